This is an optimization exercise on Yosys and OpenROAD, whose aim is small area, not a production implementation. RTL that was checked went through simulation tests only; none was proved equivalent to the original. The runs stand in the order in which they began. Some may have run side by side, so a run need not build on the results above it, and the first need not be the original design. The series may have gaps, and a smaller design here may also do less where the tests do not look. Function not checked in runs 4 to 7: the RTL went through the layout flow alone. No activity file was given, so power comes from the tool's default toggle rates.

==> constraint.sdc <==
create_clock -name core_clock -period 10.0 [get_ports {sys_clk}]
set_input_delay 2.0000 -clock core_clock [delete_from_list [all_inputs] [get_ports {sys_clk}]]
set_output_delay 2.0000 -clock core_clock [all_outputs]
set_load 0.01 [all_outputs]
==> config.mk <==
export PLATFORM = sky130hd
export DESIGN_NAME = NewdephaseV1
export DESIGN_NICKNAME = NewdephaseV1
export VERILOG_FILES = /design/flow/design.v
export SDC_FILE = /design/flow/constraint.sdc
export NUM_CORES = 4
export LEC_CHECK = 0
export CAP_MARGIN = 20
export CORE_MARGIN = 2
export CORE_UTILIZATION = 40
export SLEW_MARGIN = 20
==> run.sh <==
#!/bin/bash
# synth_recipe.tcl (not shown) runs the flow's synth.tcl, then flattens the netlist and writes it again
# the make line also repeats each setting of config.mk as NAME=value (left out here)
make -C /OpenROAD-flow-scripts/flow DESIGN_CONFIG=/design/flow/config.mk WORK_HOME=/design/flow/orfs CLKGATE_MAP_FILE= SYNTH_SCRIPT=/design/flow/synth_recipe.tcl finish
==> design.v <==
`timescale 1ns / 1ps
module NewdephaseV1(
    input                               sys_clk                    ,
    input                               sys_rstn                   ,
    input                               GRI_DATA_Valid             ,
    input              [  15:0]         Cor_Peak_Index             ,
    input                               Cor_Peak_Valid             ,
    input                               GRI_MXY                    , 
    output             [   1:0]         phase_out                  ,
    output                              phase_valid                 
 );
    localparam                              static_num = 10             ; 
    reg                                     GRI_DATA_Valid_d1          ;
    reg                                     GRI_DATA_Valid_d2          ;
    wire                                    GRI_START                  ;
    always @(posedge sys_clk) begin
        if(!sys_rstn) begin
            GRI_DATA_Valid_d1 <= 'd0 ;
            GRI_DATA_Valid_d2 <= 'd0 ;
        end
        else begin
            GRI_DATA_Valid_d1 <= GRI_DATA_Valid    ;
            GRI_DATA_Valid_d2 <= GRI_DATA_Valid_d1 ;
        end
    end
    assign  GRI_START = GRI_DATA_Valid_d1 & (~GRI_DATA_Valid_d2);
    (*mark_debug="true"*)reg                    [   7:0]         state                      ;
    (*mark_debug="true"*)reg      signed        [  15:0]         peak_std                   ;  
    (*mark_debug="true"*)reg      signed        [  15:0]         peak_sum                   ;
    (*mark_debug="true"*)reg                                     peak_sum_valid             ;
    always @(posedge sys_clk) begin
        if(!sys_rstn) begin
            state          <= 'd0 ;
            peak_std       <= 'd0 ;
            peak_sum       <= 'd0 ;
            peak_sum_valid <= 'd0 ;
        end
        else begin
            case (state)
                'd0 : begin
                    peak_sum_valid <= 'd0 ;
                    if(GRI_START) begin
                        state <= 'd1      ;
                    end
                    else begin
                        state <= state    ;
                    end
                end
                'd1 : begin
                    if(Cor_Peak_Valid) begin
                        state    <= 'd2            ;
                        peak_std <= Cor_Peak_Index ;                    
                    end
                    else begin
                        state    <= state    ;
                        peak_std <= peak_std ;
                    end
                end
                'd2 : begin
                    if(Cor_Peak_Valid) begin
                        state    <= 'd3                                           ; 
                        peak_sum <= Cor_Peak_Index  - 1000 - peak_std             ;
                    end
                    else begin
                        state    <= state    ;
                        peak_sum <= peak_sum ;
                    end
                end
                'd3 : begin
                    if(Cor_Peak_Valid) begin
                        state    <= 'd4                                           ; 
                        peak_sum <= peak_sum + Cor_Peak_Index  - 2000 - peak_std  ;
                    end
                    else begin
                        state    <= state    ;
                        peak_sum <= peak_sum ;
                    end                
                end
                'd4 : begin
                    if(Cor_Peak_Valid) begin
                        state    <= 'd5                                           ; 
                        peak_sum <= peak_sum + Cor_Peak_Index  - 3000 - peak_std  ;
                    end
                    else begin
                        state    <= state    ;
                        peak_sum <= peak_sum ;
                    end                
                end      
                'd5 : begin
                    if(Cor_Peak_Valid) begin
                        state    <= 'd6                                           ; 
                        peak_sum <= peak_sum + Cor_Peak_Index  - 4000 - peak_std  ;
                    end
                    else begin
                        state    <= state    ;
                        peak_sum <= peak_sum ;
                    end                
                end      
                'd6 : begin
                    if(Cor_Peak_Valid) begin
                        state    <= 'd7                                           ; 
                        peak_sum <= peak_sum + Cor_Peak_Index  - 5000 - peak_std  ;
                    end
                    else begin
                        state    <= state    ;
                        peak_sum <= peak_sum ;
                    end                
                end  
                'd7 : begin
                    if(Cor_Peak_Valid) begin
                        state    <= 'd8                                           ; 
                        peak_sum <= peak_sum + Cor_Peak_Index  - 6000 - peak_std  ;
                    end
                    else begin
                        state    <= state    ;
                        peak_sum <= peak_sum ;
                    end                
                end      
                'd8 : begin
                    if(Cor_Peak_Valid) begin
                        state    <= (GRI_MXY)?'d10:'d9                            ; 
                        peak_sum <= peak_sum + Cor_Peak_Index  - 7000 - peak_std  ;
                    end
                    else begin
                        state    <= state    ;
                        peak_sum <= peak_sum ;
                    end                
                end 
                'd9 : begin
                    if(Cor_Peak_Valid) begin
                        state    <= 'd10                                          ; 
                        peak_sum <= peak_sum + Cor_Peak_Index  - 9000 - peak_std  ;
                    end
                    else begin
                        state    <= state    ;
                        peak_sum <= peak_sum ;
                    end                
                end    
                'd10 : begin
                    peak_sum_valid <= 1'd1 ;
                    state          <=  'd0 ;
                end                                               
            endcase
        end
    end
    (*mark_debug="true"*)reg                    [   1:0]         phase_out_r                ;
    (*mark_debug="true"*)reg                                     phase_valid_r              ;
    (*mark_debug="true"*)reg                    [   7:0]         pos_result_cnt             ;
    (*mark_debug="true"*)reg                    [   7:0]         neg_result_cnt             ;
    (*mark_debug="true"*)reg                    [   7:0]         phase_sta                  ;
    (*mark_debug="true"*)reg                    [   7:0]         gri_cnt                    ;
    always @(posedge sys_clk) begin
        if(!sys_rstn) begin
            gri_cnt        <= 'd0  ;
            phase_sta      <= 'd0  ;
            phase_out_r    <= 'b10 ;
            phase_valid_r  <= 'd0  ;
            pos_result_cnt <= 'd0  ;
            neg_result_cnt <= 'd0  ;
        end
        else begin
            case (phase_sta) 
                'd0 : begin
                    phase_valid_r    <= 1'd0                        ;
                    if(peak_sum_valid) begin
                        if(peak_sum <= 16'd23 && peak_sum >= 16'd12 ) begin
                            pos_result_cnt <= pos_result_cnt + 1'd1 ;
                        end
                        else if(peak_sum <= -16'd12 && peak_sum >= -16'd23 ) begin
                            neg_result_cnt <= neg_result_cnt + 1'd1 ;
                        end
                        else begin
                            pos_result_cnt <= pos_result_cnt ;
                            neg_result_cnt <= neg_result_cnt ;
                        end
                        gri_cnt      <= gri_cnt + 1'd1          ;
                    end
                    else begin
                        phase_valid_r <= (gri_cnt == static_num -1)?'d1 : 'd0       ;
                        gri_cnt       <= (gri_cnt == static_num -1)?'d0 : gri_cnt   ;
                        phase_sta     <= (gri_cnt == static_num -1)?'d1 : phase_sta ;
                    end
                end
                'd1 : begin
                    neg_result_cnt  <= 'd0   ;
                    pos_result_cnt  <= 'd0   ;
                    phase_valid_r   <= 1'd0  ;
                    phase_sta       <= 'd0   ;
                    if( neg_result_cnt >= pos_result_cnt ) begin
                        phase_out_r <= 2'b01 ;
                    end
                    else begin
                        phase_out_r <= 2'b10 ;
                    end
                end
            endcase
        end
    end
assign  phase_out   = phase_out_r   ;
assign  phase_valid = phase_valid_r ;
endmodule
==> results of run 1 <==
==> flip-flops by register name, summed over array words and instances (netlist names), 2 cells and up <==
register	cells
phase_out_r	2
gri_cnt	8
peak_sum	16
neg_result_cnt	8
pos_result_cnt	8
peak_std	16
state	4
==> power groups by stage <==
stage / Sequential (mW) / Clock (mW) / Combinational (mW)
3_5_place_dp: 0.285 / 0 / 0.603
3_3_place_gp: 0.285 / 0 / 0.604
6_report: 0.279 / 0.344 / 0.618
5_1_grt: 0.280 / 0.361 / 0.676
2_1_floorplan: 0.280 / 0 / 0.454
4_1_cts: 0.279 / 0.352 / 0.607
==> critical path: cells and delay by family <==
family / cells / cell delay, ns
buffers and inverters: 2 / 0.56
AND/OR/NAND/NOR: 4 / 0.57
adder cells (fa/ha/maj): 4 / 1.26
XOR/XNOR: 1 / 0.15
AO/OA/AOI/OAI: 13 / 2.79
==> layer usage <==
layer  vias to the layer above  GRT usage  share of wire
li1                       4190          -              -
met1                      3867      0.322           0.47
met2                       242      0.385           0.44
met3                        69     0.0339          0.052
met4                         0     0.0967          0.040
met5                         -          0              0
==> final timing paths <==
kind,from,endpoint,slack [ns],cells past startpoint
setup / recovery,Cor_Peak_Index[0],peak_sum[14]$_SDFFE_PN0P_,2.88,24
hold / removal,peak_std[2]$_SDFFE_PN0P_,peak_std[2]$_SDFFE_PN0P_,0.46,2
setup reg to reg,peak_sum[0]$_SDFFE_PN0P_,peak_sum[14]$_SDFFE_PN0P_,4.63,23
hold reg to reg,peak_std[2]$_SDFFE_PN0P_,peak_std[2]$_SDFFE_PN0P_,0.46,2
==> area by class of cell <==
type | count | area, um^2 | area share
multi-input cells | 962 | 6680 | 0.718
well taps | 275 | 344 | 0.0370
flip-flops and latches | 67 | 1340 | 0.144
inverters | 95 | 357 | 0.0383
clock buffers | 10 | 229 | 0.0246
repair buffers | 27 | 260 | 0.0280
clock inverters | 6 | 88.8 | 0.00955
==> cells in the final DEF (no fill, tap or decap), drive strengths merged, types with 15 or more instances in the layout <==
cell and instances:
nand2 116, a31oi 23, a21boi 21, nor3 17
clkdlybuf4s50 23, o21ai 70, ha 120, dfxtp 67
nor2b 15, a21o 23, nor2 90, nand3 32
a211oi 15, xnor2 57, xor2 36, inv 96
a21oi 110, nand2b 22
==> through the flow <==
step | instances | setup slack [ns] | util | total power [mW]
finish | 1442 | 2.88 | 0.442 | 1.24
global route | 1442 | 2.50 | 0.442 | 1.32
CTS | 1442 | 2.96 | 0.442 | 1.24
detailed placement | 1426 | 2.63 | 0.427 | 0.888
global placement | 1426 | 2.74 | 0.427 | 0.888
floorplan | 1173 | 3.96 | - | 0.734
==> logic make-up after synthesis <==
group / count (synthesis) / share of synthesized area
mux: 5 / 0.00585
xor+xnor: 93 / 0.0982
flops: 67 / 0.157
compound gates: 388 / 0.301
fa+ha+maj: 123 / 0.182
buf+inv: 144 / 0.0634
simple gates: 353 / 0.193
==> run summary, run 1 <==
outcome timing/DRC/antenna clean; Crit Path Class in -> reg; post-synthesis cell type count 69; CP Capture Type flop; peak supply drop 75.3 uV; sequential fraction of the synthesis area 0.157; synth top area cells ha_1 (18%), dfxtp_1 (16%), a21oi_1 (6.4%); clk_skew 0.00869 ns; vias in the first global route 7857; max-cap violations 0; top-count cell post-synth ha_1; fmax 140 MHz; top cell type's share of synthesized area 0.175; Worst EP arrival 7.34 ns; internal power 723 uW; final hold viol count 0; Power Density 133 nW/um^2; DRC errors left 0; CP max-delay cell clkdlybuf4s50_1; cell area after layout 9300 um^2; chip width 150 um; Netlist Area Pre-Place 8560 um^2; Root Buffer clkbuf_16; Leak Pwr 3.78 nW; global-route wire length before repair 42400 um; number of port buffers 23; Async SR Flop Fraction 0; Max FO, Critical Path 18; gr usage total 0.240; Syn Nets 1317; initial drt markers 653; Layout fillers 2170; pin count of the biggest net entering global routing 51; Max Slew Vio Count 0; part of the power in the clock network 0.277; synth cell count leaders ha_1 (120), nand2_1 (116), a21oi_1 (110); Std-Cell Rows 53; #FFs+latches synth 67; vias per cell 5.80; Sum Neg Setup Slack 0 ns; post-CTS setup buffer count 0; DR WL/cell 18.7 um; detailed placement HPWL 21200 um; core area 21000 um^2; area leader, netlist ha_1; remaining antenna violation count 0; cts hold-fix bufs 0; gpl congestion 0.957; initial antenna violation count 0; CP most frequent cell a21oi_1; Least-Margin Pin Slew 1.15 ns; Initial Utilization 0.407; H-tree Lvls 3; Logic pwr share 0.498; dominant synthesized flop cell dfxtp_1; first-pass iteration count of the detailed router 5; later-pin clock latency in the skew report 0.33 ns; Sw Ratio 0.417; Worst Path Required 10.22 ns; placed cell area 8980 um^2; layout cells sized above 1 0.0360; # diodes 0; Hold Crit Class reg -> reg; RSZ-0062 raised after global routing false; crit-path cells clkdlybuf4s50_1, ha_1, inv_1, fa_1, nor2b_1, o21ai_0, a21boi_0, o21ai_0, nand2b_1, a21o_1, a21oi_1, xnor2_1, ha_1, ha_1, a21oi_1, o31ai_1, a31oi_1, or4_1, a21oi_1, a211o_1, o32ai_1, nand3_1, a211oi_2, a21oi_1; die area 22600 um^2; number of synthesized flops with an enable pin 0; Min Hold Slack 0.464 ns; Post-layout nets 1306; Clock Pin Slew Worst Setup and Hold Paths 0.06 ns; Worst Setup Start Kind input port; clk buf depth 2; routed wire length 27000 um; Sequential Power Share 0.225; fin crit share 0.712; switching pwr 518 uW; cts bufs inserted 9; slew margin rel. 0.228; Vias 8368; Ys Warns 1; CTS tree built; post_cts resized 0; aggregate global routing overflow 0; Chip Height 150 um; I/O pin cnt 24; # setup viols final 0; CP peak stage delay 0.50 ns; Layout area overhead 8.65%; Avg Cell Area, Syn 7.30 um^2; minimum clock period 7.12 ns; Syn Inst Count 1173; number of clock sinks 67
==> run 2: changes to the inputs <==
==> design.v (replaced) <==
module NewdephaseV1(
    input               sys_clk,
    input               sys_rstn,
    input               GRI_DATA_Valid,
    input      [15:0]   Cor_Peak_Index,
    input               Cor_Peak_Valid,
    input               GRI_MXY,
    output     [1:0]    phase_out,
    output              phase_valid
);
    localparam [15:0] OFS = 16'd27992;             
    localparam [15:0] KM  = 16'd28000 - 16'd37000;  
    localparam [3:0] S_IDLE = 4'd0,  S_CAP = 4'd1,
                     S_P1 = 4'd2, S_P7 = 4'd8, S_P8 = 4'd9,
                     S_FXS = 4'd10, S_FXM = 4'd11;
    reg        g1, g2;
    reg [3:0]  state;
    reg        sv;           
    reg [15:0] std;
    reg [15:0] acc;
    reg [3:0]  cnt;          
    reg [4:0]  dif;          
    reg        po;           
    wire gstart = g1 & ~g2;
    wire v      = Cor_Peak_Valid;
    wire is_cap  = (state == S_CAP);
    wire is_peak = (state >= S_P1) && (state <= S_P8);
    wire is_fxs  = (state == S_FXS);
    wire is_fxm  = (state == S_FXM);
    wire [15:0] b = ({16{is_peak & v}} & Cor_Peak_Index)
                  | ({16{is_fxs}} & std)
                  | ({16{is_fxm}} & KM);
    wire [16:0] c;
    wire [15:0] sum;
    assign c[0] = 1'b0;
    genvar i;
    generate for (i = 0; i < 16; i = i + 1) begin : g_add
        assign sum[i]   = acc[i] ^ b[i] ^ c[i];
        assign c[i+1]   = (acc[i] & b[i]) | (acc[i] & c[i]) | (b[i] & c[i]);
    end endgenerate
    always @(posedge sys_clk) begin
        if (is_cap & v) begin
            std <= Cor_Peak_Index;
            acc <= {~Cor_Peak_Index[12:0], 3'b000};
        end else begin
            acc <= sum;
        end
    end
    always @(posedge sys_clk) begin
        if (!sys_rstn) begin
            g1    <= 1'b0;
            g2    <= 1'b0;
            state <= S_IDLE;
            sv    <= 1'b0;
        end else begin
            g1 <= GRI_DATA_Valid;
            g2 <= g1;
            sv <= is_fxs | is_fxm;
            case (state)
                S_IDLE: if (gstart) state <= S_CAP;
                S_FXS, S_FXM: state <= S_IDLE;
                S_P7: if (v) state <= GRI_MXY ? S_FXS : S_P8;
                S_P8: if (v) state <= S_FXM;
                default: if (v) state <= state + 4'd1;
            endcase
        end
    end
    wire hi  = (acc[15:6] == 10'b0110110101) & ~acc[4];
    wire pos = hi &  acc[5] & (acc[3] | acc[2]);
    wire neg = hi & ~acc[5] & (acc[3:0] != 4'd0) & (acc[3:0] <= 4'd12);
    always @(posedge sys_clk) begin
        if (!sys_rstn) begin
            cnt <= 4'd0;
            dif <= 5'h1F;
            po  <= 1'b1;
        end else begin
            if (cnt == 4'd10) begin
                cnt <= 4'd0;
                dif <= 5'h1F;
                po  <= ~dif[4];
            end else if (cnt == 4'd9) begin
                cnt <= 4'd10;
            end else if (sv) begin
                cnt <= cnt + 4'd1;
                if (pos) dif <= dif + 5'd1;
                else if (neg) dif <= dif - 5'd1;
            end
        end
    end
    assign phase_valid = (cnt == 4'd10);
    assign phase_out   = {po, ~po};
endmodule
==> run 2 against run 1 <==
Worst hold slack improved by 0.025 ns. Maximum frequency decreased by 19%. Global-route usage fell by 9.5 points. Power decreased by 47%. Combinational power fell by about 60%. Non-clock buffer count did not move. Worst setup slack worse by 1.7 ns. Register-to-register slack lost 2.0 ns. Final cell count shrank 77%. Synthesized cell count down 81%. Critical path type unchanged. Largest power group is now sequential cells.
==> run summary, run 2 <==
number of clock sinks 49 (-27%); Crit Path Class in -> reg; chip width 84.0 um (-44%); Avg Cell Area, Syn 11.2 um^2 (+54%); met2 GRT Util 0.209 (-0.176); top-count cell post-synth dfxtp_1; CP peak stage delay 0.54 ns (+0.04 ns); global-route wire length before repair 8110 um (-81%); Netlist Area Pre-Place 2560 um^2 (-70%); # setup viols final 0 (unchanged); crit-path cells clkdlybuf4s50_1, o41ai_1, a21oi_1, a22o_1, ha_1, fa_1, inv_1, fa_1, fa_1, fa_1, fa_1, fa_1, fa_1, fa_1, fa_1, fa_1, fa_1, fa_1, fa_1, fa_1, xor2_1, xnor2_1, mux2i_1; Final Util 0.472 (+0.0294); die area 7060 um^2 (-69%); Logic pwr share 0.380 (-0.118); Clock Pin Slew Worst Setup and Hold Paths 0.09 ns (+0.03 ns); Syn Inst Count 228 (-81%); placed cells 323 (-77%); Vias 1743 (-79%); synth top area cells dfxtp_1 (26%), edfxtp_1 (19%), fa_1 (12%); fin crit share 0.883 (+0.171); CP most frequent cell fa_1; max-cap violations 0 (unchanged); H-tree Lvls 2 (-1); Worst R2R Setup Slack 2.63 ns (-2.00 ns); I/O pin cnt 24 (unchanged); number of synthesized flops with an enable pin 16 (+16); number of port buffers 23 (unchanged); cts hold-fix bufs 0 (unchanged); pin count of the biggest net entering global routing 33 (-35%); Initial Utilization 0.408 (+0.00103); Buffers & Inverters on Critical Path 2 (unchanged); Worst EP arrival 9.01 ns (+1.67 ns); cts bufs inserted 5 (-4); GR peak layer met1; remaining antenna violation count 0 (unchanged); routed wire length 4730 um (-82%); Sequential Power Share 0.446 (+0.221); Worst Path Required 10.18 ns (-0.04 ns); Worst Setup Start Kind input port; Syn Nets 276 (-79%); layout cells sized above 1 0.0472 (+0.0113); CP max-delay cell clkdlybuf4s50_1; Max FO, Critical Path 5 (-13); gpl congestion 0.776 (-19%); CP Capture Type flop; reg2reg path depth 24 (+4.3%); worst slack at placement 0.865 ns (-1.76 ns); Layout area overhead 15.6%; clk_skew 0.00747 ns (-0.00122 ns); synth cell count leaders dfxtp_1 (33), inv_1 (23), edfxtp_1 (16), mux2i_1 (16), fa_1 (15); Sum Neg Setup Slack 0 ns (unchanged); Root Buffer clkbuf_8; sequential fraction of the synthesis area 0.445 (+0.289); Hold Crit Class reg -> reg; Leak Pwr 1.07 nW (-72%); worst r2r dst acc[15]$_DFF_P_; initial antenna violation count 0 (unchanged); met1 Use GR 0.212 (-0.110); slew margin rel. 0.671 (+0.444); core area 6280 um^2 (-70%); Least-Margin Pin Slew 0.491 ns (-0.663 ns); most frequent cells in the layout dfxtp_1 (33), inv_1 (23), clkdlybuf4s50_1 (23); DR WL/cell 14.3 um (-24%); # diodes 0 (unchanged); cell area after layout 2960 um^2 (-68%); Sw Ratio 0.353 (-0.0646); Total Power 654 uW (-47%); vias per cell 5.27 (-9.3%); part of the power in the clock network 0.175 (-0.102); final hold viol count 0 (unchanged); Std-Cell Rows 29 (-45%); later-pin clock latency in the skew report 0.31 ns (-0.02 ns); Post-layout nets 301 (-77%); #FFs+latches synth 49 (-27%); internal power 424 uW (-41%); Power Density 221 nW/um^2 (+66%); RSZ-0062 raised after global routing false; peak supply drop 118 uV (+57%); area leader, netlist dfxtp_1; Async SR Flop Fraction 0 (unchanged); PnR worst setup slack 1.17 ns (-1.71 ns); switching pwr 231 uW (-55%); Min Hold Slack 0.489 ns (+0.0249 ns); initial drt markers 110 (-83%); Top delay family on crit path adder cells; detailed placement HPWL 3360 um (-84%); post_cts resized 0 (unchanged); aggregate global routing overflow 0 (unchanged); Layout Cells excl Fill 331 (-77%); Largest regs acc x16, std x16, dif x5; clk buf depth 2 (unchanged); hold-critical path endpoint dif[2]$_SDFFE_PP1P_; placed cell area 2880 um^2 (-68%); first-pass iteration count of the detailed router 4 (-1); gr usage total 0.144 (-0.0953); CTS tree built; post-CTS setup buffer count 0 (unchanged); DRC errors left 0 (unchanged); post-synthesis cell type count 47 (-32%); dominant synthesized flop cell dfxtp_1; M3 GR Usage 0.0336 (-0.000309); Hold Path Depth 2 (unchanged); vias in the first global route 1634 (-79%); Layout fillers 579 (-73%); Ys Warns 1 (unchanged); outcome timing/DRC/antenna clean; top cell type's share of synthesized area 0.258 (+0.0824); most common cell after layout, fill and taps aside dfxtp_1; Max Slew Vio Count 0 (unchanged); r2r startpoint state[1]$_SDFFE_PN0P_; fmax 113 MHz (-19%); minimum clock period 8.83 ns (+1.71 ns); Chip Height 84.0 um (-44%); Hold Crit Start dif[2]$_SDFFE_PP1P_
[run 2: cell types whose count changed in the layout (fill, tap and decap cells not counted), moves of 20 or more]
cell / delta
a21boi_0: -21
a21o_1: -21
a21oi_1: -100
a31oi_1: -23
dfxtp_1: -34
ha_1: -108
inv_1: -72
nand2_1: -103
nand2b_1: -20
nand3_1: -30
nor2_1: -80
o21ai_0: -64
xnor2_1: -50
xor2_1: -32
[run 2: worst reg2reg max path, cell delays in order (launching register included)]
cell,delay (ns)
dfxtp_1,0.38
inv_1,0.12
ha_1,0.25
o21bai_1,0.11
a21oi_1,0.38
a22o_1,0.21
ha_1,0.15
fa_1,0.16
inv_1,0.05
fa_1,0.37
fa_1,0.39
fa_1,0.39
fa_1,0.38
fa_1,0.39
fa_1,0.39
fa_1,0.38
fa_1,0.38
fa_1,0.39
fa_1,0.39
fa_1,0.38
fa_1,0.40
fa_1,0.39
xor2_1,0.16
xnor2_1,0.16
mux2i_1,0.08
[run 2: logic make-up (layout without fill, tap and decap cells)]
| family | after synthesis | after routing | synth area share |
|---|---|---|---|
| simple gates | 49 | 49 | 0.109 |
| xor+xnor | 9 | 9 | 0.0308 |
| fa+ha+maj | 27 | 27 | 0.176 |
| mux | 16 | 16 | 0.0625 |
| compound gates | 46 | 46 | 0.128 |
| flops | 49 | 49 | 0.445 |
| buf+inv | 32 | 58 | 0.0483 |
[run 2: cell type report]
cell class / instances / area (um^2) / area share
clock buffers: 8 / 80.1 / 0.0270
inverters: 23 / 86.3 / 0.0292
multi-input cells: 147 / 1300 / 0.438
flip-flops and latches: 49 / 1140 / 0.385
well taps: 77 / 96.3 / 0.0325
repair buffers: 27 / 260 / 0.0879
[run 2: power by group through the flow]
stage / Combinational, mW / Clock, mW / Sequential, mW
detailed placement: 0.248 / 0 / 0.294
global route: 0.287 / 0.128 / 0.297
global placement: 0.247 / 0 / 0.295
floorplan: 0.194 / 0 / 0.284
CTS: 0.250 / 0.118 / 0.291
finish: 0.248 / 0.114 / 0.292
[run 2: worst max path at each step]
stage,startpoint,end,cells past startpoint
floorplan,Cor_Peak_Valid,acc[15]$_DFF_P_,23
global placement,Cor_Peak_Valid,acc[15]$_DFF_P_,23
detailed placement,Cor_Peak_Valid,acc[15]$_DFF_P_,23
CTS,Cor_Peak_Valid,acc[15]$_DFF_P_,23
global route,Cor_Peak_Valid,acc[15]$_DFF_P_,23
finish,Cor_Peak_Valid,acc[15]$_DFF_P_,23
[run 2: routing by layer]
metal | routed length (um) | share of wire
met5 | 0 | 0
met1 | 2370 | 0.50
met3 | 180 | 0.038
met4 | 72 | 0.015
met2 | 2100 | 0.44
==> run 3: changes to the inputs <==
==> flow/run.sh (new file) <==
#!/bin/bash
# Standard layout, with the full log kept here.
bash standard.sh > standard.log 2>&1
==> standard.sh (new file) <==
#!/bin/bash
# synth_recipe.tcl (not shown) runs the flow's synth.tcl, then flattens the netlist and writes it again
# the make line also repeats each setting of config.mk as NAME=value (left out here)
make -C /OpenROAD-flow-scripts/flow DESIGN_CONFIG=/design/flow/config.mk WORK_HOME=/design/flow/orfs CLKGATE_MAP_FILE= SYNTH_SCRIPT=/design/flow/synth_recipe.tcl "${@:-finish}"
removed: run.sh
==> run 3 against run 2 <==
Design area unchanged. Wire length is the same. Worst hold slack stayed put. Register-to-register slack is essentially flat. Count of clock-buffer cells in the layout unchanged. Global-route usage did not move. Synthesized cell count unchanged. Maximum frequency stayed put. Clock skew stayed put. Combinational power barely moved. Die area did not move. Critical path type unchanged. Largest cell class unchanged. Highest routed layer unchanged.
==> run summary, run 3 <==
routed wire length 4730 um (unchanged); number of port buffers 23 (unchanged); CP most frequent cell fa_1; clk buf depth 2 (unchanged); cts bufs inserted 5 (unchanged); RSZ-0062 raised after global routing false; CP Capture Type flop; synth cell count leaders dfxtp_1 (33), inv_1 (23), edfxtp_1 (16), mux2i_1 (16), fa_1 (15); CP peak stage delay 0.54 ns (about the same); Syn Nets 276 (unchanged); placed cells 323 (unchanged); Sequential Power Share 0.446 (about the same); Initial Utilization 0.408 (unchanged); Hold Crit Class reg -> reg; Largest regs acc x16, std x16, dif x5; switching pwr 231 uW (unchanged); Worst EP arrival 9.01 ns (about the same); I/O pin cnt 24 (unchanged); core area 6280 um^2 (unchanged); Layout Cells excl Fill 331 (unchanged); outcome timing/DRC/antenna clean; Crit Path Class in -> reg; final hold viol count 0 (unchanged); Ys Warns 1 (unchanged); #FFs+latches synth 49 (unchanged); part of the power in the clock network 0.175 (about the same); # diodes 0 (unchanged); dominant synthesized flop cell dfxtp_1; initial drt markers 110 (unchanged); cts hold-fix bufs 0 (unchanged); peak supply drop 118 uV (unchanged); area leader, netlist dfxtp_1; vias per cell 5.27 (unchanged); Netlist Area Pre-Place 2560 um^2 (unchanged); Worst Path Required 10.18 ns (about the same); DR WL/cell 14.3 um (unchanged); Least-Margin Pin Slew 0.491 ns (unchanged); gr usage total 0.144 (unchanged); Clock Pin Slew Worst Setup and Hold Paths 0.09 ns (about the same); max-cap violations 0 (unchanged); post-CTS setup buffer count 0 (unchanged); layout cells sized above 1 0.0472 (unchanged); initial antenna violation count 0 (unchanged); top-count cell post-synth dfxtp_1; post_cts resized 0 (unchanged); Max Slew Vio Count 0 (unchanged); top cell type's share of synthesized area 0.258 (unchanged); aggregate global routing overflow 0 (unchanged); minimum clock period 8.83 ns (unchanged); CP max-delay cell clkdlybuf4s50_1; most common cell after layout, fill and taps aside dfxtp_1; slew margin rel. 0.671 (unchanged); Sum Neg Setup Slack 0 ns (unchanged); H-tree Lvls 2 (unchanged); Worst Setup Start Kind input port; remaining antenna violation count 0 (unchanged); Std-Cell Rows 29 (unchanged); number of synthesized flops with an enable pin 16 (unchanged); Vias 1743 (unchanged); fmax 113 MHz (unchanged); # setup viols final 0 (unchanged); Power Density 221 nW/um^2 (unchanged); Leak Pwr 1.07 nW (unchanged); Min Hold Slack 0.489 ns (unchanged); Sw Ratio 0.353 (unchanged); Async SR Flop Fraction 0 (unchanged); Logic pwr share 0.380 (about the same); global-route wire length before repair 8110 um (unchanged); pin count of the biggest net entering global routing 33 (unchanged); crit-path cells clkdlybuf4s50_1, o41ai_1, a21oi_1, a22o_1, ha_1, fa_1, inv_1, fa_1, fa_1, fa_1, fa_1, fa_1, fa_1, fa_1, fa_1, fa_1, fa_1, fa_1, fa_1, fa_1, xor2_1, xnor2_1, mux2i_1; Chip Height 84.0 um (unchanged); internal power 424 uW (unchanged); clk_skew 0.00747 ns (unchanged); die area 7060 um^2 (unchanged); detailed placement HPWL 3360 um (unchanged); synth top area cells dfxtp_1 (26%), edfxtp_1 (19%), fa_1 (12%); gpl congestion 0.776 (unchanged); chip width 84.0 um (unchanged); Max FO, Critical Path 5 (unchanged); Syn Inst Count 228 (unchanged); Post-layout nets 301 (unchanged); Layout area overhead 15.6% (unchanged); Avg Cell Area, Syn 11.2 um^2 (unchanged); vias in the first global route 1634 (unchanged); first-pass iteration count of the detailed router 4 (unchanged); post-synthesis cell type count 47 (unchanged); later-pin clock latency in the skew report 0.31 ns (about the same); DRC errors left 0 (unchanged); number of clock sinks 49 (unchanged); Root Buffer clkbuf_8; sequential fraction of the synthesis area 0.445 (unchanged); most frequent cells in the layout dfxtp_1 (33), inv_1 (23), clkdlybuf4s50_1 (23); fin crit share 0.883 (unchanged); CTS tree built
==> run 3: metal layers <==
layer	routed length, um	track usage
met5	0	0
met4	72	0.0484
met3	180	0.0336
met2	2100	0.209
met1	2370	0.212
==> run 3: logic make-up (layout without fill, tap and decap cells) <==
| family | Yosys count | in the layout | synth area share |
|---|---|---|---|
| buffers and inverters | 32 | 58 | 0.0483 |
| AND/OR/NAND/NOR | 49 | 49 | 0.109 |
| flip-flops | 49 | 49 | 0.445 |
| adder cells (fa/ha/maj) | 27 | 27 | 0.176 |
| AO/OA/AOI/OAI | 46 | 46 | 0.128 |
| multiplexers | 16 | 16 | 0.0625 |
| XOR/XNOR | 9 | 9 | 0.0308 |
==> run 3: final cells by class <==
type / instances / area [um^2]
flip-flops and latches: 49 / 1140
clock buffers: 8 / 80.1
well taps: 77 / 96.3
fillers: 579 / 3320
multi-input cells: 147 / 1300
repair buffers: 27 / 260
inverters: 23 / 86.3
==> run 3: per-stage QoR <==
stage | power [mW] | setup slack [ns] | instance area [um^2] | util
3_5_place_dp | 0.543 | 0.865 | 2880 | 0.459
3_3_place_gp | 0.543 | 1.02 | 2880 | 0.459
5_1_grt | 0.712 | 0.876 | 2960 | 0.472
2_1_floorplan | 0.478 | 1.39 | 2560 | -
4_1_cts | 0.659 | 1.19 | 2960 | 0.472
6_report | 0.654 | 1.17 | 2960 | 0.472
==> run 3: worst paths after layout <==
path	startpoint	endpoint	slack [ns]	cells past startpoint
min reg2reg	dif[2]$_SDFFE_PP1P_	dif[2]$_SDFFE_PP1P_	0.49	2
max reg2reg	state[1]$_SDFFE_PN0P_	acc[15]$_DFF_P_	2.63	24
max	Cor_Peak_Valid	acc[15]$_DFF_P_	1.17	23
min	dif[2]$_SDFFE_PP1P_	dif[2]$_SDFFE_PP1P_	0.49	2
==> run 3: critical path: cells and delay by family <==
kind            cells  cell delay (ns)
compound gates      3             0.67
xor+xnor            2             0.32
fa+ha+maj          15             5.33
buf+inv             2             0.59
mux                 1             0.08
==> run 3: power groups by stage <==
stage	Sequential (mW)	Combinational, mW	Clock (mW)
floorplan	0.284	0.194	0
global placement	0.295	0.247	0
detailed placement	0.294	0.248	0
CTS	0.291	0.250	0.118
global route	0.297	0.287	0.128
finish	0.292	0.248	0.114
==> run 4: changes to the inputs <==
==> design.v (replaced) <==
module NewdephaseV1(
    input               sys_clk,
    input               sys_rstn,
    input               GRI_DATA_Valid,
    input      [15:0]   Cor_Peak_Index,
    input               Cor_Peak_Valid,
    input               GRI_MXY,
    output     [1:0]    phase_out,
    output              phase_valid
);
    localparam [15:0] KM = 16'd9000;    
    wire v = Cor_Peak_Valid;
    reg        g1, g2;
    reg [3:0]  s;
    reg        sv;           
    wire gstart = g1 & ~g2;
    wire idle   = ~(s[0] | s[1] | s[2] | s[3]);
    wire fx     = s[3] & s[1];
    wire fclr   = ~sys_rstn | fx;
    wire t      = idle ? gstart : v;
    wire c1     = t & s[0];
    wire c2     = c1 & s[1];
    wire c3     = c2 & s[2];
    wire jump   = s[3] & ~s[1] & ~s[0] & v & GRI_MXY;    
    wire cap    = ~s[3] & ~s[2] & ~s[1] & s[0] & v;
    wire pkv    = v & (s[3] ? ~s[1] : (s[2] | s[1]));
    wire is_fxs = fx & s[0];
    wire is_fxm = fx & ~s[0];
    always @(posedge sys_clk) begin
        g1   <= sys_rstn & GRI_DATA_Valid;
        g2   <= g1;
        sv   <= sys_rstn & fx;
        s[0] <= ~fclr & (s[0] ^ t);
        s[1] <= ~fclr & ((s[1] ^ c1) | jump);
        s[2] <= ~fclr & (s[2] ^ c2);
        s[3] <= ~fclr & (s[3] ^ c3);
    end
    reg [15:0] std;
    reg [15:0] acc;
    wire [15:0] b = ({16{pkv}} & ~Cor_Peak_Index)
                  | ({16{is_fxs}} & ~std)
                  | ({16{is_fxm}} & KM);
    wire [16:1] c;
    wire [15:0] sum;
    dph_ha u_ha (.a(acc[0]), .b(b[0]), .s(sum[0]), .co(c[1]));
    genvar i;
    generate for (i = 1; i < 16; i = i + 1) begin : g_add
        dph_fa u_fa (.a(acc[i]), .b(b[i]), .ci(c[i]), .s(sum[i]), .co(c[i+1]));
    end endgenerate
    always @(posedge sys_clk) begin
        if (cap) begin
            std <= Cor_Peak_Index;
            acc <= {Cor_Peak_Index[12:0], 3'b000};
        end else begin
            acc <= sum;
        end
    end
    wire hi  = (acc[15:6] == 10'b1001001010) & ~acc[4];
    wire pos = hi & ~acc[5] & (acc[3:0] != 4'd0) & (acc[3:0] <= 4'd12);
    wire neg = hi &  acc[5] & (acc[3] | acc[2]);
    reg [3:0] cnt;
    reg [4:0] dif;           
    reg       po;            
    wire dec  = cnt[3] & cnt[1];
    wire c9   = cnt[3] & cnt[0];
    wire inc  = sv | c9;
    wire vclr = ~sys_rstn | dec;
    wire up   = sv & pos;
    wire dn   = sv & neg;
    wire [4:0] tg;
    assign tg[0] = up | dn;
    assign tg[1] = tg[0] & (dif[0] ^ dn);
    assign tg[2] = tg[1] & (dif[1] ^ dn);
    assign tg[3] = tg[2] & (dif[2] ^ dn);
    assign tg[4] = tg[3] & (dif[3] ^ dn);
    always @(posedge sys_clk) begin
        cnt[0] <= ~vclr & (cnt[0] ^ inc);
        cnt[1] <= ~vclr & (cnt[1] ^ (inc & cnt[0]));
        cnt[2] <= ~vclr & (cnt[2] ^ (inc & cnt[0] & cnt[1]));
        cnt[3] <= ~vclr & (cnt[3] ^ (inc & cnt[0] & cnt[1] & cnt[2]));
        dif    <= {5{vclr}} | (dif ^ tg);
        po     <= ~sys_rstn | (dec ? ~dif[4] : po);
    end
    assign phase_valid = dec;
    assign phase_out   = {po, ~po};
endmodule
module dph_fa(input a, input b, input ci, output s, output co);
    assign s  = a ^ b ^ ci;
    assign co = (a & b) | (a & ci) | (b & ci);
endmodule
module dph_ha(input a, input b, output s, output co);
    assign s  = a ^ b;
    assign co = a & b;
endmodule
==> run.sh (new file) <==
#!/bin/bash
# synth_recipe.tcl (not shown) runs the flow's synth.tcl, then flattens the netlist and writes it again
# the make line also repeats each setting of config.mk as NAME=value (left out here)
make -C /OpenROAD-flow-scripts/flow DESIGN_CONFIG=/design/flow/config.mk WORK_HOME=/design/flow/orfs CLKGATE_MAP_FILE= SYNTH_SCRIPT=/design/flow/synth_recipe.tcl finish
--- a/config.mk
+++ b/config.mk
@@ -9,3 +9,5 @@
 export CORE_MARGIN = 2
 export CORE_UTILIZATION = 40
 export SLEW_MARGIN = 20
+export SYNTH_HIERARCHICAL = 1
+export SYNTH_MINIMUM_KEEP_SIZE = 0
removed: flow/run.sh
removed: standard.sh
==> run 4 against run 3 <==
Final cell count fell by 15%. Global-route usage is 1.0 points higher. Via count is 15% lower. Flip-flop and latch count did not move. Worst setup slack got worse by 0.17 ns. Clock power increased by 6%. Sequential share of layout area up 3.2 points. Still clean. Power is 18% lower. Count of clock-buffer cells in the layout fell by 2. Largest power group unchanged.
==> run summary, run 4 <==
outcome timing/DRC/antenna clean; DR WL/cell 15.5 um (+8.2%); Leak Pwr 1.10 nW (+2.8%); Crit Path Class in -> reg; Clock Pin Slew Worst Setup and Hold Paths 0.09 ns (about the same); # diodes 0 (unchanged); fmax 111 MHz (-1.9%); clk buf depth 2 (unchanged); Max Slew Vio Count 0 (unchanged); final hold viol count 0 (unchanged); minimum clock period 9.00 ns (+0.173 ns); RSZ-0062 raised after global routing false; detailed placement HPWL 3270 um (-2.7%); synth cell count leaders dfxtp_1 (33), edfxtp_1 (16), fa_1 (15); H-tree Lvls 2 (unchanged); CP Capture Type flop; Hold Crit Class reg -> reg; core area 5570 um^2 (-11%); WL met2 2270 um (+7.9%); placed cell area 2640 um^2 (-8.3%); met1 wire length 1920 um (-19%); Syn Nets 227 (-18%); gpl congestion 0.770 (-0.75%); register area 1140 um^2 (unchanged); Worst Setup Start Kind input port; synth top area cells dfxtp_1 (28%), edfxtp_1 (21%), fa_1 (13%); Layout area overhead 17.1%; CTS tree built; number of port buffers 23 (unchanged); slew margin rel. 0.676 (+0.00441); Layout fillers 502 (-13%); r2r startpoint s[1]$_DFF_P_; Crit. Startpoint Cor_Peak_Valid; vias in the first global route 1528 (-6.5%); initial drt markers 68 (-38%); top-count cell post-synth dfxtp_1; Total Power 537 uW (-18%); Vias 1475 (-15%); initial antenna violation count 0 (unchanged); Worst R2R Setup Slack 2.31 ns (-0.32 ns); Async SR Flop Fraction 0 (unchanged); cts hold-fix bufs 0 (unchanged); later-pin clock latency in the skew report 0.30 ns (about the same); multi-input logic area 1150 um^2 (-11%); fin crit share 0.900 (+0.0173); Max FO, Critical Path 4 (-1); Std-Cell Rows 27 (-6.9%); Worst EP arrival 9.20 ns (+0.19 ns); top cell type's share of synthesized area 0.283 (+0.0251); Worst Path Required 10.20 ns (+0.02 ns); Top Metal Used met4; dominant synthesized flop cell dfxtp_1; DRC errors left 0 (unchanged); hold-critical path endpoint g2$_DFF_P_; peak supply drop 120 uV (+1.6%); Avg Cell Area, Syn 12.7 um^2 (+13%); cts bufs inserted 5 (unchanged); max-cap violations 0 (unchanged); pin count of the biggest net entering global routing 33 (unchanged); Netlist Area Pre-Place 2330 um^2 (-8.9%); post-CTS setup buffer count 0 (unchanged); Chip Height 80.4 um (-4.3%); # setup viols final 0 (unchanged); cell area after layout 2730 um^2 (-7.7%); aggregate global routing overflow 0 (unchanged); Ys Warns 7 (+6); gr usage total 0.155 (+0.0104); Largest regs acc x16, std x16, dif x5; Post-layout nets 253 (-16%); remaining antenna violation count 0 (unchanged); reg2reg path depth 20 (-17%); layout cells sized above 1 0.137 (+0.0902); #FFs+latches synth 49 (unchanged); first-pass iteration count of the detailed router 4 (unchanged); Least-Margin Pin Slew 0.485 ns (-0.00589 ns); Syn Inst Count 184 (-19%); number of synthesized flops with an enable pin 16 (unchanged); met3 WL 136 um (-24%); worst slack at placement 0.713 ns (-0.152 ns); sequential fraction of the synthesis area 0.489 (+0.0434); post_cts resized 0 (unchanged); PnR worst setup slack 0.998 ns (-0.173 ns); global-route wire length before repair 7470 um (-7.9%); Hold Crit Start g1$_DFF_P_; Power Density 196 nW/um^2 (-11%); die area 6460 um^2 (-8.5%); routed wire length 4380 um (-7.5%); Sum Neg Setup Slack 0 ns (unchanged); number of clock sinks 49 (unchanged); Initial Utilization 0.419 (+0.0106); most common cell after layout, fill and taps aside dfxtp_1; Min Hold Slack 0.355 ns (-0.134 ns); I/O pin cnt 24 (unchanged); most frequent cells in the layout dfxtp_1 (33), clkdlybuf4s50_1 (23), edfxtp_1 (16); post-synthesis cell type count 42 (-11%); clk_skew 0.00335 ns (-0.00412 ns); worst r2r dst acc[15]$_DFF_P_; chip width 80.4 um (-4.3%); Hold Path Depth 0 (-2); vias per cell 5.21 (-1.0%); Root Buffer clkbuf_8; area leader, netlist dfxtp_1
run 4: worst max-delay path by stage:
stage,cells after the start,to
after global placement,20,acc[15]$_DFF_P_
after global routing,20,acc[15]$_DFF_P_
after floorplan,20,acc[15]$_DFF_P_
after CTS,20,acc[15]$_DFF_P_
after detailed placement,20,acc[15]$_DFF_P_
final,20,acc[15]$_DFF_P_
run 4: cell type report:
class                      count  share of cell area
tap                           72              0.0330
timing repair buffer          25              0.0897
clock buffer                   6              0.0302
inverter                       4             0.00549
sequential                    49               0.417
clock inverter                 2             0.00320
multi-input combinational    125               0.421
run 4: modules after synthesis, one instance, submodules excluded:
module / cell area (um^2) / copies in the design / cells / flops+latches
dph_ha: 12.5 / 1 / 1 / 0
NewdephaseV1: 2020 / 1 / 168 / 49
dph_fa: 20.0 / 15 / 1 / 0
run 4: logic make-up (layout without fill, tap and decap cells):
family | Yosys count | in the layout | synth area share
flops | 49 | 49 | 0.489
buf+inv | 10 | 37 | 0.0182
simple gates | 50 | 50 | 0.143
compound gates | 32 | 32 | 0.0895
xor+xnor | 5 | 5 | 0.0188
mux | 16 | 16 | 0.0756
fa+ha+maj | 22 | 22 | 0.166
run 4: power breakdown:
part	switching, mW	internal (mW)
Sequential	0.0429	0.252
Combinational	0.0490	0.0714
Clock	0.0663	0.0550
Total	0.158	0.378
run 4: worst max-delay path, stage by stage:
cell and delay, ns:
clkdlybuf4s50_1 0.46, nand3_1 0.17, o22ai_1 0.11, ha_1 0.23, fa_1 0.40, fa_1 0.39, fa_1 0.39, fa_1 0.40
fa_1 0.39, fa_1 0.39, fa_1 0.40, fa_1 0.39, fa_1 0.39, fa_1 0.39, fa_1 0.38, fa_1 0.42
fa_1 0.40, fa_1 0.39, fa_1 0.45, mux2_2 0.26
run 4: layer usage:
| metal | vias up | GRT usage |
|---|---|---|
| met1 | 721 | 0.193 |
| met4 | 0 | 0.0407 |
| met3 | 5 | 0.0371 |
| met5 | - | 0 |
| li1 | 724 | - |
| met2 | 25 | 0.268 |
run 4: through the flow:
| stage | utilization | std cells |
|---|---|---|
| 2_1_floorplan | - | 184 |
| 3_3_place_gp | 0.474 | 275 |
| 3_5_place_dp | 0.474 | 275 |
| 4_1_cts | 0.490 | 283 |
| 5_1_grt | 0.490 | 283 |
| 6_report | 0.490 | 283 |
==> run 5: changes to the inputs <==
==> flow/run.sh (new file) <==
#!/bin/bash
# Standard ORFS layout; the port buffers use the smallest buffer cell.
export BUFFER_PORTS_ARGS="-buffer_cell sky130_fd_sc_hd__buf_1"
bash standard.sh > standard.log 2>&1
==> standard.sh (new file) <==
#!/bin/bash
# synth_recipe.tcl (not shown) runs the flow's synth.tcl, then flattens the netlist and writes it again
# the make line also repeats each setting of config.mk as NAME=value (left out here)
make -C /OpenROAD-flow-scripts/flow DESIGN_CONFIG=/design/flow/config.mk WORK_HOME=/design/flow/orfs CLKGATE_MAP_FILE= SYNTH_SCRIPT=/design/flow/synth_recipe.tcl "${@:-finish}"
removed: run.sh
==> run 5 against run 4 <==
Final cell count unchanged. Wire length down 6.1%. Worst setup slack better by 0.30 ns. Register-to-register slack worse by 0.04 ns. Clock power up 12%. Global-route usage down 0.61 points. Largest cell class unchanged.
==> run summary, run 5 <==
cts bufs inserted 5 (unchanged); top cell type's share of synthesized area 0.283 (unchanged); DRC errors left 0 (unchanged); Final Util 0.467 (-0.0231); final hold viol count 0 (unchanged); top-count cell post-synth dfxtp_1; clk buf depth 2 (unchanged); pin count of the biggest net entering global routing 33 (unchanged); Sum Neg Setup Slack 0 ns (unchanged); vias per cell 5.12 (-1.8%); DR WL/cell 14.5 um (-6.1%); Largest regs acc x16, std x16, dif x5; number of clock sinks 49 (unchanged); Power Density 209 nW/um^2 (+6.5%); Syn Inst Count 184 (unchanged); Worst Setup Start Kind input port; number of synthesized flops with an enable pin 16 (unchanged); remaining antenna violation count 0 (unchanged); Initial Utilization 0.419 (unchanged); Syn Nets 227 (unchanged); Crit Path Class in -> reg; Chip Height 80.4 um (unchanged); Async SR Flop Fraction 0 (unchanged); Ys Warns 7 (unchanged); detailed placement HPWL 3030 um (-7.4%); most frequent cells in the layout dfxtp_1 (33), buf_1 (23), edfxtp_1 (16); layout cells sized above 1 0.133 (-0.00474); slew margin rel. 0.661 (-0.0141); vias in the first global route 1501 (-1.8%); routed wire length 4110 um (-6.1%); most common cell after layout, fill and taps aside dfxtp_1; CP Capture Type flop; global-route wire length before repair 7260 um (-2.8%); post_cts resized 0 (unchanged); RSZ-0062 raised after global routing false; Clock Pin Slew Worst Setup and Hold Paths 0.08 ns (about the same); H-tree Lvls 2 (unchanged); Root Buffer clkbuf_8; placed cells 275 (unchanged); synth top area cells dfxtp_1 (28%), edfxtp_1 (21%), fa_1 (13%); area leader, netlist dfxtp_1; Leak Pwr 1.04 nW (-5.3%); Max FO, Critical Path 16 (+12); Least-Margin Pin Slew 0.506 ns (+0.0211 ns); CTS tree built; post-synthesis cell type count 42 (unchanged); Worst Path Required 10.19 ns (about the same); aggregate global routing overflow 0 (unchanged); fin crit share 0.870 (-0.0303); Max Slew Vio Count 0 (unchanged); later-pin clock latency in the skew report 0.30 ns (about the same); gpl congestion 0.725 (-5.8%); Layout area overhead 11.6%; initial antenna violation count 0 (unchanged); clk_skew 0.00561 ns (+0.00226 ns); dominant synthesized flop cell dfxtp_1; Layout Cells excl Fill 283 (unchanged); number of port buffers 23 (unchanged); synth cell count leaders dfxtp_1 (33), edfxtp_1 (16), fa_1 (15); PnR worst setup slack 1.30 ns (+0.303 ns); chip width 80.4 um (unchanged); gr usage total 0.149 (-0.00605); minimum clock period 8.70 ns (-0.303 ns); Avg Cell Area, Syn 12.7 um^2 (unchanged); Worst EP arrival 8.89 ns (-0.31 ns); die area 6460 um^2 (unchanged); cts hold-fix bufs 0 (unchanged); max-cap violations 0 (unchanged); fmax 115 MHz (+3.5%); # diodes 0 (unchanged); first-pass iteration count of the detailed router 4 (unchanged); peak supply drop 128 uV (+7.1%); # setup viols final 0 (unchanged); #FFs+latches synth 49 (unchanged); core area 5570 um^2 (unchanged); outcome timing/DRC/antenna clean; Hold Crit Class reg -> reg; Post-layout nets 253 (unchanged); post-CTS setup buffer count 0 (unchanged); Std-Cell Rows 27 (unchanged); worst slack at placement 0.979 ns (+0.265 ns); Vias 1448 (-1.8%); I/O pin cnt 24 (unchanged); initial drt markers 26 (-62%); Layout fillers 540 (+7.6%); sequential fraction of the synthesis area 0.489 (unchanged); Min Hold Slack 0.361 ns (+0.00613 ns); Netlist Area Pre-Place 2330 um^2 (unchanged)
[run 5: worst max-delay path, stage by stage]
cell     delay, ns
buf_1         0.11
nand3_1       0.08
buf_4         0.21
o22ai_1       0.11
ha_1          0.21
fa_1          0.37
fa_1          0.39
fa_1          0.39
fa_1          0.39
fa_1          0.39
fa_1          0.39
fa_1          0.41
fa_1          0.39
fa_1          0.38
fa_1          0.39
fa_1          0.40
fa_1          0.39
fa_1          0.39
fa_1          0.39
fa_1          0.43
mux2_2        0.26
[run 5: area by class of cell]
type                       instances  area (um^2)  share of cell area
clock buffer                       6         72.6              0.0279
clock inverter                     2         33.8              0.0130
inverter                           4         15.0             0.00576
multi-input combinational        125         1150               0.442
sequential                        49         1140               0.438
tap                               72         90.1              0.0346
timing repair buffer              25          101              0.0389
[run 5: final timing paths]
check	slack (ns)	from	endpoint	depth (start not counted)
max reg2reg	2.27	s[1]$_DFF_P_	acc[15]$_DFF_P_	21
max	1.30	Cor_Peak_Valid	acc[15]$_DFF_P_	21
min reg2reg	0.36	g1$_DFF_P_	g2$_DFF_P_	0
min	0.36	g1$_DFF_P_	g2$_DFF_P_	0
[run 5: power by group]
part           switching (mW)  leakage [nW]  internal [mW]
registers              0.0432         0.418          0.252
logic                  0.0474         0.574         0.0653
clock network          0.0626        0.0528         0.0739
total                   0.153          1.04          0.391
[run 5: stage by stage]
step	total power, mW	cell area, um^2
2_1_floorplan	0.378	2330
6_report	0.544	2610
3_5_place_dp	0.415	2500
4_1_cts	0.553	2610
5_1_grt	0.586	2610
3_3_place_gp	0.413	2500
[run 5: Yosys stat by module (local to each module, per instance)]
| module | times used | cells inside | cell area [um^2] | flip-flops and latches |
|---|---|---|---|---|
| NewdephaseV1 | 1 | 168 | 2020 | 49 |
| dph_fa | 15 | 1 | 20.0 | 0 |
| dph_ha | 1 | 1 | 12.5 | 0 |
[run 5: logic make-up after synthesis]
logic type               share of synthesized area
adder cells (fa/ha/maj)                      0.166
multiplexers                                0.0756
XOR/XNOR                                    0.0188
buffers and inverters                       0.0182
AND/OR/NAND/NOR                              0.143
AO/OA/AOI/OAI                               0.0895
flip-flops                                   0.489
[run 5: metal layers]
metal  track usage  up-vias  part of all wire  wire (um)
met5             0        -                 0          0
met4        0.0508        0             0.014         56
met3        0.0404        6             0.031        129
met2         0.241       20              0.48       1980
met1         0.192      699              0.47       1950
li1              -      723                 -          -
==> run 6: changes to the inputs <==
==> flow/run.sh (replaced) <==
#!/bin/bash
export BUFFER_PORTS_ARGS="-buffer_cell sky130_fd_sc_hd__buf_1"
export CTS_ARGS="-sink_clustering_enable -repair_clock_nets -buf_list sky130_fd_sc_hd__clkbuf_8 -sink_clustering_size 50 -sink_clustering_max_diameter 300 -dont_use_dummy_load"
bash standard.sh > standard.log 2>&1
==> run 6 against run 5 <==
First-iteration DRC count down 31%. Critical path depth unchanged. Critical path type unchanged. Still clean on timing, DRC and antenna. Global-route usage is essentially flat. Count of clock-buffer cells in the layout fell by 1. Largest power group unchanged.
==> run summary, run 6 <==
outcome timing/DRC/antenna clean; Root Buffer clkbuf_8; Top delay family on crit path adder cells; aggregate global routing overflow 0 (unchanged); initial antenna violation count 0 (unchanged); Worst Path Required 10.19 ns (about the same); largest family of logic cells by synthesized area adder cells; Buffers & Inverters on Critical Path 2 (unchanged); Min Hold Slack 0.361 ns (-0.000287 ns); Power Density 199 nW/um^2 (-4.6%); peak supply drop 128 uV (-0.63%); Worst EP arrival 8.89 ns (about the same); post-CTS setup buffer count 0 (unchanged); vias per cell 5.15 (+0.72%); Hold Crit Start g1$_DFF_P_; synth top area cells dfxtp_1 (28%), edfxtp_1 (21%), fa_1 (13%); first-pass iteration count of the detailed router 5 (+1); minimum clock period 8.70 ns (-0.00117 ns); number of clock sinks 49 (unchanged); cts bufs inserted 5 (unchanged); Hold Crit Class reg -> reg; crit-path cells buf_1, nand3_1, buf_4, o22ai_1, ha_1, fa_1, fa_1, fa_1, fa_1, fa_1, fa_1, fa_1, fa_1, fa_1, fa_1, fa_1, fa_1, fa_1, fa_1, fa_1, mux2_2; CP peak stage delay 0.43 ns (about the same); Ys Warns 7 (unchanged); Vias 1443 (-0.35%); routed wire length 4100 um (-0.24%); placed cell area 2500 um^2 (unchanged); final hold viol count 0 (unchanged); XOR/XNOR Fraction of Synth Area 0.0188 (unchanged); CP Capture Type flop; sequential fraction of the synthesis area 0.489 (unchanged); fin crit share 0.870 (about the same); area leader, netlist dfxtp_1; clk_skew 0.0147 ns (+0.00911 ns); die area 6460 um^2 (unchanged); Post-layout nets 253 (unchanged); r2r startpoint s[1]$_DFF_P_; later-pin clock latency in the skew report 0.30 ns (about the same); worst r2r dst acc[15]$_DFF_P_; most common cell after layout, fill and taps aside dfxtp_1; Largest regs acc x16, std x16, dif x5; gpl congestion 0.725 (unchanged); H-tree Lvls 2 (unchanged); worst slack at placement 0.979 ns (unchanged); number of synthesized flops with an enable pin 16 (unchanged); dominant synthesized flop cell dfxtp_1; Async SR Flop Fraction 0 (unchanged); Syn Nets 227 (unchanged); Sum Neg Setup Slack 0 ns (unchanged); CP most frequent cell fa_1; global-route wire length before repair 7250 um (about the same); Synth Area in Adders 0.166 (unchanged); post-synthesis cell type count 42 (unchanged); max-cap violations 0 (unchanged); cts hold-fix bufs 0 (unchanged); Crit. path cell count 21 (unchanged); Max FO, Critical Path 16 (unchanged); layout cells sized above 1 0.130 (-0.00289); number of port buffers 23 (unchanged); Worst Setup Start Kind input port; pin count of the biggest net entering global routing 33 (unchanged); Std-Cell Rows 27 (unchanged); gr usage total 0.149 (+0.000275); synth cell count leaders dfxtp_1 (33), edfxtp_1 (16), fa_1 (15); chip width 80.4 um (unchanged); Clock Pin Slew Worst Setup and Hold Paths 0.08 ns (about the same); DR WL/cell 14.7 um (+0.83%); CTS tree built; Leak Pwr 1.03 nW (-1.6%); post-synthesis compound-gate area fraction 0.0895 (unchanged); initial drt markers 18 (-31%); Syn Inst Count 184 (unchanged); reg2reg path depth 21 (unchanged); CP max-delay cell fa_1; Avg Cell Area, Syn 12.7 um^2 (unchanged); clk buf depth 2 (unchanged); Initial Utilization 0.419 (unchanged); remaining antenna violation count 0 (unchanged); Total Power 512 uW (-6.0%); hold-critical path endpoint g2$_DFF_P_; vias in the first global route 1497 (-0.27%); # setup viols final 0 (unchanged); Netlist Area Pre-Place 2330 um^2 (unchanged); Post-Synth Simple-Gate Area 0.143 (unchanged); RSZ-0062 raised after global routing false; top cell type's share of synthesized area 0.283 (unchanged); Final Util 0.461 (-0.00673); cell area after layout 2570 um^2 (-1.4%); Chip Height 80.4 um (unchanged); PnR worst setup slack 1.30 ns (+0.00117 ns); DRC errors left 0 (unchanged); top-count cell post-synth dfxtp_1; multiplexer area fraction after synthesis 0.0756 (unchanged); I/O pin cnt 24 (unchanged); detailed placement HPWL 3030 um (unchanged); Layout area overhead 9.97%; slew margin rel. 0.664 (+0.00267); placed cells 275 (unchanged); Layout fillers 542 (+0.37%); most frequent cells in the layout dfxtp_1 (33), buf_1 (23), edfxtp_1 (16); Least-Margin Pin Slew 0.502 ns (-0.00399 ns); # diodes 0 (unchanged); #FFs+latches synth 49 (unchanged); Crit Path Class in -> reg; Max Slew Vio Count 0 (unchanged); fmax 115 MHz (about the same); Layout Cells excl Fill 280 (-1.1%); core area 5570 um^2 (unchanged); Worst R2R Setup Slack 2.27 ns (about the same); Hold Path Depth 0 (unchanged); post_cts resized 0 (unchanged)
==> run 6: cell families after synthesis <==
| family | Yosys count |
|---|---|
| AND/OR/NAND/NOR | 50 |
| flip-flops | 49 |
| AO/OA/AOI/OAI | 32 |
| adder cells (fa/ha/maj) | 22 |
| multiplexers | 16 |
| buffers and inverters | 10 |
| XOR/XNOR | 5 |
==> run 6: power breakdown <==
part	switching, mW	internal (mW)
combinational	0.0472	0.0653
clock	0.0587	0.0452
sequential	0.0433	0.252
total	0.149	0.362
==> run 6: layer usage <==
| metal | track usage | vias to the layer above | wire [um] |
|---|---|---|---|
| li1 | - | 721 | - |
| met1 | 0.192 | 696 | 1930 |
| met2 | 0.242 | 20 | 1990 |
| met3 | 0.0404 | 6 | 127 |
| met4 | 0.0508 | 0 | 56 |
| met5 | 0 | - | 0 |
==> run 6: worst max-delay path by stage <==
stage,endpoint,slack [ns],startpoint
floorplan,acc[15]$_DFF_P_,1.16,Cor_Peak_Valid
global placement,acc[15]$_DFF_P_,1.14,Cor_Peak_Valid
detailed placement,acc[15]$_DFF_P_,0.98,Cor_Peak_Valid
CTS,acc[15]$_DFF_P_,1.32,Cor_Peak_Valid
global route,acc[15]$_DFF_P_,1.05,Cor_Peak_Valid
finish,acc[15]$_DFF_P_,1.30,Cor_Peak_Valid
==> run 6: area by class of cell <==
class / count / area [um^2] / area share
Timing Repair Buffer: 25 / 101 / 0.0395
Tap cell: 72 / 90.1 / 0.0351
Inverter: 4 / 15.0 / 0.00585
Clock buffer: 5 / 68.8 / 0.0268
Multi-Input combinational cell: 125 / 1150 / 0.448
Sequential cell: 49 / 1140 / 0.444
==> run 6: per-module statistics from Yosys, one instance, submodules excluded <==
module | cells inside | times used | flip-flops and latches
NewdephaseV1 | 168 | 1 | 49
dph_fa | 1 | 15 | 0
dph_ha | 1 | 1 | 0
==> run 7: changes to the inputs <==
--- a/design.v
+++ b/design.v
@@ -59,27 +59,27 @@
     wire pos = hi & ~acc[5] & (acc[3:0] != 4'd0) & (acc[3:0] <= 4'd12);
     wire neg = hi &  acc[5] & (acc[3] | acc[2]);
     reg [3:0] cnt;
-    reg [4:0] dif;           
+    reg [4:0] e;
     reg       po;            
     wire dec  = cnt[3] & cnt[1];
     wire c9   = cnt[3] & cnt[0];
     wire inc  = sv | c9;
     wire vclr = ~sys_rstn | dec;
-    wire up   = sv & pos;
-    wire dn   = sv & neg;
+    wire a1   = sv & pos;            
+    wire a0   = sv & ~pos & ~neg;    
     wire [4:0] tg;
-    assign tg[0] = up | dn;
-    assign tg[1] = tg[0] & (dif[0] ^ dn);
-    assign tg[2] = tg[1] & (dif[1] ^ dn);
-    assign tg[3] = tg[2] & (dif[2] ^ dn);
-    assign tg[4] = tg[3] & (dif[3] ^ dn);
+    assign tg[0] = a0;
+    assign tg[1] = a1 | (a0 & e[0]);
+    assign tg[2] = tg[1] & e[1];
+    assign tg[3] = tg[2] & e[2];
+    assign tg[4] = tg[3] & e[3];
     always @(posedge sys_clk) begin
         cnt[0] <= ~vclr & (cnt[0] ^ inc);
         cnt[1] <= ~vclr & (cnt[1] ^ (inc & cnt[0]));
         cnt[2] <= ~vclr & (cnt[2] ^ (inc & cnt[0] & cnt[1]));
         cnt[3] <= ~vclr & (cnt[3] ^ (inc & cnt[0] & cnt[1] & cnt[2]));
-        dif    <= {5{vclr}} | (dif ^ tg);
-        po     <= ~sys_rstn | (dec ? ~dif[4] : po);
+        e      <= {5{~vclr}} & (e ^ tg);
+        po     <= ~sys_rstn | (dec ? (e[4] | (e[3] & (e[2] | e[1]))) : po);
     end
     assign phase_valid = dec;
     assign phase_out   = {po, ~po};
==> flow/run.sh (replaced) <==
#!/bin/bash
export BUFFER_PORTS_ARGS="-buffer_cell sky130_fd_sc_hd__buf_1"
export CTS_ARGS="-sink_clustering_enable -repair_clock_nets -buf_list sky130_fd_sc_hd__clkbuf_16 -root_buf sky130_fd_sc_hd__clkbuf_16 -sink_clustering_size 50 -sink_clustering_max_diameter 300 -dont_use_dummy_load"
bash standard.sh > standard.log 2>&1
==> run 7 against run 6 <==
Utilization fell by 0.13 points. Sequential power is essentially flat. Power rose by 6.4%. Clock power is 46% higher. Critical path depth down 1. Wire length down 7.9%. Worst hold slack worse by 0.019 ns. Flip-flop and latch count stayed put. Worst setup slack gained 0.023 ns. Largest cell class is now registers.
==> run summary, run 7 <==
outcome timing/DRC/antenna clean; # setup viols final 0 (unchanged); M3 GR Usage 0.0364 (-0.00409); Crit Path Class in -> reg; Worst Setup Start Kind input port; placed cell area 2390 um^2 (-4.4%); final hold viol count 0 (unchanged); top-count cell post-synth dfxtp_1; sequential fraction of the synthesis area 0.509 (+0.0199); dominant synthesized flop cell dfxtp_1; Root Buffer clkbuf_16; Leak Pwr 1.04 nW (+1.6%); gpl congestion 0.725 (about the same); CP most frequent cell fa_1; met2 GRT Util 0.221 (-0.0203); remaining antenna violation count 0 (unchanged); Largest regs acc x16, std x16, e x5; Sum Neg Setup Slack 0 ns (unchanged); Post-layout nets 241 (-4.7%); later-pin clock latency in the skew report 0.28 ns (-0.02 ns); vias per cell 5.05 (-2.0%); CP peak stage delay 0.43 ns (about the same); Ys Warns 7 (unchanged); post_cts resized 0 (unchanged); Vias 1334 (-7.6%); chip width 78.9 um (-1.9%); synth top area cells dfxtp_1 (29%), edfxtp_1 (21%), fa_1 (13%); Buffers & Inverters on Critical Path 1 (-1); Least-Margin Pin Slew 0.524 ns (+0.0214 ns); Std-Cell Rows 27 (unchanged); initial antenna violation count 0 (unchanged); aggregate global routing overflow 0 (unchanged); pin count of the biggest net entering global routing 33 (unchanged); synth cell count leaders dfxtp_1 (33), edfxtp_1 (16), fa_1 (15); Total Power 544 uW (+6.4%); clk_skew 0.0109 ns (-0.00378 ns); CTS tree built; Min Hold Slack 0.342 ns (-0.0187 ns); Worst EP arrival 8.83 ns (-0.06 ns); Avg Cell Area, Syn 13.3 um^2 (+4.6%); global-route wire length before repair 6490 um (-11%); DR WL/cell 14.3 um (-2.3%); Final Util 0.459 (-0.00130); max-cap violations 0 (unchanged); DRC errors left 0 (unchanged); Layout area overhead 12.0%; Top delay family on crit path adder cells; core area 5470 um^2 (-1.8%); I/O pin cnt 24 (unchanged); Netlist Area Pre-Place 2240 um^2 (-3.9%); Syn Inst Count 169 (-8.2%); slew margin rel. 0.651 (-0.0134); number of synthesized flops with an enable pin 16 (unchanged); most frequent cells in the layout dfxtp_1 (33), buf_1 (23), edfxtp_1 (16); crit-path cells buf_1, nand3_1, o22ai_1, ha_1, fa_1, fa_1, fa_1, fa_1, fa_1, fa_1, fa_1, fa_1, fa_1, fa_1, fa_1, fa_1, fa_1, fa_1, fa_1, mux2_2; CP Capture Type flop; cell area after layout 2510 um^2 (-2.1%); clk buf depth 2 (unchanged); Initial Utilization 0.410 (-0.00893); Max FO, Critical Path 6 (-10); #FFs+latches synth 49 (unchanged); routed wire length 3780 um (-7.9%); post-synthesis cell type count 37 (-12%); fmax 115 MHz (+0.27%); Async SR Flop Fraction 0 (unchanged); RSZ-0062 raised after global routing false; H-tree Lvls 2 (unchanged); detailed placement HPWL 2780 um (-8.1%); die area 6220 um^2 (-3.7%); # diodes 0 (unchanged); Max Slew Vio Count 0 (unchanged); most common cell after layout, fill and taps aside dfxtp_1; first-pass iteration count of the detailed router 4 (-1); Chip Height 78.9 um (-1.9%); area leader, netlist dfxtp_1; fin crit share 0.868 (-0.00230); met1 Use GR 0.176 (-0.0159); gr usage total 0.136 (-0.0132); Syn Nets 216 (-4.8%); Clock Pin Slew Worst Setup and Hold Paths 0.06 ns (-0.02 ns); top cell type's share of synthesized area 0.294 (+0.0115); initial drt markers 49 (+31); post-CTS setup buffer count 0 (unchanged); number of clock sinks 49 (unchanged); cts hold-fix bufs 0 (unchanged); Worst Path Required 10.16 ns (-0.03 ns); minimum clock period 8.68 ns (-0.0230 ns); vias in the first global route 1378 (-7.9%); cts bufs inserted 5 (unchanged); layout cells sized above 1 0.109 (-0.0204); peak supply drop 141 uV (+10%); Hold Crit Class reg -> reg; GR peak layer met2; CP max-delay cell fa_1; Power Density 217 nW/um^2 (+8.7%); number of port buffers 23 (unchanged)
-- run 7: changes by cell type in the layout (fill, tap and decap cells not counted), moves of 3 or more --
cell and change:
and3_1 +3, clkbuf_16 +5, clkbuf_8 -5, ha_1 +4, mux2i_1 -3, nand2_1 -5
or3_1 -3
-- run 7: final cells by class --
type	count	area, um^2
clock buffers	5	125
fillers	521	2960
inverters	4	15.0
multi-input cells	110	1050
flip-flops and latches	49	1140
well taps	72	90.1
repair buffers	24	93.8
-- run 7: worst paths after layout --
kind | start | end | slack, ns | depth (start not counted)
worst max-delay path | Cor_Peak_Valid | acc[15]$_DFF_P_ | 1.32 | 20
worst min-delay path | g1$_DFF_P_ | g2$_DFF_P_ | 0.34 | 0
worst max register to register | s[1]$_DFF_P_ | acc[15]$_DFF_P_ | 2.33 | 20
worst min register to register | g1$_DFF_P_ | g2$_DFF_P_ | 0.34 | 0
-- run 7: stage by stage --
step	std cells	setup WS, ns
final	264	1.32
after CTS	264	1.32
after global routing	264	1.10
after detailed placement	259	1.03
after floorplan	169	1.28
after global placement	259	1.18
-- run 7: worst reg2reg max path: stages (launching register included) --
cell	delay, ns
dfxtp_1	0.36
or3_4	0.45
nand3_1	0.26
o22ai_1	0.15
ha_1	0.21
fa_1	0.38
fa_1	0.38
fa_1	0.38
fa_1	0.39
fa_1	0.39
fa_1	0.39
fa_1	0.39
fa_1	0.39
fa_1	0.39
fa_1	0.40
fa_1	0.40
fa_1	0.40
fa_1	0.39
fa_1	0.39
fa_1	0.43
mux2_2	0.26
-- run 7: report_power, final --
group / internal (mW) / switching (mW) / total [mW]
logic: 0.0580 / 0.0422 / 0.100
registers: 0.252 / 0.0397 / 0.292
clock network: 0.0884 / 0.0638 / 0.152
total: 0.399 / 0.146 / 0.544
-- run 7: cells by family (layout without fill, tap and decap cells) --
family                   after synthesis  count (layout)  share of synthesized area
flip-flops                            49              49                      0.509
multiplexers                          13              13                     0.0653
buffers and inverters                 10              33                     0.0240
adder cells (fa/ha/maj)               26              26                      0.195
AND/OR/NAND/NOR                       37              37                      0.105
AO/OA/AOI/OAI                         32              32                     0.0937
XOR/XNOR                               2               2                    0.00781
-- run 7: metal layers --
layer	up-vias	part of all wire
li1	663	-
met1	647	0.46
met2	20	0.49
met3	4	0.034
met4	0	0.013
met5	-	0
-- run 7: Yosys stat by module (local to each module, per instance) --
module / flops+latches / copies in the design / area (um^2) / cells
dph_ha: 0 / 1 / 12.5 / 1
dph_fa: 0 / 15 / 20.0 / 1
NewdephaseV1: 49 / 1 / 1930 / 153

-- afterwards: timing with drivers on the ports --
In the flow no input, the clock included, has a driving cell. The finished layouts below were timed again as built, in two steps. Step 1 (the two cells are an assumption about what drives the block):
set clk [get_ports {sys_clk}]
set_driving_cell -lib_cell sky130_fd_sc_hd__clkbuf_16 $clk
set_driving_cell -lib_cell sky130_fd_sc_hd__buf_2 [delete_from_list [all_inputs] $clk]
Step 2 times the ports against the registers' clock, not the clock port: input delays grow and output delays shrink by t, the midpoint of the rising clock arrivals with the driver on. Slacks: no drivers / after step 1 / after step 2; pairs: no drivers / after step 1.
| run | t (ns) | setup WS [ns] | worst hold slack (ns) | latest minus earliest clock arrival (ns) | cell pins on the clock port's net |
|---|---|---|---|---|---|
| run 1 | 0.368 | 2.882 / 2.899 / 2.530 | 0.464 / 0.464 / 0.464 | 0.009 / 0.009 | 1 |
| run 2 | 0.331 | 1.171 / 1.179 / 0.848 | 0.489 / 0.489 / 0.489 | 0.007 / 0.008 | 1 |
| run 3 | 0.331 | 1.171 / 1.179 / 0.848 | 0.489 / 0.489 / 0.489 | 0.007 / 0.008 | 1 |
| run 4 | 0.325 | 0.998 / 0.993 / 0.668 | 0.355 / 0.355 / 0.355 | 0.003 / 0.003 | 1 |
| run 5 | 0.322 | 1.301 / 1.307 / 0.985 | 0.361 / 0.361 / 0.361 | 0.006 / 0.005 | 1 |
| run 6 | 0.317 | 1.302 / 1.308 / 0.992 | 0.361 / 0.361 / 0.361 | 0.014 / 0.015 | 1 |
| run 7 | 0.307 | 1.325 / 1.341 / 1.034 | 0.342 / 0.342 / 0.342 | 0.012 / 0.012 | 1 |
After both steps setup and hold are still met in every run listed. For run 1, which loses most, drivers alone change the setup slack by +0.017 ns; drivers and shift together by -0.352 ns.
